This design comes from an exercise in tuning for small area on the open sky130 flow, not from production work. Only simulation tests tie the RTL to the original design; equivalence was not proved. The runs stand in the order in which they began. Some may have run side by side, so a run need not build on the results above it, and the first need not be the original design. The series may have gaps, and a smaller design here may also do less where the tests do not look. The clock cells of runs 7 to 11 come from the design's own scripts or RTL, not from TritonCTS. No driver is modelled on the clock port, so clock power and skew are understated where the tree is cut down; a real chip needs a root buffer or a tree. Power and IR drop assume default switching activity.

$ cat flow/design.v
module micro
(
    input  logic        _iClk,
    input  logic        _iReset,
    input  logic [7:0]  _iInstMemData,
    output logic [7:0]  _oInstMemAddr,
    input  logic [7:0]  _iDataMemRData,
    output logic [7:0]  _oDataMemAddr,
    output logic [7:0]  _oDataMemWData,
    output logic        _oDataMemWrite
);
    logic [3:0] cnt;
    logic [7:1] pc;
    logic [7:0] acc;
    logic       flagC, flagN, flagNZ;    
    logic [1:0] cls;
    logic       x;
    logic [1:0] f;
    wire        exec  = cnt[3];
    wire [2:0]  step  = cnt[2:0];
    wire        step0 = (step == 3'd0);
    wire [7:0]  k     = _iInstMemData;
    wire [7:0] op = _iInstMemData;
    wire       dinv = (op[5:3] != 3'd0) ||
                      (op[2] && (op[7:6] == 2'b00 || op[7:6] == 2'b11));
    wire [1:0] dcls = dinv ? 2'b11 : op[7:6];
    wire       dx   = dinv || (op[7:6] == 2'b00 ? op[1] : op[2]);
    always_ff @(posedge _iClk) begin
        if (!exec) begin
            cls <= dcls;
            x   <= dx;
            f   <= op[1:0];
        end
    end
    wire isMem   = (cls == 2'b00);
    wire isArith = (cls == 2'b01);
    wire isLogic = (cls == 2'b10);
    wire isJump  = (cls == 2'b11);
    wire store   = isMem && f[0];
    wire storei  = store && x;
    wire load    = isMem && !f[0];
    assign _oInstMemAddr  = {pc, exec};
    assign _oDataMemAddr  = storei ? acc : k;
    assign _oDataMemWData = storei ? k : acc;
    assign _oDataMemWrite = exec && step0 && store;
    wire b   = x ? k[step] : _iDataMemRData[step];
    wire a   = acc[0];
    wire cin = flagC && (f[1] || !step0);
    wire sum = a ^ b ^ cin;
    wire cout = ((a ^ f[0]) & b) | ((a ^ f[0]) & cin) | (b & cin);
    logic lres;
    always_comb begin
        case (f)
            2'b00:   lres = !(a | b);
            2'b01:   lres = !(a & b);
            2'b10:   lres = a ^ b;
            default: lres = !(a ^ b);
        endcase
    end
    wire r     = isMem ? b : (isArith ? sum : lres);
    wire alu   = exec && (isArith || isLogic);
    wire wrAcc = alu || (exec && load);
    logic cond;
    always_comb begin
        case (f)
            2'b00:   cond = 1'b1;
            2'b01:   cond = !flagNZ;
            2'b10:   cond = flagC;
            default: cond = flagN;
        endcase
    end
    wire taken = isJump && !x && cond;
    wire last  = (cnt == 4'hF);
    wire [6:0] pcAdd = (last && taken) ? k[7:1] : 7'd0;
    logic [7:1] pcNext;
    logic [7:1] pcC;
    always_comb begin
        pcC[1] = last;
        for (int i = 1; i < 7; i++) begin
            pcNext[i] = pc[i] ^ pcAdd[i-1] ^ pcC[i];
            pcC[i+1]  = (pc[i] & pcAdd[i-1]) | (pc[i] & pcC[i]) | (pcAdd[i-1] & pcC[i]);
        end
        pcNext[7] = pc[7] ^ pcAdd[6] ^ pcC[7];
    end
    always_ff @(posedge _iClk, posedge _iReset) begin
        if (_iReset) begin
            cnt    <= 4'd0;
            pc     <= 7'd0;
            acc    <= 8'd0;
            flagC  <= 1'b0;
            flagN  <= 1'b0;
            flagNZ <= 1'b0;
        end
        else begin
            cnt <= cnt + 4'd1;
            pc  <= pcNext;
            acc <= {wrAcc ? r : a, acc[7:1]};
            if (alu) begin
                flagN  <= r;
                flagNZ <= r || (flagNZ && !step0);
                flagC  <= isArith && cout;
            end
        end
    end
endmodule
$ cat flow/run.sh
#!/bin/bash
# synth_recipe.tcl (not shown) runs the flow's synth.tcl, then flattens the netlist and writes it again
# the make line also repeats each setting of config.mk as NAME=value (left out here)
make -C /OpenROAD-flow-scripts/flow DESIGN_CONFIG=/design/flow/config.mk WORK_HOME=/design/flow/orfs CLKGATE_MAP_FILE= SYNTH_SCRIPT=/design/flow/synth_recipe.tcl finish
$ cat flow/config.mk
export PLATFORM = sky130hd
export DESIGN_NAME = micro
export DESIGN_NICKNAME = micro
export VERILOG_FILES = /design/flow/design.v
export SDC_FILE = /design/flow/constraint.sdc
export NUM_CORES = 4
export LEC_CHECK = 0
export CAP_MARGIN = 20
export CORE_MARGIN = 2
export CORE_UTILIZATION = 40
export SLEW_MARGIN = 20
$ cat flow/constraint.sdc
create_clock -name core_clock -period 10.0 [get_ports {_iClk}]
set_input_delay 2.0000 -clock core_clock [delete_from_list [all_inputs] [get_ports {_iClk}]]
set_output_delay 2.0000 -clock core_clock [all_outputs]
set_load 0.01 [all_outputs]
==> results of run 1 <==
[cells by family (layout without fill, tap and decap cells)]
family | Yosys count | count (layout) | share of synthesized area, %
flip-flops | 27 | 27 | 42.20
AO/OA/AOI/OAI | 18 | 18 | 7.234
XOR/XNOR | 6 | 6 | 3.166
adder cells (fa/ha/maj) | 14 | 14 | 13.26
buffers and inverters | 21 | 61 | 5.577
AND/OR/NAND/NOR | 35 | 35 | 10.63
multiplexers | 21 | 21 | 17.94
[where the power goes]
group          total, mW  switching (mW)  internal [mW]  leakage (nW)
Combinational     0.0303          0.0128         0.0175         0.594
Sequential         0.117         0.00274          0.114         0.323
Clock             0.0629          0.0343         0.0286        0.0228
Total              0.210          0.0498          0.160         0.940
[layout make-up]
type / count / share of cell area (%)
timing repair buffer: 42 / 19.53
inverter: 15 / 2.616
sequential: 27 / 32.56
tap: 50 / 2.907
clock buffer: 4 / 2.093
multi-input combinational: 94 / 40.29
[metrics by stage]
| step | util (%) | instance area (sq um) |
|---|---|---|
| after floorplan | - | 1660 |
| after global placement | 52.67 | 2107 |
| after detailed placement | 52.67 | 2107 |
| after CTS | 53.80 | 2152 |
| after global routing | 53.80 | 2152 |
| final | 53.80 | 2152 |
[sequential cells by signal, summed over array words and instances (netlist names)]
| name | flops |
|---|---|
| x | 1 |
| f | 2 |
| pc | 7 |
| flagNZ | 1 |
| cnt | 4 |
| flagN | 1 |
| acc | 8 |
| flagC | 1 |
| cls | 2 |
[cells in the final DEF, fill, tap and decap left out, types with 3 or more instances in the layout]
| master | count |
|---|---|
| nand2b_1 | 3 |
| o21ai_1 | 4 |
| clkdlybuf4s50_1 | 42 |
| nand3_1 | 4 |
| o21ai_0 | 8 |
| nor2_1 | 4 |
| ha_1 | 8 |
| fa_1 | 6 |
| edfxtp_1 | 5 |
| xor2_1 | 3 |
| mux2_2 | 12 |
| xnor2_1 | 3 |
| clkbuf_8 | 3 |
| mux2i_1 | 3 |
| inv_1 | 15 |
| nand2_1 | 13 |
| mux4_1 | 4 |
| and2_1 | 5 |
| dfrtp_1 | 22 |
[layer usage]
| layer | part of all wire, % | track usage [%] |
|---|---|---|
| met5 | 0 | 0 |
| met4 | 1.5 | 5.250 |
| met3 | 5.0 | 4.934 |
| met2 | 50 | 31.13 |
| met1 | 44 | 24.07 |
[worst max-delay path: cells and delay by family]
kind / cells / cell delay (ps)
AOI/OAI and AO/OA: 1 / 190
buffers and inverters: 3 / 1250
[how the worst max path moves through the flow]
| stage | startpoint | slack (ps) | depth (start not counted) | end |
|---|---|---|---|---|
| 2_1_floorplan | _iInstMemData[1] | 5460 | 10 | pc[7] |
| 3_3_place_gp | _iInstMemData[6] | 4550 | 4 | _oDataMemWData[6] |
| 3_5_place_dp | _iInstMemData[7] | 4560 | 4 | _oDataMemWData[7] |
| 4_1_cts | _iInstMemData[7] | 4540 | 4 | _oDataMemWData[7] |
| 5_1_grt | _iInstMemData[7] | 4470 | 4 | _oDataMemWData[7] |
| 6_report | _iInstMemData[7] | 4570 | 4 | _oDataMemWData[7] |
==> impl_metrics.json, run 1 <==
{
  "cp-end-kind": "output pin",
  "reg2regPathDepth": 13,
  "cts_root_buf": "clkbuf_8",
  "post-cts-setup-buffers": 0,
  "synth_cell_types": 32,
  "syn_nets": 174,
  "cts_resized": 0,
  "final-hold-violation-count": 0,
  "postCtsHoldBufs": 0,
  "worst_setup_path_start_kind": "input pin",
  "yosysWarnings": 1,
  "dieArea_sq_um": 4682,
  "vias": 1177,
  "ys.flop_type": "dfrtp_1",
  "htreeDepth": 1,
  "place.gp.congestion": 0.8349,
  "placed_cells": 228,
  "synth_top_area_cell": "dfrtp_1",
  "hold_path_class": "reg -> reg",
  "grt_start_max_net_pins": 23,
  "synth.avg_cell_area_sq_um": 11.69,
  "yosysMostFrequentCell": "dfrtp_1",
  "fp-row-count": 23,
  "postRouteAntennaNets": 0,
  "grt_pass1_wl_um": 6251,
  "drc": 0,
  "critical_path.cell_chain": "clkdlybuf4s50_1 > inv_1 > o21ai_0 > clkdlybuf4s50_1",
  "power.density_nw_per_um2": 97.58,
  "setup_tns_ps": 0,
  "setup_violations": 0,
  "cpMostUsedCell": "clkdlybuf4s50_1",
  "fin_total_pwr_mw": 0.2100,
  "period_share_pct": 54.34,
  "io_buffers": 42,
  "fp.dieW_um": 68.43,
  "areaGrowthSynthToFinish_pct": 29.62,
  "cts_tree": "yes",
  "wire_per_inst_um": 16.13,
  "setup_ws_ps": 4566,
  "worst_clock_skew_ps": 6.579,
  "ys_seq_area_share_pct": 42.20,
  "fill_cells": 340,
  "leakage_nw": 0.9398,
  "worstSetupPathType": "in -> out",
  "clk_pin_slew_ps": 90,
  "rsz0062_at_grt": "no",
  "slew_viol_final": 0,
  "diodes": 0,
  "clk_latency_ps": 270,
  "pre_cts_ws_ps": 4558,
  "grt-ovfl-total": 0,
  "drt-total-wl_um": 3743,
  "status": "no timing/DRC/antenna violations",
  "worst_path_max_delay_cell": "clkdlybuf4s50_1",
  "worstHoldPathCells": 0,
  "dr.pass1.iters": 4,
  "netlist_area_sq_um": 1660,
  "ioPinCount": 43,
  "ys_top_cells_by_count": "dfrtp_1, inv_1, nand2_1",
  "min_to": "acc[1]",
  "netlist.area_leader.share_pct": 33.16,
  "grtUsageTotal_pct": 18.76,
  "drt_iter0_drc": 77,
  "netlist_instances": 142,
  "worst_slew_pin_slew_ps": 878.8,
  "synth-seq-cells": 27,
  "dp_hpwl_um": 2852,
  "r2r_end": "pc[7]",
  "cts_num_sinks": 27,
  "cts_buffers": 3,
  "min_period_ps": 5434,
  "maxCapViolCount": 0,
  "start_util_pct": 41.51,
  "fin_cells": 232,
  "cp_data_arrival_time_ps": 3430,
  "register_area_sq_um": 700.7,
  "timing.reg2reg.setup_slack_ps": 6270,
  "max_stage_delay_ps": 590,
  "core_area_sq_um": 4000,
  "fin_hold_ws_ps": 406.4,
  "antenna_found_initial": 0,
  "slew_headroom_pct": 41.35,
  "synth_area_leaders": "dfrtp_1, edfxtp_1, mux2_2",
  "synth-async-reset-ratio_pct": 81.48,
  "grt_pass1_vias": 1254,
  "max-vdd-ir-drop_mv": 0.06931,
  "die_h_um": 68.43,
  "drive_gt1_share_pct": 10.99,
  "max_freq_mhz": 184.0,
  "r2r-start": "cnt[1]",
  "cts_max_path_buffers": 2,
  "hp-start": "acc[2]",
  "synth_edf_count": 5,
  "worstPathRequired_ps": 8000,
  "nets": 215,
  "viasPerCell": 5.073,
  "multi_input_area_sq_um": 867.1,
  "critPathMaxFanout": 4
}
==> run 2, diff against run 1 <==
==> flow/flow/run.sh (new file) <==
#!/bin/bash
# Standard ORFS layout (standard.sh), with the port buffers that global
# placement inserts made from the smallest buffer cell instead of the default pick.
set -euo pipefail
export BUFFER_PORTS_ARGS="-buffer_cell sky130_fd_sc_hd__buf_1"
bash standard.sh > standard.log 2>&1
==> flow/standard.sh (new file) <==
#!/bin/bash
# synth_recipe.tcl (not shown) runs the flow's synth.tcl, then flattens the netlist and writes it again
# the make line also repeats each setting of config.mk as NAME=value (left out here)
make -C /OpenROAD-flow-scripts/flow DESIGN_CONFIG=/design/flow/config.mk WORK_HOME=/design/flow/orfs CLKGATE_MAP_FILE= SYNTH_SCRIPT=/design/flow/synth_recipe.tcl "${@:-finish}"
--- a/flow/config.mk
+++ b/flow/config.mk
@@ -10,2 +10,3 @@
 export CORE_UTILIZATION = 40
+export CTS_BUF_LIST = sky130_fd_sc_hd__clkbuf_8
 export SLEW_MARGIN = 20
removed: flow/run.sh
==> run 2 against run 1 <==
Total power shrank 2.4%; cell area shrank 12%; maximum frequency grew 15%; combinational power shrank 26%; largest power group unchanged; sequential cell count is the same; largest cell class unchanged.
==> impl_metrics.json, run 2 <==
{
  "grt_pass1_vias": 1180,
  "drt-met1-wl_um": 1586,
  "synth_top_area_cell": "dfrtp_1",
  "ys_top_cells_by_count": "dfrtp_1, inv_1, nand2_1",
  "leakage_nw": 0.8285,
  "dr.pass1.iters": 4,
  "netlist_instances": 142,
  "netlist.area_leader.share_pct": 33.16,
  "drt_iter0_drc": 37,
  "clk_pin_slew_ps": 100,
  "setup_ws_ps": 5263,
  "slew_viol_final": 0,
  "netlist_area_sq_um": 1660,
  "muxShareOfSynthArea_pct": 17.94,
  "cpMostUsedCell": "buf_1",
  "power.density_nw_per_um2": 108.3,
  "drt-total-wl_um": 3510,
  "io_buffers": 42,
  "areaGrowthSynthToFinish_pct": 14.02,
  "worst_setup_path_start_kind": "input pin",
  "max_freq_mhz": 211.1,
  "layout_commonest_cell": "buf_1",
  "max_stage_delay_ps": 220,
  "setup_violations": 0,
  "r2r-start": "f[0]",
  "internal_power_mw": 0.1520,
  "fp.dieW_um": 68.43,
  "worstSetupPathType": "in -> out",
  "clk_latency_ps": 280,
  "synth_area_leaders": "dfrtp_1, edfxtp_1, mux2_2",
  "wl_met2_um": 1721,
  "cts_max_path_buffers": 2,
  "post-cts-setup-buffers": 0,
  "power_frac_clock_pct": 32.2,
  "vias": 1190,
  "start_util_pct": 41.51,
  "viasPerCell": 5.129,
  "die_h_um": 68.43,
  "htreeDepth": 1,
  "syn_nets": 174,
  "fp-row-count": 23,
  "worst_path_max_delay_cell": "o21ai_0",
  "synth_top_family_by_area": "multiplexers",
  "grt_pass1_wl_um": 5740,
  "slew_headroom_pct": 41.92,
  "grt_start_max_net_pins": 23,
  "max-vdd-ir-drop_mv": 0.07517,
  "yosysMostFrequentCell": "dfrtp_1",
  "synth_cell_types": 32,
  "cts_num_sinks": 27,
  "p_sw_share_pct": 25.83,
  "worst_clock_skew_ps": 2.498,
  "layout_common_cells": "buf_1, dfrtp_1, inv_1",
  "top_register": "acc",
  "cp-end-kind": "output pin",
  "final-hold-violation-count": 0,
  "cp_data_arrival_time_ps": 2740,
  "ys_seq_area_share_pct": 42.20,
  "diodes": 0,
  "largest_reg_flops": 8,
  "postCtsHoldBufs": 0,
  "antenna_found_initial": 0,
  "grt-ovfl-total": 0,
  "cts_resized": 0,
  "fill_cells": 390,
  "pre_cts_ws_ps": 5104,
  "nets": 215,
  "synth.avg_cell_area_sq_um": 11.69,
  "drive_gt1_share_pct": 11.54,
  "synth_edf_count": 5,
  "power_frac_comb_pct": 10.9,
  "core_area_sq_um": 4000,
  "dieArea_sq_um": 4682,
  "min_period_ps": 4737,
  "status": "no timing/DRC/antenna violations",
  "hold_path_class": "reg -> reg",
  "synth-seq-cells": 27,
  "cts_buffers": 3,
  "ioPinCount": 43,
  "wire_per_inst_um": 15.13,
  "critPathMaxFanout": 4,
  "period_share_pct": 47.37,
  "critical_path.cell_chain": "buf_1 > inv_1 > o21ai_0 > buf_1",
  "wl_met3_um": 177,
  "startpoint": "_iInstMemData[7]",
  "p_seq_share_pct": 56.9,
  "setup_tns_ps": 0,
  "ys.flop_type": "dfrtp_1",
  "maxCapViolCount": 0,
  "highest_layer": "met4",
  "cts_root_buf": "clkbuf_8",
  "synth_compound_area_share_pct": 7.234,
  "postRouteAntennaNets": 0,
  "power_switching_mw": 0.05295,
  "hp-start": "acc[2]",
  "worstPathRequired_ps": 8000,
  "rsz0062_at_grt": "no",
  "drc": 0,
  "synth-simple-area-share_pct": 10.63,
  "synth-adder-area-share_pct": 13.26,
  "fin_total_pwr_mw": 0.2050,
  "synth_xor_area_share_pct": 3.165,
  "yosysWarnings": 1,
  "place.gp.congestion": 0.8194,
  "grtUsageTotal_pct": 17.09,
  "synth-async-reset-ratio_pct": 81.48,
  "fin_hold_ws_ps": 408.1,
  "reg_top3": "acc: 8 flops, pc: 7 flops, cnt: 4 flops",
  "cts_tree": "yes",
  "dp_hpwl_um": 2706,
  "worst_slew_pin_slew_ps": 870.3
}
==> run 2: cell counts after synthesis <==
Identical to the previous run, type by type.
==> run 2: path summary, 6_finish.rpt <==
path	to	slack [ps]	cells past startpoint
max	_oDataMemWData[7]	5260	4
min	acc[1]	410	0
max reg2reg	pc[7]	6340	12
min reg2reg	acc[1]	410	0
max in group asynchronous	acc[0]	7600	2
min in group asynchronous	cnt[2]	1860	2
==> run 2: critical path: cells and delay by family <==
kind / cells / cell delay (ps)
buffers and inverters: 3 / 520
AO/OA/AOI/OAI: 1 / 220
==> run 2: per-stage QoR <==
step,util (%),instance area (sq um),instances
after floorplan,-,1660,142
after global placement,46.11,1844,228
after detailed placement,46.11,1844,228
after CTS,47.33,1893,232
after global routing,47.33,1893,232
final,47.33,1893,232
==> run 2: cell families (layout without fill, tap and decap cells) <==
kind of cell	after synthesis	in the layout
simple gates	35	35
flops	27	27
mux	21	21
buf+inv	21	61
compound gates	18	18
fa+ha+maj	14	14
xor+xnor	6	6
==> run 2: cell type report <==
type | count | area [sq um] | share of cell area [%]
Sequential cell | 27 | 700.7 | 37.01
Inverter | 15 | 56.30 | 2.974
Tap cell | 50 | 62.56 | 3.305
Multi-Input combinational cell | 94 | 867.1 | 45.80
Clock inverter | 1 | 7.507 | 0.3966
Clock buffer | 3 | 41.29 | 2.181
Timing Repair Buffer | 42 | 157.7 | 8.328
==> run 2: routing by layer <==
metal	vias to the layer above	global-route usage (%)
met5	-	0
met4	0	3.750
met3	4	4.441
met2	39	28.97
met1	574	21.84
li1	573	-
==> run 2: power by group through the flow <==
stage          Clock [mW]  Combinational, mW  Sequential, mW
6_report           0.0659             0.0224           0.117
5_1_grt            0.0739             0.0249           0.117
4_1_cts            0.0665             0.0226           0.117
3_5_place_dp            0             0.0224           0.119
3_3_place_gp            0             0.0220           0.119
2_1_floorplan           0             0.0148           0.118
==> run 3, diff against run 2 <==
--- a/flow/config.mk
+++ b/flow/config.mk
@@ -11,2 +11,4 @@
 export CTS_BUF_LIST = sky130_fd_sc_hd__clkbuf_8
+export CTS_CLUSTER_DIAMETER = 200
+export CTS_CLUSTER_SIZE = 50
 export SLEW_MARGIN = 20
==> run 3 against run 2 <==
Largest cell class unchanged; synthesized area did not move; clock-buffer cell count unchanged; final cell count unchanged; cell area is the same; sequential share of layout area stayed put; non-clock buffer count unchanged; sequential power about the same.
==> impl_metrics.json, run 3 <==
{
  "status": "no timing/DRC/antenna violations",
  "cts_tree": "yes",
  "worstPathRequired_ps": 8000,
  "postCtsHoldBufs": 0,
  "nets": 215,
  "cpLargestDelayFamily": "buffers and inverters",
  "power.density_nw_per_um2": 108.3,
  "layout_commonest_cell": "buf_1",
  "critPathMaxFanout": 4,
  "synth_edf_count": 5,
  "r2r_end": "pc[7]",
  "final-hold-violation-count": 0,
  "syn_nets": 174,
  "antenna_found_initial": 0,
  "dp_hpwl_um": 2706,
  "grt_pass1_vias": 1180,
  "cp-end-kind": "output pin",
  "worstHoldPathCells": 0,
  "worst_setup_path_start_kind": "input pin",
  "worst-path-buf-inv": 3,
  "synth_top_area_cell": "dfrtp_1",
  "place.gp.congestion": 0.8194,
  "leakage_nw": 0.8285,
  "io_buffers": 42,
  "setup_violations": 0,
  "dieArea_sq_um": 4682,
  "hold_path_class": "reg -> reg",
  "worstSetupPathType": "in -> out",
  "viasPerCell": 5.129,
  "synth_cell_types": 32,
  "post-cts-setup-buffers": 0,
  "period_share_pct": 47.37,
  "areaGrowthSynthToFinish_pct": 14.02,
  "max_freq_mhz": 211.1,
  "drive_gt1_share_pct": 11.54,
  "slew_headroom_pct": 41.92,
  "yosysMostFrequentCell": "dfrtp_1",
  "fp.dieW_um": 68.43,
  "cts_max_path_buffers": 2,
  "top_register": "acc",
  "synth.avg_cell_area_sq_um": 11.69,
  "cts_root_buf": "clkbuf_8",
  "fp-row-count": 23,
  "place_area_sq_um": 1844,
  "grt_start_max_net_pins": 23,
  "worst_path_max_delay_cell": "o21ai_0",
  "diodes": 0,
  "synth-async-reset-ratio_pct": 81.48,
  "cts_num_sinks": 27,
  "netlist_area_sq_um": 1660,
  "layout_common_cells": "buf_1, dfrtp_1, inv_1",
  "wire_per_inst_um": 15.13,
  "die_h_um": 68.43,
  "timing.reg2reg.setup_slack_ps": 6340,
  "cp_data_arrival_time_ps": 2740,
  "ys_seq_area_share_pct": 42.20,
  "drt-total-wl_um": 3510,
  "min_to": "acc[1]",
  "grt_pass1_wl_um": 5740,
  "r2r-start": "f[0]",
  "fin_area_sq_um": 1893,
  "cts_resized": 0,
  "worst_clock_skew_ps": 2.498,
  "clk_latency_ps": 280,
  "ioPinCount": 43,
  "reg2regPathDepth": 12,
  "setup_tns_ps": 0,
  "cts_buffers": 3,
  "netlist.area_leader.share_pct": 33.16,
  "cpMostUsedCell": "buf_1",
  "fin_hold_ws_ps": 408.1,
  "min_period_ps": 4737,
  "reg_top3": "acc: 8 flops, pc: 7 flops, cnt: 4 flops",
  "max-vdd-ir-drop_mv": 0.07517,
  "drt_iter0_drc": 37,
  "largest_reg_flops": 8,
  "grt-ovfl-total": 0,
  "synth_area_leaders": "dfrtp_1, edfxtp_1, mux2_2",
  "postRouteAntennaNets": 0,
  "critical_path.cell_chain": "buf_1 > inv_1 > o21ai_0 > buf_1",
  "drc": 0,
  "clk_pin_slew_ps": 100,
  "hp-start": "acc[2]",
  "rsz0062_at_grt": "no",
  "ys.flop_type": "dfrtp_1",
  "netlist_instances": 142,
  "htreeDepth": 1,
  "start_util_pct": 41.51,
  "worst_slew_pin_slew_ps": 870.3,
  "maxCapViolCount": 0,
  "core_area_sq_um": 4000,
  "yosysWarnings": 1,
  "synth-seq-cells": 27,
  "fin_total_pwr_mw": 0.2050,
  "ys_top_cells_by_count": "dfrtp_1, inv_1, nand2_1",
  "slew_viol_final": 0,
  "grtUsageTotal_pct": 17.09,
  "vias": 1190,
  "dr.pass1.iters": 4,
  "max_stage_delay_ps": 220
}
run 3: cell counts after synthesis:
No cell type changed its count.
run 3: per-stage QoR:
| stage | worst slack, ps | util [%] | instances |
|---|---|---|---|
| after global placement | 5246 | 46.11 | 228 |
| after detailed placement | 5104 | 46.11 | 228 |
| after CTS | 5276 | 47.33 | 232 |
| final | 5263 | 47.33 | 232 |
| after floorplan | 5457 | - | 142 |
| after global routing | 5199 | 47.33 | 232 |
run 3: worst max-delay path by stage:
stage	slack, ps	depth (start not counted)	end	startpoint
after floorplan	5460	10	pc[7]	_iInstMemData[1]
after global placement	5250	11	pc[7]	_iInstMemData[1]
after detailed placement	5100	11	pc[7]	_iInstMemData[1]
after CTS	5280	4	_oDataMemWData[7]	_iInstMemData[7]
after global routing	5200	4	_oDataMemWData[6]	_iInstMemData[6]
final	5260	4	_oDataMemWData[7]	_iInstMemData[7]
run 3: layout make-up:
type | count | area [sq um]
fillers | 390 | 2107
repair buffers | 42 | 157.7
flip-flops and latches | 27 | 700.7
clock buffers | 3 | 41.29
clock inverters | 1 | 7.507
multi-input cells | 94 | 867.1
inverters | 15 | 56.30
well taps | 50 | 62.56
run 3: kinds of logic (layout without fill, tap and decap cells):
family	count (synthesis)	in the layout	share of synthesized area (%)
buf+inv	21	61	5.577
flops	27	27	42.20
xor+xnor	6	6	3.166
compound gates	18	18	7.234
fa+ha+maj	14	14	13.26
simple gates	35	35	10.63
mux	21	21	17.94
run 3: metal layers:
layer,wire length [um],vias to the layer above,GRT usage [%]
met4,25,0,3.750
li1,-,573,-
met1,1586,574,21.84
met2,1721,39,28.97
met5,0,-,0
met3,177,4,4.441
run 3: power by group:
group	switching [mW]	internal [mW]
Sequential	0.00256	0.114
Combinational	0.0128	0.00959
Clock	0.0376	0.0284
run 3: worst register-to-register path, delay by kind of cell (launching register included):
kind / cells / cell delay [ps]
xor gates and xnor gates: 2 / 300
buffers and inverters: 1 / 50
AOI/OAI and AO/OA: 1 / 160
adders and majority gates: 6 / 2060
muxes: 1 / 280
and+or+nand+nor: 1 / 120
DFF: 1 / 560
==> run 4, diff against run 3 <==
==> flow/flow/run.sh (replaced) <==
#!/bin/bash
# Layout flow: the standard ORFS flow (standard.sh) with three changes.
#  1. Synthesis maps logic with an area-oriented ABC script (flow/abc_area.script)
#     instead of ORFS's delay-oriented one. Synthesis is otherwise the standard
#     script (synth_recipe.tcl), so the registers are the standard synthesis's.
#  2. The buffers global placement puts on every input and output port use the
#     smallest buffer cell.
#  3. Clock tree synthesis uses no dummy load cells.
# Each tool's output goes to a log file in this folder.
set -euo pipefail
here=$PWD
rm -rf "$here/scripts_synth"
cp -r "$FLOW_HOME/scripts" "$here/scripts_synth"
cp "$here/flow/abc_area.script" "$here/scripts_synth/abc_speed.script"
SCRIPTS_DIR="$here/scripts_synth" bash standard.sh synth > synth.log 2>&1
export BUFFER_PORTS_ARGS="-buffer_cell sky130_fd_sc_hd__buf_1"
export CTS_ARGS="-sink_clustering_enable -repair_clock_nets -buf_list sky130_fd_sc_hd__clkbuf_8 -dont_use_dummy_load"
bash standard.sh > layout.log 2>&1
==> flow/flow/abc_area.script (new file) <==
strash
dch -f
map -a
strash
dch -f
map -a
topo
--- a/flow/config.mk
+++ b/flow/config.mk
@@ -11,4 +11,2 @@
 export CTS_BUF_LIST = sky130_fd_sc_hd__clkbuf_8
-export CTS_CLUSTER_DIAMETER = 200
-export CTS_CLUSTER_SIZE = 50
 export SLEW_MARGIN = 20
==> run 4 against run 3 <==
Critical endpoint is now _oDataMemWData[1]; core utilization rose by 1.4 points; final cell count rose by 13%; still clean; global-route usage down 0.11 points; synthesized area decreased by 7.0%; sequential share of layout area increased by 2.0 points; sequential power is 5% higher; clock skew up 9.1 ps.
==> impl_metrics.json, run 4 <==
{
  "areaGrowthSynthToFinish_pct": 16.29,
  "synth_top_family_by_area": "compound AO/OA/AOI/OAI gates",
  "netlist_area_sq_um": 1544,
  "io_buffers": 42,
  "worst_slew_pin_slew_ps": 983.6,
  "drive_gt1_share_pct": 1.860,
  "netlist_instances": 171,
  "cts_buffers": 3,
  "ys.flop_type": "dfrtp_1",
  "yosysMostFrequentCell": "nand2_1",
  "setup_violations": 0,
  "min_period_ps": 4684,
  "core_area_sq_um": 3689,
  "place.gp.congestion": 0.7630,
  "maxCapViolCount": 0,
  "layout_commonest_cell": "buf_1",
  "dr.pass1.iters": 4,
  "vias": 1266,
  "netlist.area_leader.share_pct": 35.66,
  "worstHoldPathCells": 0,
  "diodes": 0,
  "critPathMaxFanout": 4,
  "muxShareOfSynthArea_pct": 0,
  "grt-ovfl-total": 0,
  "cts_max_path_buffers": 2,
  "r2r-start": "cnt[0]",
  "r2r_end": "pc[7]",
  "drt-total-wl_um": 3270,
  "slew_headroom_pct": 34.24,
  "synth-seq-cells": 27,
  "final-hold-violation-count": 0,
  "synth_cell_types": 21,
  "nets": 249,
  "synth_compound_area_share_pct": 16.29,
  "cts_num_sinks": 27,
  "clk_latency_ps": 270,
  "synth-async-reset-ratio_pct": 81.48,
  "cts_resized": 0,
  "postCtsHoldBufs": 0,
  "top_register": "acc",
  "worst_clock_skew_ps": 11.63,
  "grt_start_max_net_pins": 33,
  "grt_pass1_vias": 1192,
  "post-cts-setup-buffers": 0,
  "cp_data_arrival_time_ps": 2680,
  "grtUsageTotal_pct": 16.97,
  "largest_reg_flops": 8,
  "wire_per_inst_um": 12.43,
  "max-vdd-ir-drop_mv": 0.09841,
  "htreeDepth": 1,
  "clk_pin_slew_ps": 80,
  "synth-simple-area-share_pct": 14.59,
  "postRouteAntennaNets": 0,
  "leakage_nw": 0.7390,
  "synth.avg_cell_area_sq_um": 9.029,
  "hold_path_class": "reg -> reg",
  "rsz0062_at_grt": "no",
  "setup_tns_ps": 0,
  "viasPerCell": 4.814,
  "timing.reg2reg.setup_slack_ps": 6280,
  "power.density_nw_per_um2": 115.3,
  "reg_top3": "acc: 8 flops, pc: 7 flops, cnt: 4 flops",
  "worstPathRequired_ps": 8000,
  "drt_iter0_drc": 33,
  "synth_top_area_cell": "dfrtp_1",
  "slew_viol_final": 0,
  "die_h_um": 66.13,
  "worstSetupPathType": "in -> out",
  "start_util_pct": 41.86,
  "synth-adder-area-share_pct": 14.26,
  "cts_tree": "yes",
  "min_to": "acc[0]",
  "fp-row-count": 22,
  "antenna_found_initial": 0,
  "period_share_pct": 46.84,
  "ys_top_cells_by_count": "nand2_1, clkinv_1, o21ai_0",
  "ioPinCount": 43,
  "synth_area_leaders": "dfrtp_1, edfxtp_1, fa_1",
  "drc": 0,
  "cp-end-kind": "output pin",
  "status": "no timing/DRC/antenna violations",
  "worst_setup_path_start_kind": "input pin",
  "dieArea_sq_um": 4373,
  "synth_edf_count": 5,
  "yosysWarnings": 1,
  "grt_pass1_wl_um": 5582,
  "cts_root_buf": "clkbuf_8",
  "fp.dieW_um": 66.13,
  "reg2regPathDepth": 13,
  "ys_seq_area_share_pct": 45.38,
  "max_freq_mhz": 213.5,
  "layout_common_cells": "buf_1, nand2_1, clkinv_1, o21ai_0, dfrtp_1",
  "syn_nets": 203,
  "dp_hpwl_um": 2524,
  "synth_xor_area_share_pct": 3.404,
  "fin_hold_ws_ps": 400.9,
  "hp-start": "acc[1]"
}
## run 4: changes by cell type after synthesis, moves of 12 or more
cell | previous run | this run
a21oi_1 | 1 | 15
clkinv_1 | 0 | 23
inv_1 | 15 | 0
mux2_2 | 12 | 0
nand2_1 | 13 | 25
o21ai_0 | 8 | 23
## run 4: cell type report
type                            count  area (sq um)
Fill cell                         382          1893
Tap cell                           48         60.06
Sequential cell                    27         700.7
Inverter                           23         86.33
Multi-Input combinational cell    120         749.5
Timing Repair Buffer               42         157.7
Clock buffer                        3         41.29
## run 4: worst max-delay path, stage by stage
cell,delay [ps]
buf_1,150
clkinv_1,160
o21ai_0,190
buf_1,180
## run 4: how the worst max path moves through the flow
stage / cells past startpoint / slack (ps) / start / endpoint
after global routing: 4 / 5200 / _iInstMemData[1] / _oDataMemWData[1]
final: 4 / 5320 / _iInstMemData[1] / _oDataMemWData[1]
after floorplan: 10 / 5360 / _iInstMemData[1] / pc[7]
after detailed placement: 11 / 5150 / _iInstMemData[1] / pc[7]
after CTS: 4 / 5290 / _iInstMemData[1] / _oDataMemWData[1]
after global placement: 11 / 5180 / _iInstMemData[1] / pc[7]
## run 4: cells by family after synthesis
logic type / Yosys count
flip-flops: 27
AND/OR/NAND/NOR: 54
XOR/XNOR: 6
AO/OA/AOI/OAI: 46
buffers and inverters: 24
adder cells (fa/ha/maj): 14
## run 4: routing by layer
layer  GRT usage (%)  vias to the layer above  share of wire [%]
met5               0                        -                  0
met4           2.296                        0               0.58
met3           5.281                        2                6.9
met2           26.00                       35                 45
met1           24.23                      567                 47
li1                -                      662                  -
## run 4: metrics by stage
stage | cells | power, mW | util [%] | instance area (sq um) | setup slack, ps
4_1_cts | 263 | 0.2091 | 48.68 | 1795 | 5292
6_report | 263 | 0.2070 | 48.68 | 1795 | 5316
5_1_grt | 263 | 0.2196 | 48.68 | 1795 | 5204
2_1_floorplan | 171 | 0.1393 | - | 1544 | 5361
3_3_place_gp | 260 | 0.1512 | 47.56 | 1754 | 5185
3_5_place_dp | 260 | 0.1512 | 47.56 | 1754 | 5147
## run 4: report_power, final
part | leakage [nW] | switching [mW] | internal, mW
Sequential | 0.310 | 0.00522 | 0.117
Clock | 0.0216 | 0.0317 | 0.0270
Combinational | 0.407 | 0.0165 | 0.00927
Total | 0.739 | 0.0534 | 0.154
==> run 5, diff against run 4 <==
--- a/flow/flow/run.sh
+++ b/flow/flow/run.sh
@@ -16,3 +16,3 @@
 export BUFFER_PORTS_ARGS="-buffer_cell sky130_fd_sc_hd__buf_1"
-export CTS_ARGS="-sink_clustering_enable -repair_clock_nets -buf_list sky130_fd_sc_hd__clkbuf_8 -dont_use_dummy_load"
+export CTS_ARGS="-repair_clock_nets -buf_list sky130_fd_sc_hd__clkbuf_16 -root_buf sky130_fd_sc_hd__clkbuf_16 -dont_use_dummy_load"
 bash standard.sh > layout.log 2>&1
==> run 5 against run 4 <==
Die area is the same; global-route usage is 0.22 points higher; cell area rose by 1.9%; first-iteration DRC count up 15%; worst hold slack worse by 4.6 ps; setup slack got worse by 8.3 ps; routed wire length rose by 0.15%; register-to-register slack about the same; synthesized cell count is the same; non-clock buffer count stayed put; critical path depth unchanged; core utilization is 0.92 points higher; critical path type unchanged; largest cell class unchanged.
==> impl_metrics.json, run 5 <==
{
  "synth-async-reset-ratio_pct": 81.48,
  "setup_tns_ps": 0,
  "min_period_ps": 4692,
  "clk_pin_slew_ps": 60,
  "clk_latency_ps": 260,
  "setup_violations": 0,
  "die_h_um": 66.13,
  "slew_viol_final": 0,
  "cts_max_path_buffers": 2,
  "largest_reg_flops": 8,
  "top_register": "acc",
  "drt-total-wl_um": 3275,
  "worst_slew_pin_slew_ps": 971.1,
  "power.density_nw_per_um2": 128.8,
  "leakage_nw": 0.7544,
  "cts_root_buf": "clkbuf_16",
  "htreeDepth": 1,
  "core_area_sq_um": 3689,
  "cts_num_sinks": 27,
  "synth.avg_cell_area_sq_um": 9.029,
  "worstSetupPathType": "in -> out",
  "layout_commonest_cell": "buf_1",
  "final-hold-violation-count": 0,
  "areaGrowthSynthToFinish_pct": 18.48,
  "ys_top_cells_by_count": "nand2_1, clkinv_1, o21ai_0",
  "synth-seq-cells": 27,
  "cp-end-kind": "output pin",
  "netlist_instances": 171,
  "synth_area_leaders": "dfrtp_1, edfxtp_1, fa_1",
  "worst_path_max_delay_cell": "o21ai_0",
  "grt_pass1_wl_um": 5637,
  "slew_headroom_pct": 35.08,
  "worst_clock_skew_ps": 7.398,
  "io_buffers": 42,
  "postRouteAntennaNets": 0,
  "post-cts-setup-buffers": 0,
  "dp_hpwl_um": 2524,
  "cts_buffers": 3,
  "critical_path.cell_chain": "buf_1 > clkinv_1 > o21ai_0 > buf_1",
  "max-vdd-ir-drop_mv": 0.09896,
  "drc": 0,
  "worst-path-buf-inv": 3,
  "nets": 249,
  "wire_per_inst_um": 12.45,
  "syn_nets": 203,
  "grt_start_max_net_pins": 33,
  "fin_hold_ws_ps": 396.3,
  "fin_area_sq_um": 1829,
  "start_util_pct": 41.86,
  "synth_cell_types": 21,
  "period_share_pct": 46.92,
  "maxCapViolCount": 0,
  "rsz0062_at_grt": "no",
  "yosysWarnings": 1,
  "cpMostUsedCell": "buf_1",
  "max_freq_mhz": 213.1,
  "hold_path_class": "reg -> reg",
  "dr.pass1.iters": 4,
  "fp.dieW_um": 66.13,
  "ioPinCount": 43,
  "postCtsHoldBufs": 0,
  "grt-ovfl-total": 0,
  "dieArea_sq_um": 4373,
  "yosysMostFrequentCell": "nand2_1",
  "place_area_sq_um": 1754,
  "pre_cts_ws_ps": 5147,
  "grt_pass1_vias": 1195,
  "place.gp.congestion": 0.7630,
  "ys_seq_area_share_pct": 45.38,
  "synth_edf_count": 5,
  "vias": 1275,
  "critPathMaxFanout": 4,
  "synth_top_area_cell": "dfrtp_1",
  "drive_gt1_share_pct": 1.860,
  "max_stage_delay_ps": 190,
  "worst_setup_path_start_kind": "input pin",
  "status": "no timing/DRC/antenna violations",
  "layout_common_cells": "buf_1, nand2_1, clkinv_1, o21ai_0, dfrtp_1",
  "grtUsageTotal_pct": 17.19,
  "netlist_area_sq_um": 1544,
  "setup_ws_ps": 5308,
  "cts_tree": "yes",
  "reg_top3": "acc: 8 flops, pc: 7 flops, cnt: 4 flops",
  "cp_data_arrival_time_ps": 2690,
  "fp-row-count": 22,
  "ys.flop_type": "dfrtp_1",
  "worstPathRequired_ps": 8000,
  "antenna_found_initial": 0,
  "cpLargestDelayFamily": "buffers and inverters",
  "diodes": 0,
  "cts_resized": 0,
  "fin_total_pwr_mw": 0.2357,
  "drt_iter0_drc": 38,
  "viasPerCell": 4.848,
  "netlist.area_leader.share_pct": 35.66
}
-- run 5: worst paths after layout --
check                                  from                end  slack [ps]  depth (start not counted)
setup / recovery           _iInstMemData[1]  _oDataMemWData[1]        5310                          4
hold / removal                       acc[1]             acc[0]         400                          0
setup reg to reg                     cnt[0]              pc[7]        6280                         13
hold reg to reg                      acc[1]             acc[0]         400                          0
max in group asynchronous           _iReset              pc[6]        7850                          2
min in group asynchronous           _iReset              pc[2]        1760                          2
-- run 5: per-layer routing --
| layer | routed length [um] | track usage [%] | up-vias |
|---|---|---|---|
| met5 | 0 | 0 | - |
| met1 | 1546 | 24.34 | 576 |
| met4 | 16 | 3.061 | 0 |
| li1 | - | - | 662 |
| met3 | 223 | 5.281 | 2 |
| met2 | 1489 | 26.25 | 35 |
-- run 5: cell type report --
class	count	area, sq um
Fill cell	374	1859
Multi-Input combinational cell	120	749.5
Sequential cell	27	700.7
Timing Repair Buffer	42	157.7
Inverter	23	86.33
Clock buffer	3	75.07
Tap cell	48	60.06
-- run 5: cell families (layout without fill, tap and decap cells) --
family / after synthesis / count (layout) / share of synthesized area, %
flops: 27 / 27 / 45.38
buf+inv: 24 / 68 / 6.078
xor+xnor: 6 / 6 / 3.404
simple gates: 54 / 54 / 14.59
compound gates: 46 / 46 / 16.29
fa+ha+maj: 14 / 14 / 14.26
-- run 5: report_power, final --
part | internal [mW] | switching [mW] | total (mW)
sequential | 0.117 | 0.00521 | 0.123
combinational | 0.00929 | 0.0165 | 0.0258
clock | 0.0529 | 0.0342 | 0.0872
-- run 5: through the flow --
step                utilization [%]  instances
finish                        49.59        263
CTS                           49.59        263
detailed placement            47.56        260
floorplan                         -        171
global placement              47.56        260
global route                  49.59        263
==> run 6, diff against run 5 <==
--- a/flow/flow/run.sh
+++ b/flow/flow/run.sh
@@ -16,3 +16,3 @@
 export BUFFER_PORTS_ARGS="-buffer_cell sky130_fd_sc_hd__buf_1"
-export CTS_ARGS="-repair_clock_nets -buf_list sky130_fd_sc_hd__clkbuf_16 -root_buf sky130_fd_sc_hd__clkbuf_16 -dont_use_dummy_load"
+export CTS_ARGS="-sink_clustering_enable -sink_clustering_size 30 -sink_clustering_max_diameter 500 -repair_clock_nets -buf_list sky130_fd_sc_hd__clkbuf_8 -root_buf sky130_fd_sc_hd__clkbuf_8 -dont_use_dummy_load"
 bash standard.sh > layout.log 2>&1
==> run 6 against run 5 <==
Clock-buffer cell count did not move; core utilization fell by 0.92 points; first-iteration DRC count fell by 13%; global-route usage fell by 0.22 points; sequential share of layout area rose by 0.72 points; largest power group unchanged; highest routed layer unchanged.
==> impl_metrics.json, run 6 <==
{
  "status": "no timing/DRC/antenna violations",
  "max_freq_mhz": 213.5,
  "p_seq_share_pct": 59.2,
  "fill_cells": 382,
  "min_period_ps": 4684,
  "yosysMostFrequentCell": "nand2_1",
  "slew_viol_final": 0,
  "die_h_um": 66.13,
  "setup_tns_ps": 0,
  "grt_pass1_wl_um": 5582,
  "max-vdd-ir-drop_mv": 0.09841,
  "power_frac_clock_pct": 28.3,
  "worst_slew_pin_slew_ps": 983.6,
  "cts_max_path_buffers": 2,
  "fp.dieW_um": 66.13,
  "worstPathRequired_ps": 8000,
  "setup_ws_ps": 5316,
  "postRouteAntennaNets": 0,
  "clk_latency_ps": 270,
  "maxCapViolCount": 0,
  "wire_per_inst_um": 12.43,
  "yosysWarnings": 1,
  "antenna_found_initial": 0,
  "startpoint": "_iInstMemData[1]",
  "setup_violations": 0,
  "dieArea_sq_um": 4373,
  "synth_area_leaders": "dfrtp_1, edfxtp_1, fa_1",
  "critPathMaxFanout": 4,
  "drive_gt1_share_pct": 1.860,
  "synth_top_area_cell": "dfrtp_1",
  "ioPinCount": 43,
  "power_switching_mw": 0.05342,
  "place.gp.congestion": 0.7630,
  "drt-total-wl_um": 3270,
  "p_sw_share_pct": 25.81,
  "viasPerCell": 4.814,
  "netlist_area_sq_um": 1544,
  "areaGrowthSynthToFinish_pct": 16.29,
  "final-hold-violation-count": 0,
  "slew_headroom_pct": 34.24,
  "htreeDepth": 1,
  "cp_data_arrival_time_ps": 2680,
  "synth_cell_types": 21,
  "timing.reg2reg.setup_slack_ps": 6280,
  "netlist_instances": 171,
  "layout_commonest_cell": "buf_1",
  "power.density_nw_per_um2": 115.3,
  "postCtsHoldBufs": 0,
  "ys.flop_type": "dfrtp_1",
  "diodes": 0,
  "fin_cells": 263,
  "placed_cells": 260,
  "worstSetupPathType": "in -> out",
  "synth-async-reset-ratio_pct": 81.48,
  "grt_start_max_net_pins": 33,
  "dr.pass1.iters": 4,
  "grt-ovfl-total": 0,
  "vias": 1266,
  "power_frac_comb_pct": 12.4,
  "fp-row-count": 22,
  "drc": 0,
  "synth.avg_cell_area_sq_um": 9.029,
  "drt_iter0_drc": 33,
  "period_share_pct": 46.84,
  "largest_reg_flops": 8,
  "reg_top3": "acc: 8 flops, pc: 7 flops, cnt: 4 flops",
  "nets": 249,
  "dp_hpwl_um": 2524,
  "cts_num_sinks": 27,
  "cts_resized": 0,
  "place_area_sq_um": 1754,
  "layout_common_cells": "buf_1, nand2_1, clkinv_1, o21ai_0, dfrtp_1",
  "cp-end-kind": "output pin",
  "core_area_sq_um": 3689,
  "rsz0062_at_grt": "no",
  "fin_total_pwr_mw": 0.2070,
  "worst_clock_skew_ps": 11.63,
  "ys_seq_area_share_pct": 45.38,
  "r2r-start": "cnt[0]",
  "internal_power_mw": 0.1535,
  "reg2regPathDepth": 13,
  "fin_area_sq_um": 1795,
  "worst_setup_path_start_kind": "input pin",
  "synth-seq-cells": 27,
  "cts_buffers": 3,
  "r2r_end": "pc[7]",
  "grtUsageTotal_pct": 16.97,
  "top_register": "acc",
  "synth_edf_count": 5,
  "pre_cts_ws_ps": 5147,
  "leakage_nw": 0.7390,
  "worstSetupEndpoint": "_oDataMemWData[1]",
  "netlist.area_leader.share_pct": 35.66,
  "ys_top_cells_by_count": "nand2_1, clkinv_1, o21ai_0",
  "hold_path_class": "reg -> reg",
  "start_util_pct": 41.86,
  "syn_nets": 203,
  "post-cts-setup-buffers": 0,
  "cts_tree": "yes",
  "grt_pass1_vias": 1192,
  "cts_root_buf": "clkbuf_8",
  "io_buffers": 42,
  "clk_pin_slew_ps": 80
}
-- run 6: cell counts after synthesis --
Identical to the previous run, type by type.
-- run 6: area by class of cell --
cell class	count	area, sq um	share of cell area, %
Clock buffer	3	41.29	2.300
Inverter	23	86.33	4.808
Multi-Input combinational cell	120	749.5	41.74
Sequential cell	27	700.7	39.02
Tap cell	48	60.06	3.345
Timing Repair Buffer	42	157.7	8.780
-- run 6: cell families (layout without fill, tap and decap cells) --
kind of cell / Yosys count / in the layout / synth area share, %
AOI/OAI and AO/OA: 46 / 46 / 16.29
xor gates and xnor gates: 6 / 6 / 3.404
adders and majority gates: 14 / 14 / 14.26
buffers and inverters: 24 / 68 / 6.078
DFF: 27 / 27 / 45.38
and+or+nand+nor: 54 / 54 / 14.59
-- run 6: critical path, stage by stage --
cell	delay [ps]
buf_1	150
clkinv_1	160
o21ai_0	190
buf_1	180
-- run 6: power by group through the flow --
stage / clock network, mW / logic, mW / registers (mW)
detailed placement: 0 / 0.0264 / 0.125
floorplan: 0 / 0.0134 / 0.126
global placement: 0 / 0.0262 / 0.125
global route: 0.0657 / 0.0300 / 0.124
CTS: 0.0601 / 0.0263 / 0.123
finish: 0.0587 / 0.0258 / 0.123
-- run 6: worst min-delay path by stage --
| stage | start | endpoint | slack [ps] | cells past startpoint |
|---|---|---|---|---|
| 2_1_floorplan | acc[1] | acc[0] | 370 | 0 |
| 3_3_place_gp | acc[1] | acc[0] | 380 | 0 |
| 3_5_place_dp | acc[1] | acc[0] | 380 | 0 |
| 4_1_cts | acc[1] | acc[0] | 400 | 0 |
| 5_1_grt | acc[1] | acc[0] | 420 | 0 |
| 6_report | acc[1] | acc[0] | 400 | 0 |
-- run 6: routing by layer --
layer | vias up | GRT usage, % | share of wire, %
met2 | 35 | 26.00 | 45
met4 | 0 | 2.296 | 0.58
met1 | 567 | 24.23 | 47
li1 | 662 | - | -
met5 | - | 0 | 0
met3 | 2 | 5.281 | 6.9
-- run 6: metrics by stage --
stage	hold slack (ps)	utilization (%)
after detailed placement	384.9	47.56
after global routing	423.2	48.68
after floorplan	374.8	-
after CTS	403.4	48.68
after global placement	384.0	47.56
final	400.9	48.68
==> run 7, diff against run 6 <==
--- a/flow/flow/run.sh
+++ b/flow/flow/run.sh
@@ -7,3 +7,4 @@
 #     smallest buffer cell.
-#  3. Clock tree synthesis uses no dummy load cells.
+#  3. Clock tree synthesis is replaced by one buffer that drives every flip-flop
+#     clock pin (flow/cts_single.tcl).
 # Each tool's output goes to a log file in this folder.
@@ -16,3 +17,4 @@
 export BUFFER_PORTS_ARGS="-buffer_cell sky130_fd_sc_hd__buf_1"
-export CTS_ARGS="-sink_clustering_enable -sink_clustering_size 30 -sink_clustering_max_diameter 500 -repair_clock_nets -buf_list sky130_fd_sc_hd__clkbuf_8 -root_buf sky130_fd_sc_hd__clkbuf_8 -dont_use_dummy_load"
+export PRE_CTS_TCL="$here/flow/cts_single.tcl"
+export CLOCK_ROOT_BUFFER=sky130_fd_sc_hd__buf_12
 bash standard.sh > layout.log 2>&1
==> flow/flow/cts_single.tcl (new file) <==
# Sourced by ORFS's cts.tcl (PRE_CTS_TCL hook) before it calls clock_tree_synthesis.
# This design has few flip-flops, close together, so instead of a buffer tree one
# strong buffer, placed at the centre of the flip-flops, drives every clock pin.
proc clock_tree_synthesis { args } {
  set block [ord::get_db_block]
  set net [[$block findBTerm _iClk] getNet]
  set sx 0.0
  set sy 0.0
  set n 0
  foreach it [$net getITerms] {
    set bb [[$it getInst] getBBox]
    set sx [expr { $sx + ([$bb xMin] + [$bb xMax]) / 2.0 }]
    set sy [expr { $sy + ([$bb yMin] + [$bb yMax]) / 2.0 }]
    incr n
  }
  set dbu [$block getDbUnitsPerMicron]
  set x [expr { $sx / $n / $dbu }]
  set y [expr { $sy / $n / $dbu }]
  puts "single clock buffer for $n sinks at ($x, $y)"
  insert_buffer -buffer_cell $::env(CLOCK_ROOT_BUFFER) -net [$net getName] \
    -location [list $x $y] -buffer_name clkbuf_root -net_name clknet_root
  foreach n2 [$block getNets] {
    foreach it [$n2 getITerms] {
      if { [[$it getMTerm] getName] == "CLK" } { $n2 setSigType CLOCK; break }
    }
  }
  $net setSigType CLOCK
  set_propagated_clock [all_clocks]
}
==> run 7 against run 6 <==
Final cell count fell by 0.76%; global-route usage fell by 0.87 points; worst hold slack improved by 6.5 ps; sequential power barely moved; critical endpoint unchanged; highest routed layer unchanged; combinational power barely moved; synthesized area did not move.
==> impl_metrics.json, run 7 <==
{
  "status": "no timing/DRC/antenna violations",
  "cp-end-kind": "output pin",
  "r2r-start": "cnt[0]",
  "synth_top_area_cell": "dfrtp_1",
  "netlist_instances": 171,
  "dp_hpwl_um": 2524,
  "viasPerCell": 4.824,
  "netlist_area_sq_um": 1544,
  "nets": 247,
  "diodes": 0,
  "drt-total-wl_um": 3233,
  "largest_reg_flops": 8,
  "die_h_um": 66.13,
  "period_share_pct": 46.83,
  "max-vdd-ir-drop_mv": 0.06742,
  "grt_pass1_wl_um": 5540,
  "io_buffers": 42,
  "layout_common_cells": "buf_1, nand2_1, clkinv_1, o21ai_0, dfrtp_1",
  "post-cts-setup-buffers": 0,
  "drt_iter0_drc": 40,
  "synth.avg_cell_area_sq_um": 9.029,
  "worstSetupPathType": "in -> out",
  "timing.reg2reg.setup_slack_ps": 6280,
  "fin_cells": 261,
  "worstPathRequired_ps": 8000,
  "ys_top_cells_by_count": "nand2_1, clkinv_1, o21ai_0",
  "fp.dieW_um": 66.13,
  "hp-start": "acc[1]",
  "rsz0062_at_grt": "no",
  "fill_cells": 383,
  "synth_area_leaders": "dfrtp_1, edfxtp_1, fa_1",
  "critPathMaxFanout": 4,
  "netlist.area_leader.share_pct": 35.66,
  "reg2regPathDepth": 13,
  "clk_latency_ps": 140,
  "ys.flop_type": "dfrtp_1",
  "maxCapViolCount": 0,
  "cts_resized": 0,
  "postRouteAntennaNets": 0,
  "ys_seq_area_share_pct": 45.38,
  "worst_setup_path_start_kind": "input pin",
  "postCtsHoldBufs": 0,
  "setup_tns_ps": 0,
  "leakage_nw": 0.7269,
  "setup_ws_ps": 5317,
  "ioPinCount": 43,
  "yosysWarnings": 1,
  "worst_slew_pin_slew_ps": 978.2,
  "min_to": "acc[0]",
  "hold_path_class": "reg -> reg",
  "grt_pass1_vias": 1171,
  "dieArea_sq_um": 4373,
  "grtUsageTotal_pct": 16.11,
  "areaGrowthSynthToFinish_pct": 14.91,
  "reg_top3": "acc: 8 flops, pc: 7 flops, cnt: 4 flops",
  "top_register": "acc",
  "synth-seq-cells": 27,
  "synth-async-reset-ratio_pct": 81.48,
  "vias": 1259,
  "grt_start_max_net_pins": 33,
  "setup_violations": 0,
  "core_area_sq_um": 3689,
  "worst_clock_skew_ps": 2.965,
  "yosysMostFrequentCell": "nand2_1",
  "clk_pin_slew_ps": 110,
  "pre_cts_ws_ps": 5147,
  "syn_nets": 203,
  "synth_edf_count": 5,
  "final-hold-violation-count": 0,
  "grt-ovfl-total": 0,
  "slew_headroom_pct": 34.60,
  "synth_cell_types": 21,
  "antenna_found_initial": 0,
  "placed_cells": 260,
  "cp_data_arrival_time_ps": 2680,
  "power.density_nw_per_um2": 108.6,
  "utilization_pct": 48.10,
  "max_freq_mhz": 213.5,
  "wire_per_inst_um": 12.39,
  "place.gp.congestion": 0.7630,
  "startpoint": "_iInstMemData[1]",
  "worstHoldPathCells": 0,
  "drc": 0,
  "fin_total_pwr_mw": 0.1926,
  "slew_viol_final": 0,
  "r2r_end": "pc[7]",
  "start_util_pct": 41.86,
  "fp-row-count": 22,
  "min_period_ps": 4683,
  "layout_commonest_cell": "buf_1",
  "drive_gt1_share_pct": 0.9390,
  "dr.pass1.iters": 4
}
run 7: changes by cell type in the layout (fill, tap and decap cells not counted):
cell      delta
buf_12       +1
clkbuf_8     -3
run 7: stage by stage:
stage / hold slack (ps) / cell area [sq um]
finish: 407.4 / 1774
global route: 430.5 / 1774
CTS: 410.1 / 1774
detailed placement: 384.9 / 1754
global placement: 384.0 / 1754
floorplan: 374.8 / 1544
run 7: logic make-up after synthesis:
group,after synthesis,synth area share [%]
xor+xnor,6,3.404
flops,27,45.38
compound gates,46,16.29
buf+inv,24,6.078
fa+ha+maj,14,14.26
simple gates,54,14.59
run 7: routing by layer:
metal | GRT usage (%) | wire length, um
met4 | 0.7653 | 15
met1 | 24.67 | 1568
met5 | 0 | 0
met3 | 2.215 | 175
met2 | 25.50 | 1474
run 7: critical path, cell delays in order:
cell	delay (ps)
buf_1	150
clkinv_1	160
o21ai_0	190
buf_1	180
run 7: how the worst max path moves through the flow:
stage | cells after the start | end | slack, ps
2_1_floorplan | 10 | pc[7] | 5360
3_3_place_gp | 11 | pc[7] | 5180
3_5_place_dp | 11 | pc[7] | 5150
4_1_cts | 4 | _oDataMemWData[1] | 5290
5_1_grt | 11 | pc[7] | 5200
6_report | 4 | _oDataMemWData[1] | 5320
run 7: power by group:
part | total, mW | switching (mW) | internal [mW]
registers | 0.123 | 0.00530 | 0.117
clock network | 0.0442 | 0.0279 | 0.0163
logic | 0.0258 | 0.0165 | 0.00928
run 7: layout make-up, without the clock buffers:
type	instances	area (sq um)	area share, %
Sequential cell	27	700.7	39.49
Tap cell	48	60.06	3.385
Multi-Input combinational cell	120	749.5	42.24
Inverter	23	86.33	4.866
Timing Repair Buffer	42	157.7	8.886
==> run 8, diff against run 7 <==
--- a/flow/design.v
+++ b/flow/design.v
@@ -25,3 +25,3 @@
                       (op[2] && (op[7:6] == 2'b00 || op[7:6] == 2'b11));
-    wire [1:0] dcls = dinv ? 2'b11 : op[7:6];
+    wire [1:0] dcls = dinv ? 2'b01 : {op[7] ^ op[6], op[7]};
     wire       dx   = dinv || (op[7:6] == 2'b00 ? op[1] : op[2]);
@@ -35,11 +35,10 @@
     wire isMem   = (cls == 2'b00);
-    wire isArith = (cls == 2'b01);
-    wire isLogic = (cls == 2'b10);
-    wire isJump  = (cls == 2'b11);
+    wire isArith = (cls == 2'b10);
+    wire isLogic = (cls == 2'b11);
+    wire isJump  = (cls == 2'b01);
     wire store   = isMem && f[0];
-    wire storei  = store && x;
     wire load    = isMem && !f[0];
     assign _oInstMemAddr  = {pc, exec};
-    assign _oDataMemAddr  = storei ? acc : k;
-    assign _oDataMemWData = storei ? k : acc;
+    assign _oDataMemAddr  = x ? acc : k;
+    assign _oDataMemWData = x ? k : acc;
     assign _oDataMemWrite = exec && step0 && store;
@@ -60,3 +59,3 @@
     wire r     = isMem ? b : (isArith ? sum : lres);
-    wire alu   = exec && (isArith || isLogic);
+    wire alu   = exec && cls[1];
     wire wrAcc = alu || (exec && load);
==> run 8 against run 7 <==
Still clean; sequential cell count unchanged; sequential power about the same; combinational power increased by 18%; sequential share of layout area increased by 0.74 points; final cell count increased by 0.77%; setup slack got worse by 8.1 ps; clock skew about the same; core utilization decreased by 0.17 points; synthesized cell count increased by 1.2%; critical path type is now in -> reg; critical endpoint is now pc[7].
==> impl_metrics.json, run 8 <==
{
  "start_util_pct": 41.60,
  "setup_violations": 0,
  "netlist_instances": 173,
  "drt-total-wl_um": 3256,
  "period_share_pct": 46.91,
  "worstPathRequired_ps": 10040,
  "clk_latency_ps": 140,
  "yosysMostFrequentCell": "nand2_1",
  "final-hold-violation-count": 0,
  "cp-end-kind": "register",
  "drive_gt1_share_pct": 0.9302,
  "ys_top_cells_by_count": "nand2_1, dfrtp_1, clkinv_1",
  "netlist_area_sq_um": 1511,
  "diodes": 0,
  "grt_pass1_vias": 1162,
  "worst_slew_pin_slew_ps": 810.0,
  "synth_edf_count": 5,
  "drt_iter0_drc": 51,
  "wire_per_inst_um": 12.38,
  "timing.reg2reg.setup_slack_ps": 6250,
  "place.gp.congestion": 0.8691,
  "leakage_nw": 0.7186,
  "viasPerCell": 4.932,
  "cts_resized": 0,
  "r2r_end": "pc[7]",
  "slew_viol_final": 0,
  "antenna_found_initial": 0,
  "fin_total_pwr_mw": 0.1975,
  "max_freq_mhz": 213.2,
  "layout_common_cells": "nand2_1, buf_1, dfrtp_1",
  "max-vdd-ir-drop_mv": 0.06274,
  "nets": 246,
  "setup_tns_ps": 0,
  "status": "no timing/DRC/antenna violations",
  "min_period_ps": 4691,
  "areaGrowthSynthToFinish_pct": 15.23,
  "synth_area_leaders": "dfrtp_1, nand2_1, edfxtp_1",
  "dp_hpwl_um": 2607,
  "grt_start_max_net_pins": 28,
  "worst_clock_skew_ps": 3.218,
  "reg2regPathDepth": 11,
  "yosysWarnings": 1,
  "top_register": "acc",
  "core_area_sq_um": 3633,
  "postCtsHoldBufs": 0,
  "grt_pass1_wl_um": 5285,
  "synth_top_area_cell": "dfrtp_1",
  "r2r-start": "x",
  "die_h_um": 65.47,
  "slew_headroom_pct": 45.67,
  "grtUsageTotal_pct": 15.50,
  "syn_nets": 202,
  "wl_met3_um": 130,
  "post-cts-setup-buffers": 0,
  "largest_reg_flops": 8,
  "ys_seq_area_share_pct": 46.36,
  "postRouteAntennaNets": 0,
  "critPathMaxFanout": 5,
  "vias": 1297,
  "worstSetupPathType": "in -> reg",
  "power.density_nw_per_um2": 113.4,
  "synth_cell_types": 22,
  "drc": 0,
  "dieArea_sq_um": 4286,
  "worst_setup_path_start_kind": "input pin",
  "wl_met2_um": 1473,
  "drt-met1-wl_um": 1635,
  "hold_path_class": "reg -> reg",
  "io_buffers": 42,
  "reg_top3": "acc: 8 flops, pc: 7 flops, cnt: 4 flops",
  "netlist.area_leader.share_pct": 36.42,
  "fp.dieW_um": 65.47,
  "worstSetupEndpoint": "pc[7]",
  "synth-async-reset-ratio_pct": 81.48,
  "ioPinCount": 43,
  "layout_commonest_cell": "nand2_1",
  "synth-seq-cells": 27,
  "startpoint": "_iInstMemData[1]",
  "maxCapViolCount": 0,
  "dr.pass1.iters": 4,
  "ys.flop_type": "dfrtp_1",
  "grt-ovfl-total": 0,
  "rsz0062_at_grt": "no",
  "cp_data_arrival_time_ps": 4730,
  "fp-row-count": 22,
  "highest_layer": "met4",
  "synth.avg_cell_area_sq_um": 8.737,
  "clk_pin_slew_ps": 110
}
-- run 8: cell count changes after synthesis, moves of 2 or more --
| cell | before | now |
|---|---|---|
| nand2_1 | 25 | 48 |
| a21oi_1 | 15 | 7 |
| o21ai_0 | 23 | 17 |
| nor2_1 | 15 | 11 |
| ha_1 | 8 | 5 |
| a31oi_1 | 2 | 0 |
| clkinv_1 | 23 | 21 |
-- run 8: per-layer routing --
| metal | track usage, % | vias to the layer above |
|---|---|---|
| met1 | 23.54 | 603 |
| met3 | 0.6849 | 2 |
| li1 | - | 661 |
| met5 | 0 | - |
| met2 | 26.15 | 31 |
| met4 | 0.5208 | 0 |
-- run 8: power breakdown --
group,total (mW),internal (mW),switching (mW)
Sequential,0.123,0.117,0.00542
Combinational,0.0305,0.0109,0.0196
Clock,0.0445,0.0163,0.0281
-- run 8: worst min-delay path by stage --
stage               endpoint  cells past startpoint    from  slack, ps
finish                acc[3]                      0  acc[4]        410
floorplan             acc[0]                      0  acc[1]        370
global route          acc[5]                      0  acc[6]        440
CTS                   acc[3]                      0  acc[4]        410
detailed placement    acc[3]                      0  acc[4]        390
global placement      acc[0]                      0  acc[1]        380
-- run 8: stage by stage --
stage | hold slack, ps | instances | cell area (sq um) | util, % | worst slack (ps)
2_1_floorplan | 374.4 | 173 | 1511 | - | 5347
3_3_place_gp | 383.5 | 262 | 1722 | 47.38 | 5171
3_5_place_dp | 386.1 | 262 | 1722 | 47.38 | 5105
4_1_cts | 411.2 | 263 | 1742 | 47.93 | 5285
5_1_grt | 436.0 | 263 | 1742 | 47.93 | 5177
6_report | 411.6 | 263 | 1742 | 47.93 | 5309
-- run 8: kinds of logic (layout without fill, tap and decap cells) --
kind of cell | count (synthesis) | count (layout) | share of synthesized area, %
buffers and inverters | 22 | 64 | 5.712
and+or+nand+nor | 76 | 76 | 20.86
adders and majority gates | 11 | 11 | 12.09
DFF | 27 | 27 | 46.36
AOI/OAI and AO/OA | 31 | 31 | 11.51
xor gates and xnor gates | 6 | 6 | 3.477
-- run 8: worst max-delay path: stages --
cell,delay (ps)
buf_1,120
nand4_1,120
fa_1,180
clkinv_1,70
fa_1,380
fa_1,380
fa_1,380
fa_1,380
fa_1,380
xor2_1,180
xor2_1,160
-- run 8: final cells by class, without the clock buffers --
class                   count  area (sq um)
fillers                   381          1892
inverters                  21         78.83
multi-input cells         124         724.4
flip-flops and latches     27         700.7
well taps                  48         60.06
repair buffers             42         157.7
==> run 9, diff against run 8 <==
--- a/flow/design.v
+++ b/flow/design.v
@@ -15,2 +15,3 @@
     logic       flagC, flagN, flagNZ;    
+    wire        init = flagN && !flagNZ;
     logic [1:0] cls;
@@ -83,2 +84,5 @@
     end
+    always_ff @(posedge _iClk) begin
+        acc <= {wrAcc ? r : (a && !(init && !exec)), acc[7:1]};
+    end
     always_ff @(posedge _iClk, posedge _iReset) begin
@@ -87,5 +91,4 @@
             pc     <= 7'd0;
-            acc    <= 8'd0;
             flagC  <= 1'b0;
-            flagN  <= 1'b0;
+            flagN  <= 1'b1;
             flagNZ <= 1'b0;
@@ -95,3 +98,2 @@
             pc  <= pcNext;
-            acc <= {wrAcc ? r : a, acc[7:1]};
             if (alu) begin
@@ -101,2 +103,5 @@
             end
+            else if (exec && init) begin
+                flagN  <= 1'b0;
+            end
         end
==> run 9 against run 8 <==
Critical path type unchanged; global-route usage up 1.1 points; worst hold slack worse by 34 ps; maximum frequency up 0.47%; final cell count up 2.3%; sequential cell count unchanged; die area down 1.3%; cell area down 1.2%; largest power group unchanged; first-iteration DRC count down 25%; synthesized cell count up 3.5%; synthesized area down 1.4%.
==> impl_metrics.json, run 9 <==
{
  "cpMostUsedCell": "fa_1",
  "postRouteAntennaNets": 0,
  "reg_top3": "acc: 8 flops, pc: 7 flops, cnt: 4 flops",
  "top_register": "acc",
  "slew_headroom_pct": 45.66,
  "diodes": 0,
  "fp-row-count": 22,
  "worstPathRequired_ps": 10040,
  "synth_top_area_cell": "dfrtp_1",
  "synth_cell_types": 24,
  "synth-async-reset-ratio_pct": 51.85,
  "clk_latency_ps": 140,
  "maxCapViolCount": 0,
  "worst_clock_skew_ps": 4.086,
  "viasPerCell": 4.792,
  "ioPinCount": 43,
  "post-cts-setup-buffers": 0,
  "dr.pass1.iters": 4,
  "worst_slew_pin_slew_ps": 806.6,
  "drc": 0,
  "status": "no timing/DRC/antenna violations",
  "leakage_nw": 0.7059,
  "multi_input_area_sq_um": 734.5,
  "dieArea_sq_um": 4230,
  "drive_gt1_share_pct": 1.357,
  "netlist.area_leader.share_pct": 21.83,
  "fin_total_pwr_mw": 0.1980,
  "max_freq_mhz": 214.2,
  "vias": 1289,
  "ys.flop_type": "dfrtp_1",
  "worst_path_max_delay_cell": "fa_1",
  "place.gp.congestion": 0.8813,
  "dp_hpwl_um": 2573,
  "drt-total-wl_um": 3293,
  "fin_hold_ws_ps": 378.1,
  "yosysWarnings": 1,
  "cpLargestDelayFamily": "adder cells",
  "synth-simple-area-share_pct": 20.91,
  "drt_iter0_drc": 38,
  "antenna_found_initial": 0,
  "cts_resized": 0,
  "core_area_sq_um": 3633,
  "syn_nets": 208,
  "yosysMostFrequentCell": "nand2_1",
  "setup_tns_ps": 0,
  "synth_top_family_by_area": "simple AND/OR/NAND/NOR gates",
  "start_util_pct": 41.01,
  "cp-end-kind": "register",
  "period_share_pct": 46.69,
  "synth-adder-area-share_pct": 12.26,
  "netlist_instances": 179,
  "synth_compound_area_share_pct": 12.59,
  "ys_seq_area_share_pct": 44.42,
  "power.density_nw_per_um2": 115.1,
  "critical_path.cell_chain": "buf_1 > nand2_1 > fa_1 > clkinv_1 > fa_1 > fa_1 > fa_1 > fa_1 > fa_1 > xor2_1 > xor2_1",
  "nets": 252,
  "synth.avg_cell_area_sq_um": 8.325,
  "synth-seq-cells": 27,
  "slew_viol_final": 0,
  "final-hold-violation-count": 0,
  "grt-ovfl-total": 0,
  "grt_pass1_vias": 1277,
  "critPathMaxFanout": 5,
  "grtUsageTotal_pct": 16.57,
  "fill_cells": 397,
  "largest_reg_flops": 8,
  "rsz0062_at_grt": "no",
  "fp.dieW_um": 65.04,
  "wire_per_inst_um": 12.24,
  "synth_area_leaders": "dfrtp_1, nand2_1, dfxtp_1",
  "clk_pin_slew_ps": 110,
  "die_h_um": 65.04,
  "ys_top_cells_by_count": "nand2_1, clkinv_1, o21ai_0",
  "muxShareOfSynthArea_pct": 0,
  "hold_path_class": "reg -> reg",
  "worst-path-buf-inv": 2,
  "cp_data_arrival_time_ps": 4710,
  "grt_start_max_net_pins": 28,
  "min_period_ps": 4669,
  "postCtsHoldBufs": 0,
  "netlist_area_sq_um": 1490,
  "max_stage_delay_ps": 390,
  "max-vdd-ir-drop_mv": 0.07074,
  "areaGrowthSynthToFinish_pct": 15.45,
  "layout_commonest_cell": "nand2_1",
  "synth_edf_count": 5,
  "grt_pass1_wl_um": 5692,
  "worstSetupPathType": "in -> reg",
  "io_buffers": 42,
  "layout_common_cells": "nand2_1, buf_1, clkinv_1",
  "worst_setup_path_start_kind": "input pin",
  "synth_xor_area_share_pct": 3.526,
  "setup_violations": 0,
  "register_area_sq_um": 661.9
}
run 9: changes by cell type after synthesis, moves of 2 or more:
cell	change
dfrtp_1	-9
dfxtp_1	+8
nand3_1	-5
nor2_1	+5
a21oi_1	+3
clkinv_1	+2
o311ai_0	-2
o31ai_1	+2
run 9: worst paths after layout:
path | endpoint | start | slack [ps] | cells past startpoint
max in group asynchronous | flagN | _iReset | 7920 | 2
min reg2reg | acc[3] | acc[4] | 380 | 0
min | acc[3] | acc[4] | 380 | 0
max reg2reg | pc[7] | f[0] | 5680 | 16
min in group asynchronous | pc[4] | _iReset | 1780 | 2
max | pc[7] | _iInstMemData[1] | 5330 | 11
run 9: kinds of logic (layout without fill, tap and decap cells):
logic type | count (synthesis) | in the layout
and+or+nand+nor | 77 | 77
AOI/OAI and AO/OA | 34 | 34
DFF | 27 | 27
buffers and inverters | 24 | 66
adders and majority gates | 11 | 11
xor gates and xnor gates | 6 | 6
run 9: metrics by stage:
stage / util (%) / cell area, sq um / setup slack, ps / cells
2_1_floorplan: - / 1490 / 5382 / 179
3_3_place_gp: 46.80 / 1700 / 5202 / 268
3_5_place_dp: 46.80 / 1700 / 5113 / 268
4_1_cts: 47.35 / 1720 / 5288 / 269
5_1_grt: 47.35 / 1720 / 5199 / 269
6_report: 47.35 / 1720 / 5331 / 269
run 9: area by class of cell, without the clock buffers:
| class | instances | area share, % |
|---|---|---|
| well taps | 48 | 3.491 |
| inverters | 23 | 5.018 |
| repair buffers | 42 | 9.164 |
| flip-flops and latches | 27 | 38.47 |
| multi-input cells | 128 | 42.69 |
run 9: report_power, final:
| part | total (mW) | switching [mW] | internal, mW |
|---|---|---|---|
| Combinational | 0.0297 | 0.0186 | 0.0110 |
| Sequential | 0.122 | 0.00561 | 0.117 |
| Clock | 0.0458 | 0.0295 | 0.0164 |
run 9: metal layers:
metal / part of all wire (%) / GRT usage (%) / up-vias
met5: 0 / 0 / -
met4: 1.1 / 2.344 / 0
met3: 4.2 / 0.6944 / 4
met2: 48 / 30.28 / 33
met1: 47 / 22.28 / 583
li1: - / - / 669
==> run 10, diff against run 9 <==
--- a/flow/config.mk
+++ b/flow/config.mk
@@ -9,4 +9,4 @@
 export CORE_MARGIN = 2
-export CORE_UTILIZATION = 40
-export CTS_BUF_LIST = sky130_fd_sc_hd__clkbuf_8
+export CORE_UTILIZATION = 65
+export PLACE_DENSITY = 0.75
 export SLEW_MARGIN = 20
==> run 10 against run 9 <==
Synthesized area unchanged; setup slack got worse by 73 ps; highest routed layer is now met3; worst hold slack got worse by 6.4 ps; critical endpoint unchanged; combinational power increased by 2%; clock power decreased by 4%; die area decreased by 36%; largest power group unchanged; critical path depth unchanged; sequential cell count unchanged; via count increased by 3.1%.
==> impl_metrics.json, run 10 <==
{
  "io_buffers": 42,
  "reg_top3": "acc: 8 flops, pc: 7 flops, cnt: 4 flops",
  "period_share_pct": 47.43,
  "place.gp.congestion": 0.8153,
  "layout_common_cells": "nand2_1, buf_1, clkinv_1",
  "netlist_area_sq_um": 1490,
  "cp-end-kind": "register",
  "antenna_found_initial": 0,
  "post-cts-setup-buffers": 0,
  "drt_iter0_drc": 33,
  "cts_resized": 0,
  "clk_pin_slew_ps": 110,
  "postRouteAntennaNets": 0,
  "synth_edf_count": 5,
  "synth.avg_cell_area_sq_um": 8.325,
  "drt-total-wl_um": 3286,
  "nets": 252,
  "worstPathRequired_ps": 10030,
  "multi_input_area_sq_um": 734.5,
  "synth-async-reset-ratio_pct": 51.85,
  "synth_cell_types": 24,
  "slew_headroom_pct": 45.39,
  "areaGrowthSynthToFinish_pct": 13.77,
  "diodes": 0,
  "grt_pass1_wl_um": 5361,
  "viasPerCell": 5.337,
  "synth_top_area_cell": "dfrtp_1",
  "drc": 0,
  "register_area_sq_um": 661.9,
  "reg2regPathDepth": 16,
  "hp-start": "acc[4]",
  "leakage_nw": 0.7059,
  "setup_violations": 0,
  "drive_gt1_share_pct": 1.357,
  "worst_setup_path_start_kind": "input pin",
  "die_h_um": 51.88,
  "ioPinCount": 43,
  "worstSetupPathType": "in -> reg",
  "grt_pass1_vias": 1224,
  "netlist_instances": 179,
  "setup_tns_ps": 0,
  "min_to": "acc[3]",
  "ys.flop_type": "dfrtp_1",
  "synth-seq-cells": 27,
  "layout_commonest_cell": "nand2_1",
  "start_util_pct": 68.02,
  "rsz0062_at_grt": "no",
  "pre_cts_ws_ps": 5068,
  "cp_data_arrival_time_ps": 4780,
  "critPathMaxFanout": 5,
  "final-hold-violation-count": 0,
  "r2r_end": "pc[7]",
  "yosysMostFrequentCell": "nand2_1",
  "ys_seq_area_share_pct": 44.42,
  "fp-row-count": 17,
  "grtUsageTotal_pct": 26.34,
  "hold_path_class": "reg -> reg",
  "top_register": "acc",
  "synth_area_leaders": "dfrtp_1, nand2_1, dfxtp_1",
  "setup_ws_ps": 5257,
  "max_freq_mhz": 210.9,
  "dr.pass1.iters": 4,
  "syn_nets": 208,
  "postCtsHoldBufs": 0,
  "largest_reg_flops": 8,
  "dieArea_sq_um": 2692,
  "status": "no timing/DRC/antenna violations",
  "fp.dieW_um": 51.88,
  "netlist.area_leader.share_pct": 21.83,
  "grt_start_max_net_pins": 28,
  "vias": 1329,
  "core_area_sq_um": 2191,
  "maxCapViolCount": 0,
  "grt-ovfl-total": 0,
  "max-vdd-ir-drop_mv": 0.08832,
  "fill_cells": 162,
  "yosysWarnings": 1,
  "dp_hpwl_um": 2561,
  "worst_clock_skew_ps": 4.686,
  "slew_viol_final": 0,
  "worstHoldPathCells": 0,
  "min_period_ps": 4743,
  "clk_latency_ps": 140,
  "wire_per_inst_um": 13.20,
  "timing.reg2reg.setup_slack_ps": 5580,
  "r2r-start": "f[0]",
  "worst_slew_pin_slew_ps": 810.5,
  "power.density_nw_per_um2": 116.1,
  "ys_top_cells_by_count": "nand2_1, clkinv_1, o21ai_0"
}
-- run 10: stage by stage --
step / instance area [sq um] / total power, mW / std cells / utilization (%) / hold slack (ps)
after floorplan: 1490 / 0.1419 / 179 / - / 351.0
after global placement: 1675 / 0.1538 / 248 / 76.47 / 354.4
after detailed placement: 1675 / 0.1547 / 248 / 76.47 / 358.1
after CTS: 1695 / 0.1975 / 249 / 77.38 / 373.4
after global routing: 1695 / 0.2054 / 249 / 77.38 / 384.4
final: 1695 / 0.1968 / 249 / 77.38 / 371.7
-- run 10: report_power, final --
group / switching (mW) / leakage (nW) / internal [mW]
logic: 0.0192 / 0.415 / 0.0113
clock network: 0.0276 / 0.00940 / 0.0163
registers: 0.00559 / 0.281 / 0.117
total: 0.0524 / 0.706 / 0.144
-- run 10: logic make-up after synthesis --
group | count (synthesis) | share of synthesized area (%)
buf+inv | 24 | 6.297
fa+ha+maj | 11 | 12.26
simple gates | 77 | 20.91
compound gates | 34 | 12.59
flops | 27 | 44.42
xor+xnor | 6 | 3.527
-- run 10: worst max-delay path by stage --
stage | cells after the start | slack (ps) | start | end
2_1_floorplan | 10 | 5380 | _iInstMemData[1] | pc[7]
3_3_place_gp | 11 | 5180 | _iInstMemData[1] | pc[7]
3_5_place_dp | 11 | 5070 | _iInstMemData[1] | pc[7]
4_1_cts | 11 | 5250 | _iInstMemData[1] | pc[7]
5_1_grt | 11 | 5140 | _iInstMemData[1] | pc[7]
6_report | 11 | 5260 | _iInstMemData[1] | pc[7]
-- run 10: routing by layer --
layer  vias to the layer above  global-route usage, %  part of all wire, %  routed length, um
met5                         -                      0                    0                  0
met4                         0                  1.754                    0                  0
met3                         0                  1.149                  3.5                115
met2                        28                  47.68                   52               1725
met1                       621                  36.68                   44               1445
li1                        680                      -                    -                  -
-- run 10: layout make-up, without the clock buffers --
type / instances / share of cell area (%)
Tap cell: 28 / 2.066
Inverter: 23 / 5.092
Timing Repair Buffer: 42 / 9.299
Sequential cell: 27 / 39.04
Multi-Input combinational cell: 128 / 43.32
-- run 10: worst max-delay path, stage by stage --
cell and delay [ps]:
buf_1 130, nand2_1 100, fa_1 170, clkinv_1 70, fa_1 380, fa_1 410, fa_1 410, fa_1 390
fa_1 390, xor2_1 180, xor2_1 160
==> run 11, diff against run 10 <==
--- a/flow/flow/run.sh
+++ b/flow/flow/run.sh
@@ -3,3 +3,4 @@
 #  1. Synthesis maps logic with an area-oriented ABC script (flow/abc_area.script)
-#     instead of ORFS's delay-oriented one. Synthesis is otherwise the standard
+#     instead of ORFS's delay-oriented one, and leaves adders to ABC instead of
+#     extracting full/half adder cells first. Synthesis is otherwise the standard
 #     script (synth_recipe.tcl), so the registers are the standard synthesis's.
@@ -15,3 +16,3 @@
 cp "$here/flow/abc_area.script" "$here/scripts_synth/abc_speed.script"
-SCRIPTS_DIR="$here/scripts_synth" bash standard.sh synth > synth.log 2>&1
+SCRIPTS_DIR="$here/scripts_synth" ADDER_MAP_FILE= bash standard.sh synth > synth.log 2>&1
 export BUFFER_PORTS_ARGS="-buffer_cell sky130_fd_sc_hd__buf_1"
--- a/flow/config.mk
+++ b/flow/config.mk
@@ -9,4 +9,4 @@
 export CORE_MARGIN = 2
-export CORE_UTILIZATION = 65
-export PLACE_DENSITY = 0.75
+export CORE_UTILIZATION = 40
+export CTS_BUF_LIST = sky130_fd_sc_hd__clkbuf_8
 export SLEW_MARGIN = 20
==> run 11 against run 10 <==
Core utilization down 30 points; worst hold slack gained 2.7 ps; synthesized cell count up 16%; total power is 3.8% higher; largest cell class unchanged; largest power group unchanged; critical endpoint is now _oDataMemAddr[6].
==> impl_metrics.json, run 11 <==
{
  "netlist.area_leader.share_pct": 21.90,
  "postRouteAntennaNets": 0,
  "fin_area_sq_um": 1715,
  "critPathMaxFanout": 6,
  "ys_seq_area_share_pct": 44.57,
  "fp-row-count": 22,
  "grt-ovfl-total": 0,
  "synth-seq-cells": 27,
  "cp_data_arrival_time_ps": 2710,
  "nets": 269,
  "setup_ws_ps": 5286,
  "dp_hpwl_um": 2759,
  "start_util_pct": 41.19,
  "post-cts-setup-buffers": 0,
  "io_buffers": 42,
  "grtUsageTotal_pct": 16.83,
  "grt_start_max_net_pins": 28,
  "period_share_pct": 47.14,
  "ioPinCount": 43,
  "dr.pass1.iters": 4,
  "place_area_sq_um": 1695,
  "placed_cells": 296,
  "max_freq_mhz": 212.1,
  "wire_per_inst_um": 11.56,
  "worstSetupPathType": "in -> out",
  "fin_total_pwr_mw": 0.2043,
  "slew_headroom_pct": 50.06,
  "syn_nets": 225,
  "clk_latency_ps": 140,
  "worst_clock_skew_ps": 5.331,
  "slew_viol_final": 0,
  "leakage_nw": 0.6743,
  "max-vdd-ir-drop_mv": 0.05802,
  "setup_tns_ps": 0,
  "status": "no timing/DRC/antenna violations",
  "synth.avg_cell_area_sq_um": 7.175,
  "ys_top_cells_by_count": "nand2_1, clkinv_1, o21ai_0",
  "drive_gt1_share_pct": 1.205,
  "synth_cell_types": 22,
  "yosysWarnings": 1,
  "drc": 0,
  "cts_resized": 0,
  "diodes": 0,
  "synth-async-reset-ratio_pct": 51.85,
  "power.density_nw_per_um2": 119.1,
  "clk_pin_slew_ps": 110,
  "setup_violations": 0,
  "place.gp.congestion": 0.8771,
  "synth_top_area_cell": "dfrtp_1",
  "maxCapViolCount": 0,
  "pre_cts_ws_ps": 5280,
  "grt_pass1_vias": 1252,
  "netlist_instances": 207,
  "core_area_sq_um": 3606,
  "fin_cells": 297,
  "worst_slew_pin_slew_ps": 749.1,
  "dieArea_sq_um": 4217,
  "rsz0062_at_grt": "no",
  "drt-total-wl_um": 3433,
  "top_register": "acc",
  "reg_top3": "acc: 8 flops, pc: 7 flops, cnt: 4 flops",
  "layout_commonest_cell": "nand2_1",
  "cp-end-kind": "output pin",
  "synth_edf_count": 5,
  "layout_common_cells": "nand2_1, buf_1, clkinv_1",
  "die_h_um": 64.94,
  "hold_path_class": "reg -> reg",
  "vias": 1455,
  "worstPathRequired_ps": 8000,
  "grt_pass1_wl_um": 5727,
  "yosysMostFrequentCell": "nand2_1",
  "fp.dieW_um": 64.94,
  "final-hold-violation-count": 0,
  "viasPerCell": 4.899,
  "worst_setup_path_start_kind": "input pin",
  "netlist_area_sq_um": 1485,
  "fin_hold_ws_ps": 374.4,
  "drt_iter0_drc": 76,
  "synth_area_leaders": "dfrtp_1, nand2_1, dfxtp_1",
  "antenna_found_initial": 0,
  "min_period_ps": 4714,
  "largest_reg_flops": 8,
  "ys.flop_type": "dfrtp_1",
  "postCtsHoldBufs": 0,
  "utilization_pct": 47.57,
  "areaGrowthSynthToFinish_pct": 15.50
}
## run 11: area by class of cell, without the clock buffers
| type | instances | area, sq um |
|---|---|---|
| Fill cell | 383 | 1891 |
| Tap cell | 48 | 60.06 |
| Sequential cell | 27 | 661.9 |
| Inverter | 32 | 120.1 |
| Timing Repair Buffer | 42 | 157.7 |
| Multi-Input combinational cell | 147 | 695.7 |
## run 11: worst paths after layout
kind,from,to,slack (ps),depth (start not counted)
hold / removal,acc[2],acc[1],370,0
setup reg to reg,cnt[0],pc[7],6570,17
max in group asynchronous,_iReset,flagN,7890,2
min in group asynchronous,_iReset,pc[1],1790,2
setup / recovery,_iInstMemData[6],_oDataMemAddr[6],5290,4
hold reg to reg,acc[2],acc[1],370,0
## run 11: routing by layer
metal  global-route usage [%]  part of all wire, %  vias to the layer above
met4                    1.064                 0.79                        0
met1                    25.16                   52                      665
met5                        0                    0                        -
met3                    1.042                  3.5                        2
li1                         -                    -                      766
met2                    27.96                   44                       22
## run 11: cells by family (layout without fill, tap and decap cells)
kind of cell	count (synthesis)	count (layout)	synth area share, %
xor gates and xnor gates	8	8	4.718
and+or+nand+nor	91	91	24.18
DFF	27	27	44.57
AOI/OAI and AO/OA	48	48	17.94
buffers and inverters	33	75	8.594
## run 11: power breakdown
group	switching [mW]	total (mW)	internal, mW
Clock	0.0282	0.0446	0.0163
Sequential	0.00567	0.124	0.118
Combinational	0.0234	0.0362	0.0128
## run 11: worst max-delay path: stages
cell and delay [ps]:
buf_1 210, clkinv_1 110, o21ai_0 210, buf_1 180

[what the ideal ports hide]
How much do the figures lean on ideal ports? The routed layouts below were timed once more, with nothing changed but the port constraints.
Step 1 sets driving cells, clkbuf_16 on the clock port and buf_2 on the other inputs (assumed; they add their load-dependent delay and slew).
Step 2 also shifts input and output timing later by t, the mid clock arrival at the registers, as if the neighbouring blocks saw the same clock.
a / b / c = ideal / step 1 / step 2; a / b = the first two.
run	shift t [ns]	slack for setup (ns)	worst setup path at the end
run 1	0.297	4.566 / 4.543 / 4.543	input to output
run 2	0.301	5.263 / 5.242 / 5.189	input to register
run 3	0.301	5.263 / 5.242 / 5.189	input to register
run 4	0.290	5.316 / 5.284 / 5.142	input to register
run 5	0.286	5.308 / 5.276 / 5.139	input to register
run 6	0.290	5.316 / 5.284 / 5.142	input to register
run 7	0.170	5.317 / 5.285 / 5.157	input to register
run 8	0.170	5.309 / 5.287 / 5.147	input to register
run 9	0.174	5.331 / 5.337 / 5.171	input to register
run 10	0.168	5.257 / 5.267 / 5.099	input to register
run 11	0.171	5.286 / 5.262 / 5.262	input to output
After both steps setup and hold are still met in every run listed.
